From an optimization exercise on the open Yosys and OpenROAD flow, aimed at small area, a short achievable clock period and few clock cycles per item; shortcuts taken in it are not production practice.
Where RTL was checked, it was by simulation tests only, not by an equivalence proof against the original.
The runs stand in the order in which they began. Some may have run side by side, so a run need not build on the results above it, and the first need not be the original design.
Some runs may be left out. An edit can pass the tests and still lose a function that they never use.
For runs 2, 5 to 7 and 9, only the layout was checked, not whether the RTL still works.

==> design.v <==
module chunk_inner_loop(
	input logic [511:0] chunk, output logic [255:0] hash,
	input logic valid, reset, clk,
	output logic ready
);
localparam [1:0] IDLE = 2'd0, PREP = 2'd1, ROUND = 2'd2;
logic [1:0]  state;
logic [5:0]  n;               
logic [31:0] w [0:15];        
logic [31:0] a, b, c, d, e, f, g, h;
logic [31:0] hv [0:7];        
logic [31:0] da, de;          
function automatic [31:0] rotr(input [31:0] x, input integer s);
	rotr = (x >> s) | (x << (32 - s));
endfunction
function automatic [31:0] kconst(input [5:0] i);
	case (i)
		6'd0: kconst = 32'h428a2f98;  6'd1: kconst = 32'h71374491;  6'd2: kconst = 32'hb5c0fbcf;  6'd3: kconst = 32'he9b5dba5;
		6'd4: kconst = 32'h3956c25b;  6'd5: kconst = 32'h59f111f1;  6'd6: kconst = 32'h923f82a4;  6'd7: kconst = 32'hab1c5ed5;
		6'd8: kconst = 32'hd807aa98;  6'd9: kconst = 32'h12835b01;  6'd10: kconst = 32'h243185be; 6'd11: kconst = 32'h550c7dc3;
		6'd12: kconst = 32'h72be5d74; 6'd13: kconst = 32'h80deb1fe; 6'd14: kconst = 32'h9bdc06a7; 6'd15: kconst = 32'hc19bf174;
		6'd16: kconst = 32'he49b69c1; 6'd17: kconst = 32'hefbe4786; 6'd18: kconst = 32'h0fc19dc6; 6'd19: kconst = 32'h240ca1cc;
		6'd20: kconst = 32'h2de92c6f; 6'd21: kconst = 32'h4a7484aa; 6'd22: kconst = 32'h5cb0a9dc; 6'd23: kconst = 32'h76f988da;
		6'd24: kconst = 32'h983e5152; 6'd25: kconst = 32'ha831c66d; 6'd26: kconst = 32'hb00327c8; 6'd27: kconst = 32'hbf597fc7;
		6'd28: kconst = 32'hc6e00bf3; 6'd29: kconst = 32'hd5a79147; 6'd30: kconst = 32'h06ca6351; 6'd31: kconst = 32'h14292967;
		6'd32: kconst = 32'h27b70a85; 6'd33: kconst = 32'h2e1b2138; 6'd34: kconst = 32'h4d2c6dfc; 6'd35: kconst = 32'h53380d13;
		6'd36: kconst = 32'h650a7354; 6'd37: kconst = 32'h766a0abb; 6'd38: kconst = 32'h81c2c92e; 6'd39: kconst = 32'h92722c85;
		6'd40: kconst = 32'ha2bfe8a1; 6'd41: kconst = 32'ha81a664b; 6'd42: kconst = 32'hc24b8b70; 6'd43: kconst = 32'hc76c51a3;
		6'd44: kconst = 32'hd192e819; 6'd45: kconst = 32'hd6990624; 6'd46: kconst = 32'hf40e3585; 6'd47: kconst = 32'h106aa070;
		6'd48: kconst = 32'h19a4c116; 6'd49: kconst = 32'h1e376c08; 6'd50: kconst = 32'h2748774c; 6'd51: kconst = 32'h34b0bcb5;
		6'd52: kconst = 32'h391c0cb3; 6'd53: kconst = 32'h4ed8aa4a; 6'd54: kconst = 32'h5b9cca4f; 6'd55: kconst = 32'h682e6ff3;
		6'd56: kconst = 32'h748f82ee; 6'd57: kconst = 32'h78a5636f; 6'd58: kconst = 32'h84c87814; 6'd59: kconst = 32'h8cc70208;
		6'd60: kconst = 32'h90befffa; 6'd61: kconst = 32'ha4506ceb; 6'd62: kconst = 32'hbef9a3f7; default: kconst = 32'hc67178f2;
	endcase
endfunction
wire last = (state == ROUND) && (n == 6'd0);    
wire pre_last = (state == ROUND) && (n == 6'd63);  
wire [31:0] sig1 = rotr(e, 6) ^ rotr(e, 11) ^ rotr(e, 25);
wire [31:0] ch   = (e & f) ^ (~e & g);
wire [31:0] sig0 = rotr(a, 2) ^ rotr(a, 13) ^ rotr(a, 22);
wire [31:0] maj  = (a & b) ^ (a & c) ^ (b & c);
wire [31:0] a_new = da + sig1 + ch + sig0 + maj;
wire [31:0] e_new = de + sig1 + ch;
wire [31:0] kn   = kconst(n);
wire [31:0] hn   = (state == ROUND) ? g : h;
wire [31:0] dn   = (state == ROUND) ? c : d;
wire [31:0] wn   = (state == ROUND) ? w[1] : w[0];
wire [31:0] da_n = hn + kn + wn + (pre_last ? hv[0] : 32'd0);
wire [31:0] de_n = dn + hn + kn + wn + (pre_last ? hv[4] : 32'd0);
wire [31:0] s0w = rotr(w[1], 7) ^ rotr(w[1], 18) ^ (w[1] >> 3);
wire [31:0] s1w = rotr(w[14], 17) ^ rotr(w[14], 19) ^ (w[14] >> 10);
wire [31:0] w_new = w[0] + s0w + w[9] + s1w;
assign ready = (state == IDLE);
assign hash = {hv[0], hv[1], hv[2], hv[3], hv[4], hv[5], hv[6], hv[7]};
integer j;
always_ff @(posedge clk) begin
	if (state == IDLE) begin
		for (j = 0; j < 16; j++) w[j] <= chunk[511 - 32*j -: 32];
	end else if (state == ROUND) begin
		for (j = 0; j < 15; j++) w[j] <= w[j+1];
		w[15] <= w_new;
	end
	if (state == ROUND) begin
		a <= a_new; b <= a; c <= b; d <= c;
		e <= e_new; f <= e; g <= f; h <= g;
	end else if (state == IDLE) begin
		a <= hv[0]; b <= hv[1]; c <= hv[2]; d <= hv[3];
		e <= hv[4]; f <= hv[5]; g <= hv[6]; h <= hv[7];
	end
	da <= da_n;
	de <= de_n;
end
always_ff @(posedge clk) begin
	if (reset) begin
		state <= IDLE;
		n <= 6'd0;
		hv[0] <= 32'h6a09e667; hv[1] <= 32'hbb67ae85; hv[2] <= 32'h3c6ef372; hv[3] <= 32'ha54ff53a;
		hv[4] <= 32'h510e527f; hv[5] <= 32'h9b05688c; hv[6] <= 32'h1f83d9ab; hv[7] <= 32'h5be0cd19;
	end else begin
		case (state)
			IDLE: begin
				n <= 6'd0;
				if (valid) state <= PREP;
			end
			PREP: begin
				n <= 6'd1;
				state <= ROUND;
			end
			default: begin
				n <= n + 6'd1;
				if (last) begin
					state <= IDLE;
					hv[0] <= a_new;      hv[1] <= hv[1] + a; hv[2] <= hv[2] + b; hv[3] <= hv[3] + c;
					hv[4] <= e_new;      hv[5] <= hv[5] + e; hv[6] <= hv[6] + f; hv[7] <= hv[7] + g;
				end
			end
		endcase
	end
end
endmodule
==> run.sh <==
#!/bin/bash
# synth_recipe.tcl (not shown) runs the flow's synth.tcl, then flattens the netlist and writes it again
# the make line also repeats each setting of config.mk as NAME=value (left out here)
make -C /OpenROAD-flow-scripts/flow DESIGN_CONFIG=/design/flow/config.mk WORK_HOME=/design/flow/orfs CLKGATE_MAP_FILE= SYNTH_SCRIPT=/design/flow/synth_recipe.tcl finish
==> config.mk <==
export PLATFORM = sky130hd
export DESIGN_NAME = chunk_inner_loop
export DESIGN_NICKNAME = chunk_inner_loop
export VERILOG_FILES = /design/flow/design.v
export SDC_FILE = /design/flow/constraint.sdc
export NUM_CORES = 4
export LEC_CHECK = 0
export CAP_MARGIN = 20
export CORE_MARGIN = 2
export CORE_UTILIZATION = 40
export SLEW_MARGIN = 20
==> constraint.sdc <==
create_clock -name core_clock -period 12.0 [get_ports {clk}]
set_input_delay 2.4000 -clock core_clock [delete_from_list [all_inputs] [get_ports {clk}]]
set_output_delay 2.4000 -clock core_clock [all_outputs]
set_load 0.01 [all_outputs]
==> results of run 1 <==
==> cells in the final DEF, fill, tap and decap left out, types with 57 or more instances in the layout <==
cell type        synthesis  layout
nand3_1                 85      84
inv_1                  664     661
edfxtp_1               736     736
o211ai_1               113     113
xnor2_1                371     371
nor3_1                  72      72
buf_4                    0      66
nand2_1               2514    2509
o21a_1                  57      57
dfxtp_1                392     391
xor2_1                 153     153
ha_1                   360     354
nor2_1                 328     324
clkdlybuf4s50_1          0     770
fa_1                   346     343
a21oi_1                518     508
clkbuf_16                0     142
a21o_1                 131     130
mux2i_1                 70      67
o21ai_0                371     360
and2_1                  72      72
==> routing by layer <==
metal  part of all wire  vias up  track usage  routed length, um
met5             0.0011        -            0                350
met4              0.051       54       0.1461              15480
met3              0.061      539      0.05736              18510
met2               0.50     2183       0.5498             152100
met1               0.39    30775       0.3707             118500
li1                   -    29556            -                  -
==> critical path: stages (launching register included) <==
cell      delay [ps]
dfxtp_1          630
nor2b_4          620
buf_4            800
nand3_1          250
nor2_4           130
buf_4            570
and2_1           260
fa_1             400
ha_1             380
nand3_1          170
o221ai_1         400
a21oi_1          160
o31ai_2          540
a41oi_1          310
o21ai_1          270
a21o_1           160
a21oi_1           70
xnor2_1          130
==> cells by family after synthesis <==
kind of cell / share of synthesized area
AND/OR/NAND/NOR: 0.1829
AO/OA/AOI/OAI: 0.1327
flip-flops: 0.4014
buffers and inverters: 0.05447
adder cells (fa/ha/maj): 0.1571
XOR/XNOR: 0.06151
multiplexers: 0.009844
==> state kept, by name, summed over array words and instances, names as in the netlist <==
name and cells:
h 32, hv 256, g 32, d 32, de 32, kn 32
n 6, c 32, da 32, w 512, b 32, state 2
f 32, a 32, e 32
==> stage by stage <==
stage	utilization	std cells	setup WS, ps
2_1_floorplan	-	8465	-2881
3_3_place_gp	0.4571	11374	5265
3_5_place_dp	0.4572	11375	5417
4_1_cts	0.4823	11633	5517
5_1_grt	0.4825	11645	5072
6_report	0.4826	11652	5469
==> worst min path at each step <==
stage | slack, ps | endpoint
after floorplan | 480 | w[0][31]
after global placement | 480 | hv[5][30]
after detailed placement | 500 | w[2][29]
after CTS | 490 | w[14][24]
after global routing | 530 | w[10][3]
final | 490 | w[14][24]
==> final cells by class <==
cell class              instances  area, um2
flip-flops and latches       1128      29950
clock inverters                74      869.6
diodes                         19      47.55
well taps                    2480       3103
multi-input cells            6255      40850
fillers                     17990      95940
inverters                     668       2520
clock buffers                 184       3791
repair buffers                844       8354
==> results.py, run 1 <==
metrics = {
    "run_status": {
        "outcome": "complete, no violations",
    },
    "timing": {
        "worstMarginPinSlew_ps": 1355,
        "setup_viol": 0,
        "max_freq_ghz": 0.1531,
        "finalSetupTns_ps": 0,
        "rsz0062_at_grt": "no",
        "slew_violations": 0,
        "slew_headroom": 0.09675,
        "clock_skew_ps": 27.04,
        "min_period_over_period": 0.5443,
        "hold_viol_final": 0,
        "period_minus_slack_ps": 6531,
        "whs_ps": 490.7,
    },
    "routing": {
        "vias_per_cell": 5.416,
        "dr.pass1.iters": 6,
        "antenna_left": 0,
        "initialDrtViolationCount": 5488,
        "avgRoutedWirePerCell_um": 26.17,
        "num_vias": 63107,
        "drt-total-wl_um": 305000,
        "drc_errors": 0,
    },
    "die": {
        "die_w_um": 435.9,
        "core-area_mm2": 0.1854,
        "dieArea_mm2": 0.1900,
        "die_y_um": 435.9,
        "rows": 158,
        "ios": 772,
        "start_util": 0.4024,
    },
    "logic_synthesis": {
        "synth.distinct_cells": 91,
        "syn_avg_cell_area_um2": 8.814,
        "ys_warn_count": 3,
        "synth_seq_area_share": 0.4014,
        "syn-cell-area_mm2": 0.07461,
        "synth_top_area_share": 0.2962,
        "syn_nets": 9686,
        "async_flop_share": 0,
        "ys.flop_type": "edfxtp_1",
        "synthTopCellsByCount": "nand2_1 (2,514), edfxtp_1 (736), inv_1 (664)",
        "synth_edf_count": 736,
        "synth_area_leaders": "edfxtp_1 (30%), nand2_1 (13%), dfxtp_1 (11%)",
        "ys_ff_latch": 1128,
        "synth_top_area_cell": "edfxtp_1",
        "synth_cells": 8465,
        "yosysMostFrequentCell": "nand2_1",
    },
    "final_layout": {
        "design_area_mm2": 0.08949,
        "num-nets-final": 10259,
        "area_growth_pct": 19.95,
        "drive_gt1_frac": 0.04097,
    },
    "worst_hold_path": {
        "min_path_cells": 2,
        "min_path_type": "flip-flop to flip-flop",
        "worstHoldStart": "w[15][24]",
    },
    "global_routing": {
        "grt_max_degree": 217,
        "grt_pass1_wl_um": 435600,
        "grt-ovfl-total": 0,
        "grt_pass1_vias": 62168,
        "gr-usage-all-layers": 0.3136,
        "antenna_found_initial": 58,
    },
    "setup_path": {
        "cp-endpoint": "da[30]",
        "r2r_slack_ps": 5470,
        "cp.arrival_ps": 7240,
        "reg2regPathDepth": 17,
        "setup.worst_path.class": "flip-flop to flip-flop",
        "cp-end-kind": "flip-flop",
        "r2r-start": "state[1]",
        "cp-start-kind": "flip-flop",
        "r2r_end": "da[30]",
        "cp-startpoint": "state[1]",
        "required_ps": 12710,
        "crit_fanout": 80,
    },
    "placed_design": {
        "placed_cell_area_mm2": 0.08478,
        "dp_hpwl_um": 238500,
        "gp_congestion": 0.9822,
        "io_buffers": 771,
    },
    "cts": {
        "cts.htree.levels": 4,
        "cts_setup_buffers": 0,
        "clock_latency_ps": 820,
        "cts_root_buffer": "clkbuf_16",
        "cts_tree": "yes",
        "cts.clk_slew.worst_paths_ps": 60,
        "clock_path_buffers": 3,
        "post_cts_resized": 0,
        "cts.sinks": 1128,
        "numCtsBuffers": 141,
        "hold_buffers": 0,
    },
    "run": {
        "maxCapViolations": 0,
    },
}
Testbench counts, summed over its fixed seeds: cycles 12,680, items 192.
Power of run 1 is not shown: the default activity estimate is doubtful for this run.
==> inputs of run 2 (changes only) <==
--- a/design.v
+++ b/design.v
@@ -35,4 +35,6 @@
 endfunction
-wire last = (state == ROUND) && (n == 6'd0);    
-wire pre_last = (state == ROUND) && (n == 6'd63);  
+wire rnd = (state == ROUND);
+wire last = rnd && (n == 6'd0);       
+wire pre_last = rnd && (n == 6'd63);  
+wire fin = rnd && (n == 6'd62 || n == 6'd63 || n == 6'd0);  
 wire [31:0] sig1 = rotr(e, 6) ^ rotr(e, 11) ^ rotr(e, 25);
@@ -44,7 +46,6 @@
 wire [31:0] kn   = kconst(n);
-wire [31:0] hn   = (state == ROUND) ? g : h;
-wire [31:0] dn   = (state == ROUND) ? c : d;
-wire [31:0] wn   = (state == ROUND) ? w[1] : w[0];
-wire [31:0] da_n = hn + kn + wn + (pre_last ? hv[0] : 32'd0);
-wire [31:0] de_n = dn + hn + kn + wn + (pre_last ? hv[4] : 32'd0);
+wire [31:0] hn   = rnd ? g : h;
+wire [31:0] dn   = rnd ? c : d;
+wire [31:0] da_n = hn + kn + w[0] + (pre_last ? hv[0] : 32'd0);
+wire [31:0] de_n = dn + hn + kn + w[0] + (pre_last ? hv[4] : 32'd0);
 wire [31:0] s0w = rotr(w[1], 7) ^ rotr(w[1], 18) ^ (w[1] >> 3);
@@ -52,2 +53,4 @@
 wire [31:0] w_new = w[0] + s0w + w[9] + s1w;
+wire [31:0] fa_sum = hv[3] + a;
+wire [31:0] fe_sum = hv[7] + e;
 assign ready = (state == IDLE);
@@ -58,3 +61,3 @@
 		for (j = 0; j < 16; j++) w[j] <= chunk[511 - 32*j -: 32];
-	end else if (state == ROUND) begin
+	end else begin
 		for (j = 0; j < 15; j++) w[j] <= w[j+1];
@@ -62,6 +65,6 @@
 	end
-	if (state == ROUND) begin
+	if (rnd) begin
 		a <= a_new; b <= a; c <= b; d <= c;
 		e <= e_new; f <= e; g <= f; h <= g;
-	end else if (state == IDLE) begin
+	end else begin
 		a <= hv[0]; b <= hv[1]; c <= hv[2]; d <= hv[3];
@@ -92,4 +95,8 @@
 					state <= IDLE;
-					hv[0] <= a_new;      hv[1] <= hv[1] + a; hv[2] <= hv[2] + b; hv[3] <= hv[3] + c;
-					hv[4] <= e_new;      hv[5] <= hv[5] + e; hv[6] <= hv[6] + f; hv[7] <= hv[7] + g;
+					hv[0] <= a_new;
+					hv[4] <= e_new;
+				end
+				if (fin) begin
+					hv[1] <= fa_sum; hv[2] <= hv[1]; hv[3] <= hv[2];
+					hv[5] <= fe_sum; hv[6] <= hv[5]; hv[7] <= hv[6];
 				end
==> results.py, run 2 <==
metrics = {
    "routing": {
        "initialDrtViolationCount": 4945,
        "avgRoutedWirePerCell_um": 25.89,
        "num_vias": 54943,
        "dr.pass1.iters": 10,
        "drt-total-wl_um": 269900,
        "drc_errors": 0,
        "antenna_left": 0,
        "vias_per_cell": 5.270,
    },
    "logic_synthesis": {
        "synth_top_area_share": 0.3684,
        "synth_top_area_cell": "dfxtp_1",
        "synth.distinct_cells": 90,
        "ys_warn_count": 3,
        "synth_cells": 7745,
        "synthTopCellsByCount": "nand2_1 (2,717), dfxtp_1 (1,128), inv_1 (620)",
        "async_flop_share": 0,
        "syn_avg_cell_area_um2": 7.915,
        "ys.flop_type": "dfxtp_1",
        "synth_seq_area_share": 0.3684,
        "synth_area_leaders": "dfxtp_1 (37%), nand2_1 (17%), fa_1 (11%)",
        "ys_ff_latch": 1128,
        "synth_edf_count": 0,
        "syn-cell-area_mm2": 0.06130,
        "yosysMostFrequentCell": "nand2_1",
        "syn_nets": 8839,
    },
    "cts": {
        "cts_setup_buffers": 0,
        "cts.sinks": 1128,
        "cts.clk_slew.worst_paths_ps": 60,
        "clock_path_buffers": 3,
        "hold_buffers": 0,
        "clock_latency_ps": 780,
        "post_cts_resized": 0,
        "cts_tree": "yes",
        "cts_root_buffer": "clkbuf_16",
        "cts.htree.levels": 4,
        "numCtsBuffers": 134,
    },
    "setup_path": {
        "reg2regPathDepth": 20,
        "cp-end-kind": "flip-flop",
        "crit_path_max_incr_delay_ps": 810,
        "crit_chain": "nand2b_4 -> buf_4 -> nand2_1 -> nand2_1 -> fa_1 -> fa_1 -> inv_1 -> fa_1 -> inv_1 -> ha_1 -> o21ai_0 -> a21oi_1 -> o211ai_1 -> a221oi_1 -> nand3_1 -> a31oi_1 -> o211a_1 -> o21a_1 -> o21a_1 -> o311ai_1",
        "setup.worst_path.class": "flip-flop to flip-flop",
        "cpMostUsedCell": "fa_1",
        "crit_family": "compound AO/OA/AOI/OAI gates",
        "r2r_end": "de[30]",
        "cp-start-kind": "flip-flop",
        "required_ps": 12640,
        "r2r-start": "state[0]",
        "r2r_slack_ps": 5570,
        "cp.arrival_ps": 7070,
        "crit_fanout": 92,
        "slowest_stage": "buf_4",
        "path_buf_inv": 3,
    },
    "final_layout": {
        "biggestRegsByFlops": "w (512), hv (256)",
        "top_register": "w",
        "final_common_cell": "nand2_1",
        "seq_area_mm2": 0.02258,
        "largest_reg_flops": 512,
        "layout_common_cells": "nand2_1 (2,717), dfxtp_1 (1,128), clkdlybuf4s50_1 (770)",
        "drive_gt1_frac": 0.03671,
        "area_growth_pct": 22.70,
        "post-route-util": 0.4946,
        "stdcell_count": 10425,
        "num-nets-final": 9378,
        "multi_input_area_mm2": 0.03493,
        "n_fill_cell": 14988,
    },
    "global_routing": {
        "grt_max_degree": 186,
        "gr-usage-all-layers": 0.3378,
        "grt_pass1_vias": 54349,
        "antenna_found_initial": 22,
        "grt_pass1_wl_um": 383900,
        "grt-ovfl-total": 0,
    },
    "timing": {
        "finalSetupTns_ps": 0,
        "slew_violations": 0,
        "setup_viol": 0,
        "rsz0062_at_grt": "no",
        "max_freq_ghz": 0.1556,
        "hold_viol_final": 0,
        "whs_ps": 411.8,
        "period_minus_slack_ps": 6427,
        "slew_headroom": 0.1536,
        "min_period_over_period": 0.5356,
        "clock_skew_ps": 37.65,
        "worstMarginPinSlew_ps": 1258,
    },
    "die": {
        "die_y_um": 395.5,
        "rows": 143,
        "die_w_um": 395.5,
        "dieArea_mm2": 0.1564,
        "start_util": 0.4031,
        "core-area_mm2": 0.1521,
        "ios": 772,
    },
    "worst_hold_path": {
        "worstHoldStart": "w[6][30]",
        "min_path_type": "flip-flop to flip-flop",
        "min_path_cells": 2,
        "holdPathEnd": "w[5][30]",
    },
    "run_status": {
        "outcome": "complete, no violations",
    },
    "placed_design": {
        "dp_hpwl_um": 214800,
        "dp_cells": 10178,
        "io_buffers": 771,
        "gp_congestion": 1.057,
    },
    "run": {
        "maxCapViolations": 0,
    },
}
[run 2: per-layer routing]
metal | up-vias | wire [um] | track usage
met5 | - | 169 | 0
met4 | 26 | 17490 | 0.1874
met3 | 630 | 21550 | 0.07831
met2 | 2444 | 127200 | 0.5643
met1 | 26164 | 103500 | 0.3992
li1 | 25679 | - | -
[run 2: metrics by stage]
stage	area, um2	setup slack (ps)
floorplan	61300	6647
global placement	70490	5756
detailed placement	70490	5786
CTS	75200	5763
global route	75210	5298
finish	75210	5573
[run 2: how the worst max path moves through the flow]
stage / start / end / slack, ps / depth (start not counted)
finish: state[0] / de[30] / 5570 / 20
global route: state[0] / de[30] / 5300 / 20
CTS: state[0] / de[30] / 5760 / 20
detailed placement: state[0] / de[30] / 5790 / 20
global placement: state[0] / de[30] / 5760 / 20
floorplan: state[0] / de[25] / 6650 / 23
[run 2: tightest hold or removal path, delay by kind of cell, from the launching register on]
| family | cells | cell delay, ps |
|---|---|---|
| flip-flops | 1 | 300 |
| AND/OR/NAND/NOR | 2 | 90 |
[run 2: area by class of cell]
type / instances / area share
antenna: 4 / 0.0001331
clock buffer: 191 / 0.05227
clock inverter: 52 / 0.01025
inverter: 623 / 0.03122
multi-input combinational: 5584 / 0.4644
sequential: 1128 / 0.3002
tap: 2030 / 0.03377
timing repair buffer: 813 / 0.1077
[run 2: kinds of logic after synthesis]
kind of cell | Yosys count | synth area share
flops | 1128 | 0.3684
mux | 40 | 0.006532
fa+ha+maj | 608 | 0.1648
buf+inv | 1033 | 0.06328
simple gates | 3382 | 0.2217
compound gates | 1103 | 0.1109
xor+xnor | 451 | 0.06444
Power of run 2 is not shown: the default activity estimate is doubtful for this run.
==> inputs of run 3 (changes only) <==
--- a/design.v
+++ b/design.v
@@ -5,5 +5,6 @@
 );
-localparam [1:0] IDLE = 2'd0, PREP = 2'd1, ROUND = 2'd2;
-logic [1:0]  state;
+logic        busy;            
 logic [5:0]  n;               
+logic        pl;              
+logic        fin;             
 logic [31:0] w [0:15];        
@@ -11,3 +12,4 @@
 logic [31:0] hv [0:7];        
-logic [31:0] da, de;          
+logic [31:0] das, dac;        
+logic [31:0] des, dec;        
 function automatic [31:0] rotr(input [31:0] x, input integer s);
@@ -35,6 +37,6 @@
 endfunction
-wire rnd = (state == ROUND);
-wire last = rnd && (n == 6'd0);       
-wire pre_last = rnd && (n == 6'd63);  
-wire fin = rnd && (n == 6'd62 || n == 6'd63 || n == 6'd0);  
+function automatic [31:0] maj3(input [31:0] x, input [31:0] y, input [31:0] z);
+	maj3 = (x & y) | (x & z) | (y & z);
+endfunction
+wire last = busy && (n == 6'd0);      
 wire [31:0] sig1 = rotr(e, 6) ^ rotr(e, 11) ^ rotr(e, 25);
@@ -43,9 +45,18 @@
 wire [31:0] maj  = (a & b) ^ (a & c) ^ (b & c);
-wire [31:0] a_new = da + sig1 + ch + sig0 + maj;
-wire [31:0] e_new = de + sig1 + ch;
-wire [31:0] kn   = kconst(n);
-wire [31:0] hn   = rnd ? g : h;
-wire [31:0] dn   = rnd ? c : d;
-wire [31:0] da_n = hn + kn + w[0] + (pre_last ? hv[0] : 32'd0);
-wire [31:0] de_n = dn + hn + kn + w[0] + (pre_last ? hv[4] : 32'd0);
+wire [31:0] a_new = das + dac + sig1 + ch + sig0 + maj;
+wire [31:0] e_new = des + dec + sig1 + ch;
+wire [31:0] kn  = kconst(n);
+wire [31:0] hn  = busy ? g : hv[7];
+wire [31:0] dn  = busy ? c : hv[3];
+wire [31:0] wn  = busy ? w[1] : chunk[511:480];
+wire [31:0] g0  = pl ? hv[0] : 32'd0;
+wire [31:0] g4  = pl ? hv[4] : 32'd0;
+wire [31:0] p_s = hn ^ kn ^ wn;
+wire [31:0] p_c = {maj3(hn, kn, wn), 1'b0};
+wire [31:0] das_n = p_s ^ p_c ^ g0;
+wire [31:0] dac_n = {maj3(p_s, p_c, g0), 1'b0};
+wire [31:0] q_s = p_s ^ p_c ^ dn;
+wire [31:0] q_c = {maj3(p_s, p_c, dn), 1'b0};
+wire [31:0] des_n = q_s ^ q_c ^ g4;
+wire [31:0] dec_n = {maj3(q_s, q_c, g4), 1'b0};
 wire [31:0] s0w = rotr(w[1], 7) ^ rotr(w[1], 18) ^ (w[1] >> 3);
@@ -55,3 +66,3 @@
 wire [31:0] fe_sum = hv[7] + e;
-assign ready = (state == IDLE);
+assign ready = !busy;
 assign hash = {hv[0], hv[1], hv[2], hv[3], hv[4], hv[5], hv[6], hv[7]};
@@ -59,3 +70,3 @@
 always_ff @(posedge clk) begin
-	if (state == IDLE) begin
+	if (!busy) begin
 		for (j = 0; j < 16; j++) w[j] <= chunk[511 - 32*j -: 32];
@@ -65,3 +76,3 @@
 	end
-	if (rnd) begin
+	if (busy) begin
 		a <= a_new; b <= a; c <= b; d <= c;
@@ -72,4 +83,4 @@
 	end
-	da <= da_n;
-	de <= de_n;
+	das <= das_n; dac <= dac_n;
+	des <= des_n; dec <= dec_n;
 end
@@ -77,4 +88,6 @@
 	if (reset) begin
-		state <= IDLE;
+		busy <= 1'b0;
 		n <= 6'd0;
+		pl <= 1'b0;
+		fin <= 1'b0;
 		hv[0] <= 32'h6a09e667; hv[1] <= 32'hbb67ae85; hv[2] <= 32'h3c6ef372; hv[3] <= 32'ha54ff53a;
@@ -82,24 +95,20 @@
 	end else begin
-		case (state)
-			IDLE: begin
-				n <= 6'd0;
-				if (valid) state <= PREP;
+		pl <= busy && (n == 6'd62);
+		fin <= busy && (n == 6'd61 || n == 6'd62 || n == 6'd63);
+		if (!busy) begin
+			n <= valid ? 6'd1 : 6'd0;
+			busy <= valid;
+		end else begin
+			n <= n + 6'd1;
+			if (last) begin
+				busy <= 1'b0;
+				n <= 6'd0;        
+				hv[0] <= a_new;
+				hv[4] <= e_new;
 			end
-			PREP: begin
-				n <= 6'd1;
-				state <= ROUND;
+			if (fin) begin
+				hv[1] <= fa_sum; hv[2] <= hv[1]; hv[3] <= hv[2];
+				hv[5] <= fe_sum; hv[6] <= hv[5]; hv[7] <= hv[6];
 			end
-			default: begin
-				n <= n + 6'd1;
-				if (last) begin
-					state <= IDLE;
-					hv[0] <= a_new;
-					hv[4] <= e_new;
-				end
-				if (fin) begin
-					hv[1] <= fa_sum; hv[2] <= hv[1]; hv[3] <= hv[2];
-					hv[5] <= fe_sum; hv[6] <= hv[5]; hv[7] <= hv[6];
-				end
-			end
-		endcase
+		end
 	end
==> flow/run.sh (new file) <==
#!/bin/bash
# Layout: the standard flow (standard.sh, unchanged synthesis), with
#  - sky130_fd_sc_hd__buf_1 as the port buffer (every port still gets one),
#  - timing repair aimed at a setup slack of SETUP_SLACK_MARGIN ns, so the
#    design is repaired below the 12 ns constraint it is signed off at.
# make's full output goes to standard.log in the work folder; ORFS's per-step
# logs stay under orfs/logs/.
set -uo pipefail
cd "$(dirname "$0")/.."
bash standard.sh \
  "BUFFER_PORTS_ARGS=-buffer_cell sky130_fd_sc_hd__buf_1" \
  "SETUP_SLACK_MARGIN=8" \
  finish > standard.log 2>&1
status=$?
tail -n 40 standard.log
exit $status
==> standard.sh (new file) <==
#!/bin/bash
# synth_recipe.tcl (not shown) runs the flow's synth.tcl, then flattens the netlist and writes it again
# the make line also repeats each setting of config.mk as NAME=value (left out here)
make -C /OpenROAD-flow-scripts/flow DESIGN_CONFIG=/design/flow/config.mk WORK_HOME=/design/flow/orfs CLKGATE_MAP_FILE= SYNTH_SCRIPT=/design/flow/synth_recipe.tcl "${@:-finish}"
--- a/config.mk
+++ b/config.mk
@@ -9,3 +9,4 @@
 export CORE_MARGIN = 2
-export CORE_UTILIZATION = 40
+export CORE_UTILIZATION = 60
+export PLACE_DENSITY = 0.72
 export SLEW_MARGIN = 20
removed: run.sh
==> results.py, run 3 <==
metrics = {
    "timing": {
        "whs_ps": 438.9,
        "setup_viol": 0,
        "worstMarginPinSlew_ps": 1075,
        "hold_viol_final": 0,
        "slew_violations": 0,
        "min_period_over_period": 0.4169,
        "period_minus_slack_ps": 5002,
        "clock_skew_ps": 26.26,
        "rsz0062_at_grt": "yes",
        "max_freq_ghz": 0.1999,
        "slew_headroom": 0.2834,
        "finalSetupTns_ps": 0,
    },
    "setup_path": {
        "setup.worst_path.class": "flip-flop to flip-flop",
        "path_buf_inv": 4,
        "crit_chain": "xnor2_4 -> xor2_2 -> fa_1 -> inv_2 -> fa_1 -> inv_2 -> fa_1 -> inv_2 -> ha_4 -> fa_2 -> a21oi_2 -> a2bb2oi_2 -> o211ai_1 -> a31oi_4 -> buf_12 -> o21ai_4 -> a21boi_2 -> a21oi_2 -> a31oi_1 -> xnor2_1 -> mux2_4",
        "cp.arrival_ps": 5600,
        "crit_family": "adder cells",
        "crit_path_max_incr_delay_ps": 530,
        "cp-end-kind": "flip-flop",
        "cp-start-kind": "flip-flop",
        "crit_fanout": 4,
        "required_ps": 12600,
        "slowest_stage": "fa_1",
    },
    "cts": {
        "clock_path_buffers": 3,
        "cts.sinks": 1095,
        "hold_buffers": 0,
        "cts_tree": "yes",
        "cts.htree.levels": 3,
        "cts_root_buffer": "clkbuf_16",
        "cts.clk_slew.worst_paths_ps": 60,
        "numCtsBuffers": 112,
        "clock_latency_ps": 730,
    },
    "logic_synthesis": {
        "ys.flop_type": "dfxtp_1",
        "ys_ff_latch": 1095,
        "synth_top_area_share": 0.3837,
        "synth_edf_count": 0,
        "syn_avg_cell_area_um2": 10.21,
        "synth_seq_area_share": 0.3837,
        "synth_top_area_cell": "dfxtp_1",
        "async_flop_share": 0,
        "yosysMostFrequentCell": "dfxtp_1",
        "synthTopCellsByCount": "dfxtp_1 (1,095), mux2_2 (739), nand2_1 (557)",
        "syn_nets": 6656,
        "synth.distinct_cells": 79,
        "ys_warn_count": 3,
        "syn-cell-area_mm2": 0.05713,
        "synth_cells": 5595,
        "synth_area_leaders": "dfxtp_1 (38%), mux2_2 (15%), fa_1 (13%)",
    },
    "die": {
        "die_w_um": 312.6,
        "ios": 772,
        "rows": 113,
        "dieArea_mm2": 0.09770,
        "core-area_mm2": 0.09473,
        "start_util": 0.6031,
        "die_y_um": 312.6,
    },
    "global_routing": {
        "grt_max_degree": 196,
        "grt_pass1_vias": 43716,
        "gr-usage-all-layers": 0.4144,
        "grt-ovfl-total": 0,
        "antenna_found_initial": 29,
        "grt_pass1_wl_um": 295200,
    },
    "routing": {
        "drc_errors": 0,
        "vias_per_cell": 5.884,
        "initialDrtViolationCount": 5200,
        "avgRoutedWirePerCell_um": 27.20,
        "num_vias": 45481,
        "dr.pass1.iters": 8,
        "drt-total-wl_um": 210200,
        "antenna_left": 0,
    },
    "worst_hold_path": {
        "min_path_type": "flip-flop to flip-flop",
    },
    "final_layout": {
        "drive_gt1_frac": 0.2481,
        "final_common_cell": "dfxtp_1",
        "top_register": "w",
        "area_growth_pct": 20.73,
        "biggestRegsByFlops": "w (512), hv (256)",
        "num-nets-final": 7415,
        "largest_reg_flops": 512,
        "layout_common_cells": "dfxtp_1 (979), buf_1 (767), mux2_2 (691)",
    },
    "run_status": {
        "outcome": "complete, no violations",
    },
    "placed_design": {
        "io_buffers": 771,
        "gp_congestion": 0.9905,
        "dp_hpwl_um": 160200,
    },
    "run": {
        "maxCapViolations": 0,
    },
}
==> run 3: cell count changes after synthesis, moves of 24 or more <==
cell | previous run | this run
dfxtp_1 | 1128 | 1095
fa_1 | 342 | 369
mux2_2 | 0 | 739
nand2_1 | 2717 | 557
o211ai_1 | 62 | 38
ha_1 | 237 | 177
nor2_1 | 236 | 161
inv_1 | 620 | 541
a21o_1 | 87 | 62
clkbuf_1 | 387 | 269
xnor2_1 | 333 | 294
o21ai_0 | 285 | 132
a21oi_1 | 362 | 305
xor2_1 | 118 | 92
==> run 3: repair_timing <==
item,CTS,global route
endpoints found under the setup margin,288,241
pin swaps,110,100
setup buffers,74,61
resized for setup,414,204
cloned,1,1
==> run 3: logic make-up (layout without fill, tap and decap cells) <==
group,Yosys count,count (layout),share of synthesized area
mux,790,790,0.1555
buf+inv,845,1699,0.05552
other cells,0,15,0
flops,1095,1095,0.3837
simple gates,1096,1096,0.08511
compound gates,807,807,0.08767
fa+ha+maj,576,576,0.1733
xor+xnor,386,386,0.05918
==> run 3: metrics by stage <==
stage / cell area (um2) / cells / util / setup slack (ps)
after floorplan: 57790 / 5595 / - / 7466
after global placement: 61330 / 7368 / 0.6474 / 6768
after detailed placement: 61330 / 7368 / 0.6474 / 6646
after CTS: 67460 / 7652 / 0.7121 / 7170
after global routing: 68960 / 7724 / 0.7279 / 6914
final: 68970 / 7729 / 0.7281 / 6998
==> run 3: routing by layer <==
metal / GRT usage / vias up / part of all wire
met1: 0.5830 / 22422 / 0.41
met3: 0.1211 / 414 / 0.12
met4: 0.1419 / 16 / 0.038
met5: 0 / - / 0.00049
met2: 0.6105 / 2456 / 0.43
li1: - / 20173 / -
==> run 3: path summary, 6_finish.rpt <==
| kind | start | slack (ps) | depth (start not counted) | endpoint |
|---|---|---|---|---|
| hold reg to reg | w[6][11] | 440 | 1 | w[5][11] |
| hold / removal | w[6][11] | 440 | 1 | w[5][11] |
| setup / recovery | e[8] | 7000 | 21 | a[30] |
| setup reg to reg | e[8] | 7000 | 21 | a[30] |
==> run 3: area by class of cell <==
class                           count  area (um2)
Multi-Input combinational cell   3655       34720
Fill cell                        6869       25760
Sequential cell                  1095       22210
Timing Repair Buffer              944        4526
Clock buffer                      163        3234
Inverter                          546        2062
Tap cell                         1265        1583
Clock inverter                     46       601.8
Antenna cell                       15       37.54
==> run 3: worst register-to-register path, cell delays in order (launching register included) <==
cell	delay, ps
dfxtp_4	390
xnor2_4	160
xor2_2	180
fa_1	530
inv_2	40
fa_1	510
inv_2	40
fa_1	510
inv_2	50
ha_4	160
fa_2	400
a21oi_2	200
a2bb2oi_2	190
o211ai_1	190
a31oi_4	210
buf_12	150
o21ai_4	70
a21boi_2	190
a21oi_2	80
a31oi_1	210
xnor2_1	120
mux2_4	270
Testbench counts for the RTL of run 3, summed over its fixed seeds: cycles 12,488, items 192.
Power of run 3 is left out: the tool's default activity adds up to more than one toggle a clock period on the data nets, which glitch-free logic cannot reach.
==> inputs of run 4 (changes only) <==
--- a/config.mk
+++ b/config.mk
@@ -9,4 +9,3 @@
 export CORE_MARGIN = 2
-export CORE_UTILIZATION = 60
-export PLACE_DENSITY = 0.72
+export CORE_UTILIZATION = 40
 export SLEW_MARGIN = 20
==> results.py, run 4 <==
metrics = {
    "run_status": {
        "outcome": "complete, no violations",
    },
    "logic_synthesis": {
        "synth_top_area_share": 0.3837,
        "synth_area_leaders": "dfxtp_1 (38%), mux2_2 (15%), fa_1 (13%)",
        "synth_edf_count": 0,
        "ys.flop_type": "dfxtp_1",
        "synth_seq_area_share": 0.3837,
        "ys_warn_count": 3,
        "synth_top_area_cell": "dfxtp_1",
        "syn_nets": 6656,
        "synth_cells": 5595,
        "synth.distinct_cells": 79,
        "syn-cell-area_mm2": 0.05713,
        "syn_avg_cell_area_um2": 10.21,
        "async_flop_share": 0,
        "yosysMostFrequentCell": "dfxtp_1",
        "ys_ff_latch": 1095,
        "synthTopCellsByCount": "dfxtp_1 (1,095), mux2_2 (739), nand2_1 (557)",
    },
    "global_routing": {
        "grt-ovfl-total": 0,
        "grt_pass1_vias": 43500,
        "gr-usage-all-layers": 0.3021,
        "grt_max_degree": 97,
        "grt_pass1_wl_um": 316400,
        "antenna_found_initial": 37,
    },
    "setup_path": {
        "cp-end-kind": "flip-flop",
        "slowest_stage": "fa_1",
        "cp-start-kind": "flip-flop",
        "r2r_slack_ps": 6920,
        "crit_fanout": 3,
        "required_ps": 12650,
        "crit_chain": "xnor2_2 -> xor2_1 -> buf_4 -> fa_1 -> inv_2 -> fa_1 -> inv_1 -> fa_1 -> inv_2 -> ha_4 -> fa_2 -> a21oi_4 -> a2bb2oi_4 -> o211ai_1 -> a31oi_4 -> o21ai_4 -> a21boi_2 -> a21oi_2 -> a31oi_1 -> xnor2_1 -> mux2_4",
        "cp.arrival_ps": 5730,
        "reg2regPathDepth": 21,
        "cp-endpoint": "a[30]",
        "cp-startpoint": "e[13]",
        "crit_path_max_incr_delay_ps": 490,
        "r2r_end": "a[30]",
        "r2r-start": "e[13]",
        "cpMostUsedCell": "fa_1",
        "setup.worst_path.class": "flip-flop to flip-flop",
    },
    "routing": {
        "initialDrtViolationCount": 3980,
        "num_vias": 44588,
        "vias_per_cell": 5.328,
        "drc_errors": 0,
        "drt-total-wl_um": 228400,
        "avgRoutedWirePerCell_um": 27.30,
        "dr.pass1.iters": 6,
        "antenna_left": 0,
    },
    "cts": {
        "cts.htree.levels": 3,
        "cts_tree": "yes",
        "numCtsBuffers": 119,
        "cts.sinks": 1095,
        "cts.clk_slew.worst_paths_ps": 60,
        "clock_path_buffers": 3,
        "clock_latency_ps": 790,
        "cts_root_buffer": "clkbuf_16",
    },
    "timing": {
        "setup_viol": 0,
        "max_freq_ghz": 0.1970,
        "slew_headroom": 0.2008,
        "finalSetupTns_ps": 0,
        "hold_viol_final": 0,
        "fin_ws_ps": 6923,
        "period_minus_slack_ps": 5077,
        "min_period_over_period": 0.4231,
        "slew_violations": 0,
        "clock_skew_ps": 65.48,
        "worstMarginPinSlew_ps": 1190,
        "rsz0062_at_grt": "yes",
    },
    "die": {
        "rows": 138,
        "die_w_um": 381.9,
        "dieArea_mm2": 0.1459,
        "die_y_um": 381.9,
        "ios": 772,
        "core-area_mm2": 0.1416,
        "start_util": 0.4035,
    },
    "final_layout": {
        "biggestRegsByFlops": "w (512), hv (256)",
        "layout_common_cells": "dfxtp_1 (967), buf_1 (759), mux2_2 (689)",
        "drive_gt1_frac": 0.2560,
        "top_register": "w",
        "area_growth_pct": 22.84,
        "num-nets-final": 7423,
        "largest_reg_flops": 512,
        "final_common_cell": "dfxtp_1",
        "n_fill_cell": 13138,
    },
    "worst_hold_path": {
        "min_path_type": "flip-flop to flip-flop",
    },
    "placed_design": {
        "gp_congestion": 0.9952,
        "pre_cts_ws_ps": 6640,
        "dp_hpwl_um": 177800,
        "io_buffers": 771,
    },
    "run": {
        "maxCapViolations": 0,
    },
}
==> run 4: cell counts after synthesis <==
No cell type changed its count.
==> run 4: worst min-delay path by stage <==
stage / start / to / slack (ps) / depth (start not counted)
after CTS: w[15][22] / w[14][22] / 420 / 1
after global placement: w[3][11] / w[2][11] / 440 / 1
final: w[15][22] / w[14][22] / 420 / 1
after floorplan: w[15][11] / w[14][11] / 430 / 1
after detailed placement: w[11][22] / w[10][22] / 440 / 1
after global routing: w[15][21] / w[14][21] / 430 / 1
==> run 4: critical path: cells and delay by family, from the launching register on <==
| kind | cells | cell delay, ps |
|---|---|---|
| buffers and inverters | 4 | 300 |
| xor gates and xnor gates | 3 | 410 |
| AOI/OAI and AO/OA | 8 | 1590 |
| muxes | 1 | 260 |
| DFF | 1 | 370 |
| adders and majority gates | 5 | 2050 |
==> run 4: metal layers <==
| layer | track usage | up-vias | share of wire |
|---|---|---|---|
| met5 | 0 | - | 0.00062 |
| met4 | 0.1032 | 24 | 0.041 |
| met3 | 0.07403 | 385 | 0.086 |
| met2 | 0.4702 | 1860 | 0.45 |
| met1 | 0.4086 | 22177 | 0.42 |
| li1 | - | 20142 | - |
==> run 4: final cells by class <==
type / count / area (um2) / area share
repair buffers: 945 / 4561 / 0.06499
clock inverters: 56 / 765.7 / 0.01091
diodes: 16 / 40.04 / 0.0005705
multi-input cells: 3655 / 34640 / 0.4936
flip-flops and latches: 1095 / 22230 / 0.3167
inverters: 546 / 2067 / 0.02945
clock buffers: 165 / 3513 / 0.05007
well taps: 1890 / 2365 / 0.03370
==> run 4: stage by stage <==
step,cells,area [um2],util,hold WS (ps)
after floorplan,5595,57790,-,432.8
after global placement,7987,62070,0.4384,435.7
after detailed placement,7987,62070,0.4384,438.4
after CTS,8296,68780,0.4858,421.3
after global routing,8363,70160,0.4956,432.1
final,8368,70180,0.4956,424.7
==> run 4: what timing repair did <==
item | 4_1_cts | 5_1_grt
pin swaps | 110 | 113
hold buffers | 0 | 0
setup endpoints to repair | 478 | 237
setup buffers | 85 | 53
resized for setup | 437 | 193
cloned | 3 | 2
==> run 4: logic make-up after synthesis <==
| logic type | after synthesis | share of synthesized area |
|---|---|---|
| fa+ha+maj | 576 | 0.1733 |
| buf+inv | 845 | 0.05552 |
| xor+xnor | 386 | 0.05918 |
| compound gates | 807 | 0.08767 |
| simple gates | 1096 | 0.08511 |
| flops | 1095 | 0.3837 |
| mux | 790 | 0.1555 |
Power of run 4 is left out for the same reason.
==> inputs of run 5 (changes only) <==
--- a/design.v
+++ b/design.v
@@ -40,2 +40,18 @@
 endfunction
+function automatic [31:0] add_bk(input [31:0] p, input [31:0] q);
+	logic [31:0] t, gg, pp;
+	integer i, k;
+	t = p ^ q; gg = p & q; pp = t;
+	for (k = 1; k < 32; k = k * 2)
+		for (i = 2*k - 1; i < 32; i = i + 2*k) begin
+			gg[i] = gg[i] | (pp[i] & gg[i-k]);
+			pp[i] = pp[i] & pp[i-k];
+		end
+	for (k = 8; k >= 1; k = k / 2)
+		for (i = 3*k - 1; i < 32; i = i + 2*k) begin
+			gg[i] = gg[i] | (pp[i] & gg[i-k]);
+			pp[i] = pp[i] & pp[i-k];
+		end
+	add_bk = t ^ {gg[30:0], 1'b0};
+endfunction
 wire last = busy && (n == 6'd0);      
@@ -64,4 +80,4 @@
 wire [31:0] w_new = w[0] + s0w + w[9] + s1w;
-wire [31:0] fa_sum = hv[3] + a;
-wire [31:0] fe_sum = hv[7] + e;
+wire [31:0] fa_sum = add_bk(hv[3], a);
+wire [31:0] fe_sum = add_bk(hv[7], e);
 assign ready = !busy;
--- a/flow/run.sh
+++ b/flow/run.sh
@@ -4,3 +4,4 @@
 #  - timing repair aimed at a setup slack of SETUP_SLACK_MARGIN ns, so the
-#    design is repaired below the 12 ns constraint it is signed off at.
+#    design is repaired below the 12 ns constraint it is signed off at,
+#  - a clock tree of clkbuf_8 buffers without dummy loads.
 # make's full output goes to standard.log in the work folder; ORFS's per-step
@@ -12,2 +13,3 @@
   "SETUP_SLACK_MARGIN=8" \
+  "CTS_ARGS=-sink_clustering_enable -repair_clock_nets -dont_use_dummy_load -buf_list sky130_fd_sc_hd__clkbuf_8" \
   finish > standard.log 2>&1
--- a/config.mk
+++ b/config.mk
@@ -9,3 +9,4 @@
 export CORE_MARGIN = 2
-export CORE_UTILIZATION = 40
+export CORE_UTILIZATION = 60
+export PLACE_DENSITY = 0.72
 export SLEW_MARGIN = 20
==> results.py, run 5 <==
metrics = {
    "run_status": {
        "outcome": "complete, no violations",
    },
    "routing": {
        "num_vias": 44962,
        "avgRoutedWirePerCell_um": 28.11,
        "dr.pass1.iters": 6,
        "vias_per_cell": 5.912,
        "drt-total-wl_um": 213800,
        "drc_errors": 0,
        "antenna_left": 0,
        "initialDrtViolationCount": 4840,
    },
    "global_routing": {
        "grt-ovfl-total": 0,
        "grt_pass1_wl_um": 296800,
        "grt_max_degree": 186,
        "antenna_found_initial": 29,
        "grt_pass1_vias": 44025,
        "gr-usage-all-layers": 0.4224,
    },
    "cts": {
        "cts.htree.levels": 4,
        "clock_path_buffers": 3,
        "cts_tree": "yes",
        "cts.clk_slew.worst_paths_ps": 60,
        "numCtsBuffers": 177,
        "cts.sinks": 1095,
        "clock_latency_ps": 880,
        "cts_root_buffer": "clkbuf_8",
    },
    "placed_design": {
        "io_buffers": 771,
        "dp_hpwl_um": 162000,
        "gp_congestion": 1.045,
    },
    "setup_path": {
        "crit_chain": "xnor2_2 -> xor2_1 -> buf_4 -> fa_1 -> inv_2 -> fa_1 -> inv_1 -> fa_1 -> inv_2 -> ha_4 -> a21o_1 -> buf_6 -> o41ai_4 -> buf_4 -> a211oi_4 -> o311ai_2 -> a21oi_2 -> buf_4 -> o21ai_4 -> mux2i_2 -> o211ai_1",
        "setup.worst_path.class": "flip-flop to flip-flop",
        "crit_path_max_incr_delay_ps": 510,
        "cp-start-kind": "flip-flop",
        "crit_fanout": 3,
        "required_ps": 12680,
        "cp.arrival_ps": 5610,
        "slowest_stage": "fa_1",
        "cp-end-kind": "flip-flop",
    },
    "die": {
        "dieArea_mm2": 0.09745,
        "ios": 772,
        "die_w_um": 312.2,
        "die_y_um": 312.2,
        "rows": 113,
        "core-area_mm2": 0.09459,
        "start_util": 0.6024,
    },
    "logic_synthesis": {
        "synth_area_leaders": "dfxtp_1 (38%), mux2_2 (15%), fa_1 (14%)",
        "ys_warn_count": 3,
        "synth_edf_count": 0,
        "ys_ff_latch": 1095,
        "synth_cells": 5479,
        "synth_seq_area_share": 0.3847,
        "syn_avg_cell_area_um2": 10.40,
        "synth_top_area_share": 0.3847,
        "synth_top_area_cell": "dfxtp_1",
        "syn_nets": 6566,
        "synth.distinct_cells": 85,
        "syn-cell-area_mm2": 0.05698,
        "async_flop_share": 0,
        "synthTopCellsByCount": "dfxtp_1 (1,095), mux2_2 (738), nand2_1 (555)",
        "ys.flop_type": "dfxtp_1",
        "yosysMostFrequentCell": "dfxtp_1",
    },
    "run": {
        "maxCapViolations": 0,
    },
    "timing": {
        "hold_viol_final": 0,
        "finalSetupTns_ps": 0,
        "setup_viol": 0,
        "min_period_over_period": 0.4111,
        "clock_skew_ps": 59.83,
        "slew_headroom": 0.1711,
        "max_freq_ghz": 0.2027,
        "slew_violations": 0,
        "worstMarginPinSlew_ps": 1209,
        "period_minus_slack_ps": 4934,
        "rsz0062_at_grt": "yes",
    },
    "final_layout": {
        "num-nets-final": 7416,
        "biggestRegsByFlops": "w (512), hv (256)",
        "n_fill_cell": 7007,
        "final_common_cell": "dfxtp_1",
        "area_growth_pct": 20.18,
        "drive_gt1_frac": 0.2790,
        "layout_common_cells": "dfxtp_1 (945), buf_1 (751), mux2_2 (683)",
        "top_register": "w",
        "seq_area_mm2": 0.02231,
        "largest_reg_flops": 512,
        "multi_input_area_mm2": 0.03505,
    },
    "worst_hold_path": {
        "min_path_type": "flip-flop to flip-flop",
    },
}
-- run 5: worst max-delay path: cells and delay by family, from the launching register on --
| kind | cells | cell delay, ps |
|---|---|---|
| AOI/OAI and AO/OA | 7 | 1300 |
| DFF | 1 | 390 |
| adders and majority gates | 4 | 1710 |
| buffers and inverters | 7 | 800 |
| muxes | 1 | 280 |
| xor gates and xnor gates | 2 | 290 |
-- run 5: worst paths after layout --
path                            cells past startpoint       from  slack [ps]         to
worst max register to register                     21       e[4]        7070  hv[0][30]
worst min register to register                      1  w[12][24]         420  w[11][24]
worst max-delay path                               21       e[4]        7070  hv[0][30]
worst min-delay path                                1  w[12][24]         420  w[11][24]
-- run 5: per-layer routing --
| layer | track usage | vias to the layer above | wire length, um |
|---|---|---|---|
| met4 | 0.2379 | 26 | 14360 |
| met5 | 0 | - | 272 |
| li1 | - | 19727 | - |
| met2 | 0.6732 | 2507 | 98760 |
| met3 | 0.1251 | 650 | 22990 |
| met1 | 0.5129 | 22052 | 77380 |
-- run 5: area by class of cell --
class | instances | area share
clock buffers | 177 | 0.03557
diodes | 13 | 0.0004750
well taps | 1265 | 0.02311
inverters | 554 | 0.03075
flip-flops and latches | 1095 | 0.3258
multi-input cells | 3525 | 0.5118
repair buffers | 976 | 0.07252
-- run 5: cells by family (layout without fill, tap and decap cells) --
kind of cell | Yosys count | in the layout | share of synthesized area
compound gates | 724 | 724 | 0.08171
xor+xnor | 371 | 371 | 0.05703
fa+ha+maj | 601 | 601 | 0.1833
buf+inv | 859 | 1707 | 0.05667
flops | 1095 | 1095 | 0.3847
mux | 791 | 791 | 0.1574
other cells | 0 | 13 | 0
simple gates | 1038 | 1038 | 0.07927
-- run 5: metrics by stage --
| stage | setup slack (ps) | cell area (um2) | utilization | hold WS [ps] | std cells |
|---|---|---|---|---|---|
| after floorplan | 7456 | 57470 | - | 432.9 | 5479 |
| after global placement | 6508 | 60890 | 0.6438 | 434.6 | 7238 |
| after detailed placement | 6521 | 60890 | 0.6438 | 438.3 | 7238 |
| after CTS | 7146 | 66790 | 0.7061 | 422.7 | 7527 |
| after global routing | 6942 | 68460 | 0.7238 | 429.0 | 7597 |
| final | 7066 | 68480 | 0.7240 | 423.0 | 7605 |
-- run 5: what timing repair did --
item / in CTS / in global routing
setup endpoints to repair: 405 / 196
resized for setup: 622 / 219
pin swaps: 142 / 139
hold buffers: 0 / 0
gates cloned: 0 / 4
setup buffers: 112 / 61
Power of run 5 is left out for the same reason.
==> inputs of run 6 (changes only) <==
--- a/flow/run.sh
+++ b/flow/run.sh
@@ -5,3 +5,6 @@
 #    design is repaired below the 12 ns constraint it is signed off at,
-#  - a clock tree of clkbuf_8 buffers without dummy loads.
+#  - a clock tree of clkbuf_8 buffers without dummy loads,
+#  - no full/half adder cells (ADDER_MAP_FILE empty): adders stay plain gates
+#    for abc, which maps them faster than the fa/ha cells. Registers are
+#    unchanged.
 # make's full output goes to standard.log in the work folder; ORFS's per-step
@@ -13,2 +16,3 @@
   "SETUP_SLACK_MARGIN=8" \
+  "ADDER_MAP_FILE=" \
   "CTS_ARGS=-sink_clustering_enable -repair_clock_nets -dont_use_dummy_load -buf_list sky130_fd_sc_hd__clkbuf_8" \
==> results.py, run 6 <==
metrics = {
    "run_status": {
        "outcome": "complete, no violations",
    },
    "timing": {
        "slew_violations": 0,
        "finalSetupTns_ps": 0,
        "setup_viol": 0,
        "period_minus_slack_ps": 4911,
        "clock_skew_ps": 73.58,
        "worstMarginPinSlew_ps": 1164,
        "max_freq_ghz": 0.2036,
        "rsz0062_at_grt": "yes",
        "hold_viol_final": 0,
        "slew_headroom": 0.2239,
        "min_period_over_period": 0.4093,
    },
    "final_layout": {
        "top_register": "w",
        "post-route-util": 0.7234,
        "largest_reg_flops": 512,
        "stdcell_count": 8753,
        "area_growth_pct": 19.62,
        "drive_gt1_frac": 0.2542,
        "num-nets-final": 7959,
        "layout_common_cells": "dfxtp_1 (963), nand2_1 (823), buf_1 (746)",
        "n_fill_cell": 7593,
        "biggestRegsByFlops": "w (512), hv (256)",
        "final_common_cell": "dfxtp_1",
    },
    "routing": {
        "num_vias": 52827,
        "drt-total-wl_um": 231300,
        "dr.pass1.iters": 7,
        "initialDrtViolationCount": 4811,
        "drc_errors": 0,
        "vias_per_cell": 6.035,
        "avgRoutedWirePerCell_um": 26.43,
        "antenna_left": 0,
    },
    "logic_synthesis": {
        "yosysMostFrequentCell": "dfxtp_1",
        "synth_top_area_cell": "dfxtp_1",
        "synth.distinct_cells": 99,
        "syn-cell-area_mm2": 0.06056,
        "synth_area_leaders": "dfxtp_1 (36%), mux2_2 (13%), xnor2_1 (9.9%)",
        "synth_cells": 6463,
        "synthTopCellsByCount": "dfxtp_1 (1,095), nand2_1 (837), mux2_2 (712)",
        "synth_top_area_share": 0.3620,
        "ys_warn_count": 3,
        "synth_seq_area_share": 0.3620,
        "syn_avg_cell_area_um2": 9.371,
        "async_flop_share": 0,
        "syn_nets": 6978,
        "ys.flop_type": "dfxtp_1",
        "ys_ff_latch": 1095,
        "synth_edf_count": 0,
    },
    "cts": {
        "cts_root_buffer": "clkbuf_8",
        "cts.htree.levels": 4,
        "cts_tree": "yes",
        "cts.clk_slew.worst_paths_ps": 60,
        "clock_path_buffers": 3,
        "hold_buffers": 0,
        "clock_latency_ps": 870,
        "numCtsBuffers": 180,
        "cts.sinks": 1095,
    },
    "die": {
        "start_util": 0.6047,
        "ios": 772,
        "die_w_um": 321.7,
        "core-area_mm2": 0.1001,
        "die_y_um": 321.7,
        "rows": 116,
        "dieArea_mm2": 0.1035,
    },
    "setup_path": {
        "required_ps": 12730,
        "r2r-start": "e[14]",
        "cp.arrival_ps": 5640,
        "cp-end-kind": "flip-flop",
        "crit_path_max_incr_delay_ps": 490,
        "cp-start-kind": "flip-flop",
        "slowest_stage": "xnor3_2",
        "crit_fanout": 4,
        "crit_chain": "xnor3_2 -> buf_12 -> o21a_4 -> maj3_2 -> a221o_1 -> a21oi_2 -> xor2_2 -> buf_4 -> inv_1 -> a21oi_2 -> o211ai_1 -> buf_4 -> a21oi_4 -> o21bai_4 -> a21o_1 -> a31o_4 -> a211oi_4 -> nor3_2 -> o31ai_2 -> xnor2_1 -> a211oi_1",
        "cp-startpoint": "e[14]",
        "setup.worst_path.class": "flip-flop to flip-flop",
    },
    "worst_hold_path": {
        "worstHoldStart": "w[7][4]",
        "min_path_type": "flip-flop to flip-flop",
    },
    "global_routing": {
        "gr-usage-all-layers": 0.4252,
        "grt_pass1_vias": 50082,
        "grt_max_degree": 180,
        "grt_pass1_wl_um": 324500,
        "grt-ovfl-total": 0,
        "antenna_found_initial": 17,
    },
    "placed_design": {
        "io_buffers": 771,
        "gp_congestion": 0.9963,
        "dp_cells": 8285,
        "dp_hpwl_um": 173100,
    },
    "run": {
        "maxCapViolations": 0,
    },
}
## run 6: cells by family (layout without fill, tap and decap cells)
group / count (synthesis) / count (layout) / share of synthesized area
adder cells (fa/ha/maj): 300 / 300 / 0.04989
XOR/XNOR: 1107 / 1107 / 0.1891
buffers and inverters: 427 / 1405 / 0.02795
flip-flops: 1095 / 1095 / 0.3620
other: 0 / 13 / 0
AND/OR/NAND/NOR: 1662 / 1662 / 0.1163
multiplexers: 785 / 785 / 0.1445
AO/OA/AOI/OAI: 1087 / 1088 / 0.1104
## run 6: through the flow
step,area [um2],hold slack [ps],setup slack [ps]
after floorplan,61040,432.8,7470
after global placement,64790,434.7,6603
after detailed placement,64790,438.4,6418
after CTS,70500,421.3,7147
after global routing,72420,430.3,6916
final,72450,423.8,7089
## run 6: per-layer routing
layer / vias to the layer above / part of all wire / GRT usage
met5: - / 0.00027 / 0
met2: 2754 / 0.44 / 0.6682
met3: 697 / 0.092 / 0.08872
met4: 10 / 0.086 / 0.2987
li1: 24094 / - / -
met1: 25272 / 0.38 / 0.5213
## run 6: layout make-up
type,count,area (um2),area share
Timing Repair Buffer,1109,5883,0.08121
Sequential cell,1095,22240,0.3070
Antenna cell,13,32.53,0.0004490
Tap cell,1298,1624,0.02242
Inverter,115,454.2,0.006269
Timing Repair inverter,1,7.507,0.0001036
Multi-Input combinational cell,4942,39730,0.5484
Clock buffer,180,2477,0.03420
## run 6: what timing repair did
item / CTS / global route
resized for setup: 476 / 254
gates cloned: 2 / 2
buffers inserted: 170 / 101
endpoints found under the setup margin: 456 / 316
pin swaps: 158 / 158
## run 6: worst paths after layout
path                    end  cells past startpoint  slack [ps]
setup / recovery  hv[0][31]                     21        7090
hold / removal      w[6][4]                      1         420
setup reg to reg  hv[0][31]                     21        7090
hold reg to reg     w[6][4]                      1         420
## run 6: critical path, delay by kind of cell (launching register included)
family                   cells  cell delay, ps
AO/OA/AOI/OAI               12            2640
XOR/XNOR                     3             830
adder cells (fa/ha/maj)      1             310
buffers and inverters        4             560
flip-flops                   1             390
AND/OR/NAND/NOR              1              80
Power of run 6 is left out for the same reason.
==> inputs of run 7 (changes only) <==
--- a/flow/run.sh
+++ b/flow/run.sh
@@ -5,6 +5,3 @@
 #    design is repaired below the 12 ns constraint it is signed off at,
-#  - a clock tree of clkbuf_8 buffers without dummy loads,
-#  - no full/half adder cells (ADDER_MAP_FILE empty): adders stay plain gates
-#    for abc, which maps them faster than the fa/ha cells. Registers are
-#    unchanged.
+#  - a clock tree of clkbuf_8 buffers without dummy loads.
 # make's full output goes to standard.log in the work folder; ORFS's per-step
@@ -15,4 +12,3 @@
   "BUFFER_PORTS_ARGS=-buffer_cell sky130_fd_sc_hd__buf_1" \
-  "SETUP_SLACK_MARGIN=8" \
-  "ADDER_MAP_FILE=" \
+  "SETUP_SLACK_MARGIN=7.2" \
   "CTS_ARGS=-sink_clustering_enable -repair_clock_nets -dont_use_dummy_load -buf_list sky130_fd_sc_hd__clkbuf_8" \
==> results.py, run 7 <==
metrics = {
    "final_layout": {
        "top_register": "w",
        "biggestRegsByFlops": "w (512), hv (256)",
        "seq_area_mm2": 0.02215,
        "drive_gt1_frac": 0.2057,
        "num-nets-final": 7308,
        "multi_input_area_mm2": 0.03278,
        "layout_common_cells": "dfxtp_1 (1,016), buf_1 (770), mux2_2 (725)",
        "largest_reg_flops": 512,
        "area_growth_pct": 13.55,
        "n_fill_cell": 7437,
        "final_common_cell": "dfxtp_1",
    },
    "die": {
        "core-area_mm2": 0.09459,
        "die_y_um": 312.2,
        "die_w_um": 312.2,
        "start_util": 0.6024,
        "rows": 113,
        "dieArea_mm2": 0.09745,
        "ios": 772,
    },
    "logic_synthesis": {
        "synth_edf_count": 0,
        "synth_cells": 5479,
        "syn_nets": 6566,
        "synth_top_area_cell": "dfxtp_1",
        "syn-cell-area_mm2": 0.05698,
        "yosysMostFrequentCell": "dfxtp_1",
        "syn_avg_cell_area_um2": 10.40,
        "synth_top_area_share": 0.3847,
        "ys.flop_type": "dfxtp_1",
        "synthTopCellsByCount": "dfxtp_1 (1,095), mux2_2 (738), nand2_1 (555)",
        "synth_seq_area_share": 0.3847,
        "synth.distinct_cells": 85,
        "async_flop_share": 0,
        "ys_warn_count": 3,
        "synth_area_leaders": "dfxtp_1 (38%), mux2_2 (15%), fa_1 (14%)",
        "ys_ff_latch": 1095,
    },
    "global_routing": {
        "grt-ovfl-total": 0,
        "gr-usage-all-layers": 0.4180,
        "antenna_found_initial": 14,
        "grt_max_degree": 96,
        "grt_pass1_wl_um": 294200,
        "grt_pass1_vias": 43674,
    },
    "setup_path": {
        "crit_chain": "xor2_1 -> xnor2_2 -> fa_1 -> fa_1 -> fa_1 -> inv_1 -> ha_2 -> inv_2 -> fa_2 -> nor2b_2 -> o31a_1 -> o221ai_4 -> a211oi_4 -> o311ai_2 -> a21oi_2 -> o211ai_1 -> and3b_2 -> o41ai_2",
        "setup.worst_path.class": "flip-flop to flip-flop",
        "crit_path_max_incr_delay_ps": 500,
        "reg2regPathDepth": 18,
        "r2r_slack_ps": 7070,
        "required_ps": 12750,
        "slowest_stage": "fa_1",
        "cpMostUsedCell": "fa_1",
        "cp-end-kind": "flip-flop",
        "cp.arrival_ps": 5670,
        "cp-start-kind": "flip-flop",
        "crit_fanout": 6,
    },
    "cts": {
        "cts_root_buffer": "clkbuf_8",
        "cts.clk_slew.worst_paths_ps": 60,
        "cts.htree.levels": 4,
        "numCtsBuffers": 176,
        "clock_latency_ps": 880,
        "cts_tree": "yes",
        "cts.sinks": 1095,
        "hold_buffers": 0,
        "clock_path_buffers": 3,
    },
    "run_status": {
        "outcome": "complete, no violations",
    },
    "timing": {
        "worstMarginPinSlew_ps": 1128,
        "min_period_over_period": 0.4106,
        "period_minus_slack_ps": 4927,
        "hold_viol_final": 0,
        "clock_skew_ps": 64.71,
        "max_freq_ghz": 0.2029,
        "slew_headroom": 0.2404,
        "setup_viol": 0,
        "finalSetupTns_ps": 0,
        "rsz0062_at_grt": "yes",
        "slew_violations": 0,
    },
    "worst_hold_path": {
        "min_path_type": "flip-flop to flip-flop",
        "min_path_cells": 1,
    },
    "routing": {
        "num_vias": 43419,
        "drc_errors": 0,
        "drt-total-wl_um": 207300,
        "initialDrtViolationCount": 3814,
        "vias_per_cell": 5.795,
        "avgRoutedWirePerCell_um": 27.67,
        "antenna_left": 0,
        "dr.pass1.iters": 6,
    },
    "placed_design": {
        "gp_congestion": 1.060,
        "dp_hpwl_um": 162400,
        "io_buffers": 771,
    },
    "run": {
        "maxCapViolations": 0,
    },
}
run 7: cell types whose count changed after synthesis, sizes merged, moves of 51 or more:
cell | previous run | this run
fa | 0 | 399
nand2 | 837 | 555
xor3 | 55 | 0
nor2 | 485 | 155
nand3 | 86 | 137
xnor3 | 63 | 0
ha | 0 | 173
maj3 | 300 | 29
xnor2 | 691 | 298
xor2 | 298 | 73
a21oi | 372 | 265
o21ai | 290 | 126
buf | 82 | 27
inv | 112 | 551
run 7: final cells by class:
cell class,instances,share of cell area
diodes,9,0.0003481
clock buffers,176,0.03744
inverters,554,0.03224
multi-input cells,3525,0.5067
flip-flops and latches,1095,0.3423
well taps,1265,0.02446
repair buffers,869,0.05653
run 7: kinds of logic (layout without fill, tap and decap cells):
| kind of cell | Yosys count | count (layout) | synth area share |
|---|---|---|---|
| flip-flops | 1095 | 1095 | 0.3847 |
| AND/OR/NAND/NOR | 1038 | 1038 | 0.07927 |
| buffers and inverters | 859 | 1599 | 0.05667 |
| multiplexers | 791 | 791 | 0.1574 |
| AO/OA/AOI/OAI | 724 | 724 | 0.08171 |
| adder cells (fa/ha/maj) | 601 | 601 | 0.1833 |
| XOR/XNOR | 371 | 371 | 0.05703 |
| other | 0 | 9 | 0 |
run 7: critical path: cells and delay by family (launching register included):
kind,cells,cell delay [ps]
fa+ha+maj,5,1910
compound gates,7,1490
xor+xnor,2,500
flops,1,390
simple gates,2,390
buf+inv,2,110
run 7: repair_timing:
| item | in CTS | in global routing |
|---|---|---|
| setup buffers | 32 | 28 |
| endpoints found under the setup margin | 126 | 84 |
| pin swaps | 39 | 40 |
| gates resized for setup | 206 | 95 |
run 7: final timing paths:
| check | start | endpoint |
|---|---|---|
| max reg2reg | e[7] | hv[0][28] |
| min reg2reg | w[13][10] | w[12][10] |
| max | e[7] | hv[0][28] |
| min | w[13][10] | w[12][10] |
run 7: metal layers:
metal  vias to the layer above  track usage  share of wire
met5                         -            0        0.00030
met4                        10       0.3179          0.090
li1                      19490            -              -
met1                     21147       0.4761           0.36
met2                      2118       0.6856           0.47
met3                       654      0.09602          0.082
run 7: per-stage QoR:
| step | worst slack, ps | util | instance area, um2 | instances | hold WS (ps) |
|---|---|---|---|---|---|
| finish | 7073 | 0.6840 | 64700 | 7493 | 425.1 |
| global route | 6952 | 0.6839 | 64690 | 7488 | 431.2 |
| CTS | 7075 | 0.6770 | 64030 | 7456 | 419.2 |
| detailed placement | 6462 | 0.6410 | 60630 | 7248 | 438.8 |
| global placement | 6516 | 0.6410 | 60630 | 7248 | 434.8 |
| floorplan | 7202 | - | 56980 | 5479 | 432.9 |
Power of run 7 is left out for the same reason.
==> inputs of run 8 (changes only) <==
--- a/design.v
+++ b/design.v
@@ -7,4 +7,4 @@
 logic [5:0]  n;               
-logic        pl;              
 logic        fin;             
+logic        tail;            
 logic [31:0] w [0:15];        
@@ -56,3 +56,4 @@
 endfunction
-wire last = busy && (n == 6'd0);      
+wire rnd = busy && !tail;
+wire last = rnd && (n == 6'd0);       
 wire [31:0] sig1 = rotr(e, 6) ^ rotr(e, 11) ^ rotr(e, 25);
@@ -61,21 +62,33 @@
 wire [31:0] maj  = (a & b) ^ (a & c) ^ (b & c);
-wire [31:0] a_new = das + dac + sig1 + ch + sig0 + maj;
-wire [31:0] e_new = des + dec + sig1 + ch;
+wire [31:0] a1s = das ^ dac ^ ch;
+wire [31:0] a1c = {maj3(das, dac, ch), 1'b0};
+wire [31:0] a2s = sig1 ^ sig0 ^ maj;
+wire [31:0] a2c = {maj3(sig1, sig0, maj), 1'b0};
+wire [31:0] a3s = a1s ^ a1c ^ a2s;
+wire [31:0] a3c = {maj3(a1s, a1c, a2s), 1'b0};
+wire [31:0] a4s = a3s ^ a3c ^ a2c;
+wire [31:0] a4c = {maj3(a3s, a3c, a2c), 1'b0};
+wire [31:0] a_new = a4s + a4c;
+wire [31:0] e1s = des ^ dec ^ ch;
+wire [31:0] e1c = {maj3(des, dec, ch), 1'b0};
+wire [31:0] e2s = e1s ^ e1c ^ sig1;
+wire [31:0] e2c = {maj3(e1s, e1c, sig1), 1'b0};
+wire [31:0] e_new = e2s + e2c;
 wire [31:0] kn  = kconst(n);
-wire [31:0] hn  = busy ? g : hv[7];
-wire [31:0] dn  = busy ? c : hv[3];
-wire [31:0] wn  = busy ? w[1] : chunk[511:480];
-wire [31:0] g0  = pl ? hv[0] : 32'd0;
-wire [31:0] g4  = pl ? hv[4] : 32'd0;
+wire [31:0] hn  = rnd ? g : hv[7];
+wire [31:0] dn  = rnd ? c : hv[3];
+wire [31:0] wn  = rnd ? w[1] : chunk[511:480];
 wire [31:0] p_s = hn ^ kn ^ wn;
 wire [31:0] p_c = {maj3(hn, kn, wn), 1'b0};
-wire [31:0] das_n = p_s ^ p_c ^ g0;
-wire [31:0] dac_n = {maj3(p_s, p_c, g0), 1'b0};
-wire [31:0] q_s = p_s ^ p_c ^ dn;
-wire [31:0] q_c = {maj3(p_s, p_c, dn), 1'b0};
-wire [31:0] des_n = q_s ^ q_c ^ g4;
-wire [31:0] dec_n = {maj3(q_s, q_c, g4), 1'b0};
+wire [31:0] das_n = p_s;
+wire [31:0] dac_n = p_c;
+wire [31:0] des_n = p_s ^ p_c ^ dn;
+wire [31:0] dec_n = {maj3(p_s, p_c, dn), 1'b0};
 wire [31:0] s0w = rotr(w[1], 7) ^ rotr(w[1], 18) ^ (w[1] >> 3);
 wire [31:0] s1w = rotr(w[14], 17) ^ rotr(w[14], 19) ^ (w[14] >> 10);
-wire [31:0] w_new = w[0] + s0w + w[9] + s1w;
+wire [31:0] w1s = w[0] ^ w[9] ^ s0w;
+wire [31:0] w1c = {maj3(w[0], w[9], s0w), 1'b0};
+wire [31:0] w2s = w1s ^ w1c ^ s1w;
+wire [31:0] w2c = {maj3(w1s, w1c, s1w), 1'b0};
+wire [31:0] w_new = w2s + w2c;
 wire [31:0] fa_sum = add_bk(hv[3], a);
@@ -92,3 +105,3 @@
 	end
-	if (busy) begin
+	if (rnd) begin
 		a <= a_new; b <= a; c <= b; d <= c;
@@ -106,4 +119,4 @@
 		n <= 6'd0;
-		pl <= 1'b0;
 		fin <= 1'b0;
+		tail <= 1'b0;
 		hv[0] <= 32'h6a09e667; hv[1] <= 32'hbb67ae85; hv[2] <= 32'h3c6ef372; hv[3] <= 32'ha54ff53a;
@@ -111,4 +124,4 @@
 	end else begin
-		pl <= busy && (n == 6'd62);
-		fin <= busy && (n == 6'd61 || n == 6'd62 || n == 6'd63);
+		fin <= rnd && (n == 6'd61 || n == 6'd62 || n == 6'd63 || n == 6'd0);
+		tail <= last;
 		if (!busy) begin
@@ -117,12 +130,7 @@
 		end else begin
-			n <= n + 6'd1;
-			if (last) begin
-				busy <= 1'b0;
-				n <= 6'd0;        
-				hv[0] <= a_new;
-				hv[4] <= e_new;
-			end
+			if (rnd && !last) n <= n + 6'd1;    
+			if (tail) busy <= 1'b0;
 			if (fin) begin
-				hv[1] <= fa_sum; hv[2] <= hv[1]; hv[3] <= hv[2];
-				hv[5] <= fe_sum; hv[6] <= hv[5]; hv[7] <= hv[6];
+				hv[0] <= fa_sum; hv[1] <= hv[0]; hv[2] <= hv[1]; hv[3] <= hv[2];
+				hv[4] <= fe_sum; hv[5] <= hv[4]; hv[6] <= hv[5]; hv[7] <= hv[6];
 			end
--- a/flow/run.sh
+++ b/flow/run.sh
@@ -12,3 +12,3 @@
   "BUFFER_PORTS_ARGS=-buffer_cell sky130_fd_sc_hd__buf_1" \
-  "SETUP_SLACK_MARGIN=7.2" \
+  "SETUP_SLACK_MARGIN=8" \
   "CTS_ARGS=-sink_clustering_enable -repair_clock_nets -dont_use_dummy_load -buf_list sky130_fd_sc_hd__clkbuf_8" \
==> results.py, run 8 <==
metrics = {
    "routing": {
        "met1_length_um": 71470,
        "avgRoutedWirePerCell_um": 26.82,
        "antenna_left": 0,
        "initialDrtViolationCount": 4007,
        "top_layer": "met5",
        "dr_wl_met2_um": 101500,
        "drt-total-wl_um": 208900,
        "met3WireLength_um": 14930,
        "vias_per_cell": 5.871,
        "dr.pass1.iters": 9,
        "num_vias": 45726,
        "drc_errors": 0,
    },
    "timing": {
        "period_minus_slack_ps": 4631,
        "finalSetupTns_ps": 0,
        "clock_skew_ps": 69.43,
        "hold_viol_final": 0,
        "slew_headroom": 0.09763,
        "max_freq_ghz": 0.2159,
        "slew_violations": 0,
        "setup_viol": 0,
        "rsz0062_at_grt": "yes",
        "min_period_over_period": 0.3859,
        "worstMarginPinSlew_ps": 1354,
    },
    "logic_synthesis": {
        "async_flop_share": 0,
        "synth_seq_area_share": 0.4044,
        "synth_top_area_share": 0.4044,
        "synth_top_area_cell": "dfxtp_1",
        "synth_cells": 5726,
        "syn_nets": 6752,
        "synth.distinct_cells": 77,
        "synth_area_leaders": "dfxtp_1 (40%), fa_1 (12%), mux2_2 (11%)",
        "yosysMostFrequentCell": "nand2_1",
        "ys_warn_count": 3,
        "syn-cell-area_mm2": 0.05579,
        "ys_ff_latch": 1127,
        "syn_avg_cell_area_um2": 9.743,
        "ys.flop_type": "dfxtp_1",
        "synthTopCellsByCount": "nand2_1 (1,305), dfxtp_1 (1,127), mux2_2 (530)",
        "synth_edf_count": 0,
    },
    "global_routing": {
        "grt-ovfl-total": 0,
        "grt_pass1_wl_um": 289500,
        "grt_pass1_vias": 45351,
        "gr-usage-all-layers": 0.4203,
        "grt_max_degree": 192,
        "antenna_found_initial": 36,
    },
    "final_layout": {
        "num-nets-final": 7543,
        "largest_reg_flops": 512,
        "layout_common_cells": "nand2_1 (1,285), dfxtp_1 (1,019), buf_1 (766)",
        "top_register": "w",
        "biggestRegsByFlops": "w (512), hv (256)",
        "drive_gt1_frac": 0.2064,
        "post-route-util": 0.7158,
        "final_common_cell": "nand2_1",
        "area_growth_pct": 17.97,
    },
    "die": {
        "dieArea_mm2": 0.09543,
        "ios": 772,
        "start_util": 0.6068,
        "rows": 111,
        "die_w_um": 308.9,
        "die_y_um": 308.9,
        "core-area_mm2": 0.09194,
    },
    "run_status": {
        "outcome": "complete, no violations",
    },
    "cts": {
        "cts.clk_slew.worst_paths_ps": 60,
        "clock_latency_ps": 890,
        "cts.htree.levels": 4,
        "cts_tree": "yes",
        "cts_root_buffer": "clkbuf_8",
        "numCtsBuffers": 181,
        "cts.sinks": 1127,
        "clock_path_buffers": 3,
    },
    "setup_path": {
        "reg2regPathDepth": 14,
        "setup.worst_path.class": "flip-flop to flip-flop",
        "cp.arrival_ps": 5400,
        "r2r_slack_ps": 7370,
        "slowest_stage": "fa_1",
        "cp-end-kind": "flip-flop",
        "cp-start-kind": "flip-flop",
        "r2r-start": "e[24]",
        "crit_family": "adder cells",
        "required_ps": 12770,
        "crit_chain": "xor2_1 -> xnor2_2 -> fa_1 -> inv_1 -> fa_1 -> fa_1 -> ha_1 -> nand4_1 -> o21a_1 -> o31a_1 -> a31oi_4 -> nand3_2 -> a211o_1 -> nand3_1",
        "crit_path_max_incr_delay_ps": 540,
        "crit_fanout": 7,
        "r2r_end": "a[30]",
        "path_buf_inv": 1,
        "cpMostUsedCell": "fa_1",
    },
    "worst_hold_path": {
        "worstHoldStart": "b[29]",
        "min_path_type": "flip-flop to flip-flop",
        "min_path_cells": 2,
        "holdPathEnd": "c[29]",
    },
    "run": {
        "maxCapViolations": 0,
    },
    "placed_design": {
        "gp_congestion": 0.9918,
        "dp_hpwl_um": 156700,
        "io_buffers": 771,
    },
}
==> run 8: layer usage <==
layer | track usage | vias to the layer above
li1 | - | 20465
met1 | 0.4471 | 22354
met2 | 0.7127 | 2131
met3 | 0.09229 | 760
met4 | 0.3553 | 16
met5 | 0 | -
==> run 8: tightest hold or removal path: cells and delay by family (launching register included) <==
| family | cells | cell delay, ps |
|---|---|---|
| simple gates | 2 | 90 |
| flops | 1 | 320 |
==> run 8: per-stage QoR <==
stage	hold slack, ps	worst slack, ps	cell area (um2)	instances
3_3_place_gp	418.0	5920	59510	7426
2_1_floorplan	409.9	7826	56390	5726
6_report	419.7	7369	65810	7788
3_5_place_dp	428.1	5892	59510	7426
4_1_cts	414.8	7495	64020	7682
5_1_grt	436.5	7213	65790	7779
==> run 8: area by class of cell <==
type | count | area [um2]
diodes | 30 | 75.07
inverters | 250 | 968.4
repair buffers | 953 | 4513
well taps | 1243 | 1555
flip-flops and latches | 1127 | 22860
fillers | 6975 | 26130
clock buffers | 181 | 2491
multi-input cells | 4004 | 33350
==> run 8: how the worst max path moves through the flow <==
stage	from	endpoint	slack, ps	cells past startpoint
floorplan	e[12]	a[30]	7830	21
detailed placement	reset	kn[8]	5890	11
global placement	reset	kn[8]	5920	11
CTS	a[5]	a[29]	7500	19
global route	e[28]	a[29]	7210	15
finish	e[24]	a[30]	7370	14
==> run 8: repair_timing <==
action	CTS	global route
cloned	1	2
setup endpoints to repair	288	186
buffers inserted	74	74
gates resized for setup	369	232
hold buffers	0	0
pin swaps	99	129
==> run 8: kinds of logic after synthesis <==
kind of cell               share of synthesized area
muxes                                         0.1093
buffers and inverters                        0.04086
adders and majority gates                     0.1603
AOI/OAI and AO/OA                            0.09344
xor gates and xnor gates                     0.05809
DFF                                           0.4044
and+or+nand+nor                               0.1336
Testbench counts for the RTL of run 8, summed over its fixed seeds: cycles 12,680, items 192.
Power of run 8 is left out for the same reason.
==> inputs of run 9 (changes only) <==
--- a/design.v
+++ b/design.v
@@ -7,4 +7,4 @@
 logic [5:0]  n;               
+logic        pl;              
 logic        fin;             
-logic        tail;            
 logic [31:0] w [0:15];        
@@ -56,4 +56,3 @@
 endfunction
-wire rnd = busy && !tail;
-wire last = rnd && (n == 6'd0);       
+wire last = busy && (n == 6'd0);      
 wire [31:0] sig1 = rotr(e, 6) ^ rotr(e, 11) ^ rotr(e, 25);
@@ -77,11 +76,15 @@
 wire [31:0] kn  = kconst(n);
-wire [31:0] hn  = rnd ? g : hv[7];
-wire [31:0] dn  = rnd ? c : hv[3];
-wire [31:0] wn  = rnd ? w[1] : chunk[511:480];
+wire [31:0] hn  = busy ? g : hv[7];
+wire [31:0] dn  = busy ? c : hv[3];
+wire [31:0] wn  = busy ? w[1] : chunk[511:480];
+wire [31:0] g0  = pl ? hv[0] : 32'd0;
+wire [31:0] g4  = pl ? hv[4] : 32'd0;
 wire [31:0] p_s = hn ^ kn ^ wn;
 wire [31:0] p_c = {maj3(hn, kn, wn), 1'b0};
-wire [31:0] das_n = p_s;
-wire [31:0] dac_n = p_c;
-wire [31:0] des_n = p_s ^ p_c ^ dn;
-wire [31:0] dec_n = {maj3(p_s, p_c, dn), 1'b0};
+wire [31:0] das_n = p_s ^ p_c ^ g0;
+wire [31:0] dac_n = {maj3(p_s, p_c, g0), 1'b0};
+wire [31:0] q_s = p_s ^ p_c ^ dn;
+wire [31:0] q_c = {maj3(p_s, p_c, dn), 1'b0};
+wire [31:0] des_n = q_s ^ q_c ^ g4;
+wire [31:0] dec_n = {maj3(q_s, q_c, g4), 1'b0};
 wire [31:0] s0w = rotr(w[1], 7) ^ rotr(w[1], 18) ^ (w[1] >> 3);
@@ -105,3 +108,3 @@
 	end
-	if (rnd) begin
+	if (busy) begin
 		a <= a_new; b <= a; c <= b; d <= c;
@@ -119,4 +122,4 @@
 		n <= 6'd0;
+		pl <= 1'b0;
 		fin <= 1'b0;
-		tail <= 1'b0;
 		hv[0] <= 32'h6a09e667; hv[1] <= 32'hbb67ae85; hv[2] <= 32'h3c6ef372; hv[3] <= 32'ha54ff53a;
@@ -124,4 +127,4 @@
 	end else begin
-		fin <= rnd && (n == 6'd61 || n == 6'd62 || n == 6'd63 || n == 6'd0);
-		tail <= last;
+		pl <= busy && (n == 6'd62);
+		fin <= busy && (n == 6'd61 || n == 6'd62 || n == 6'd63);
 		if (!busy) begin
@@ -130,7 +133,12 @@
 		end else begin
-			if (rnd && !last) n <= n + 6'd1;    
-			if (tail) busy <= 1'b0;
+			n <= n + 6'd1;
+			if (last) begin
+				busy <= 1'b0;
+				n <= 6'd0;        
+				hv[0] <= a_new;
+				hv[4] <= e_new;
+			end
 			if (fin) begin
-				hv[0] <= fa_sum; hv[1] <= hv[0]; hv[2] <= hv[1]; hv[3] <= hv[2];
-				hv[4] <= fe_sum; hv[5] <= hv[4]; hv[6] <= hv[5]; hv[7] <= hv[6];
+				hv[1] <= fa_sum; hv[2] <= hv[1]; hv[3] <= hv[2];
+				hv[5] <= fe_sum; hv[6] <= hv[5]; hv[7] <= hv[6];
 			end
--- a/flow/run.sh
+++ b/flow/run.sh
@@ -12,3 +12,3 @@
   "BUFFER_PORTS_ARGS=-buffer_cell sky130_fd_sc_hd__buf_1" \
-  "SETUP_SLACK_MARGIN=8" \
+  "SETUP_SLACK_MARGIN=7.5" \
   "CTS_ARGS=-sink_clustering_enable -repair_clock_nets -dont_use_dummy_load -buf_list sky130_fd_sc_hd__clkbuf_8" \
==> results.py, run 9 <==
metrics = {
    "global_routing": {
        "grt_pass1_vias": 43515,
        "gr-usage-all-layers": 0.4315,
        "grt_pass1_wl_um": 296600,
        "grt-ovfl-total": 0,
        "antenna_found_initial": 15,
        "grt_max_degree": 187,
    },
    "timing": {
        "whs_ps": 426.9,
        "min_period_over_period": 0.4101,
        "worstMarginPinSlew_ps": 1173,
        "finalSetupTns_ps": 0,
        "slew_violations": 0,
        "setup_viol": 0,
        "period_minus_slack_ps": 4921,
        "clock_skew_ps": 87.33,
        "slew_headroom": 0.2151,
        "max_freq_ghz": 0.2032,
        "rsz0062_at_grt": "yes",
        "hold_viol_final": 0,
    },
    "logic_synthesis": {
        "yosysMostFrequentCell": "dfxtp_1",
        "synth_top_family_by_area": "adder cells",
        "yosys.area_share.simple": 0.08290,
        "synth.distinct_cells": 79,
        "synth_mux_area_frac": 0.1575,
        "synth_edf_count": 0,
        "syn_avg_cell_area_um2": 10.54,
        "synth_top_area_share": 0.3892,
        "synth_cells": 5346,
        "synth_adder_area_share": 0.1801,
        "ys_warn_count": 3,
        "syn_nets": 6432,
        "synth_top_area_cell": "dfxtp_1",
        "ys.flop_type": "dfxtp_1",
        "ys_ff_latch": 1095,
        "synth_area_leaders": "dfxtp_1 (39%), mux2_2 (15%), fa_1 (14%)",
        "async_flop_share": 0,
        "syn-cell-area_mm2": 0.05632,
        "synth-compound-area-share": 0.08619,
        "synth_seq_area_share": 0.3892,
        "synth_xor_xnor_area_share": 0.05878,
        "synthTopCellsByCount": "dfxtp_1 (1,095), mux2_2 (746), nand2_1 (594)",
    },
    "final_layout": {
        "area_growth_pct": 15.16,
        "largest_reg_flops": 512,
        "num-nets-final": 7211,
        "top_register": "w",
        "final_common_cell": "dfxtp_1",
        "layout_common_cells": "dfxtp_1 (1,010), buf_1 (770), mux2_2 (737)",
        "n_fill_cell": 7165,
        "biggestRegsByFlops": "w (512), hv (256)",
        "drive_gt1_frac": 0.2203,
        "design_area_mm2": 0.06486,
    },
    "routing": {
        "antenna_left": 0,
        "dr.pass1.iters": 6,
        "avgRoutedWirePerCell_um": 28.70,
        "num_vias": 43628,
        "initialDrtViolationCount": 3693,
        "vias_per_cell": 5.903,
        "drc_errors": 0,
        "drt-total-wl_um": 212100,
    },
    "worst_hold_path": {
        "min_path_type": "flip-flop to flip-flop",
        "min_path_cells": 1,
    },
    "die": {
        "die_w_um": 310.4,
        "rows": 112,
        "ios": 772,
        "die_y_um": 310.4,
        "start_util": 0.6044,
        "core-area_mm2": 0.09319,
        "dieArea_mm2": 0.09634,
    },
    "cts": {
        "cts.clk_slew.worst_paths_ps": 60,
        "cts.sinks": 1095,
        "cts.htree.levels": 4,
        "clock_path_buffers": 3,
        "clock_latency_ps": 880,
        "hold_buffers": 0,
        "numCtsBuffers": 174,
        "cts_tree": "yes",
        "cts_root_buffer": "clkbuf_8",
    },
    "setup_path": {
        "crit_fanout": 6,
        "cp-end-kind": "flip-flop",
        "reg2regPathDepth": 14,
        "required_ps": 12710,
        "cp.arrival_ps": 5640,
        "setup.worst_path.class": "flip-flop to flip-flop",
        "cp-start-kind": "flip-flop",
    },
    "placed_design": {
        "io_buffers": 771,
        "placed_cell_area_mm2": 0.06016,
        "dp_hpwl_um": 164900,
        "gp_congestion": 1.052,
    },
    "run_status": {
        "outcome": "complete, no violations",
    },
    "run": {
        "maxCapViolations": 0,
    },
}
==> run 9: what timing repair did <==
action,CTS,global route
pin swaps,47,55
endpoints found under the setup margin,153,98
resized for setup,248,150
buffers inserted,45,34
gates cloned,2,0
==> run 9: final cells by class <==
class	instances	area, um2	area share
Antenna cell	14	35.03	0.0005401
Multi-Input combinational cell	3571	33260	0.5127
Tap cell	1254	1569	0.02419
Clock buffer	174	2395	0.03692
Timing Repair Buffer	890	3953	0.06094
Inverter	393	1486	0.02292
Sequential cell	1095	22170	0.3418
==> run 9: layer usage <==
layer,vias to the layer above,track usage,share of wire
li1,19361,-,-
met1,21393,0.5004,0.36
met2,2189,0.6992,0.47
met3,677,0.1003,0.088
met4,8,0.3201,0.083
met5,-,0,0.00025
==> run 9: metrics by stage <==
step	std cells	worst slack [ps]	util
after floorplan	5346	7457	-
after global placement	7122	6572	0.6456
after detailed placement	7122	6591	0.6456
after CTS	7343	7159	0.6853
after global routing	7385	6996	0.6959
final	7391	7079	0.6960
==> run 9: worst paths after layout <==
kind	startpoint	end	slack, ps
worst max-delay path	e[11]	hv[0][26]	7080
worst min-delay path	w[4][13]	w[3][13]	430
worst max register to register	e[11]	hv[0][26]	7080
worst min register to register	w[4][13]	w[3][13]	430
==> run 9: kinds of logic (layout without fill, tap and decap cells) <==
| group | count (synthesis) | count (layout) |
|---|---|---|
| AOI/OAI and AO/OA | 760 | 760 |
| xor gates and xnor gates | 378 | 378 |
| adders and majority gates | 572 | 572 |
| buffers and inverters | 680 | 1457 |
| DFF | 1095 | 1095 |
| muxes | 792 | 792 |
| other | 0 | 14 |
| and+or+nand+nor | 1069 | 1069 |
==> run 9: worst max-delay path, cell delays in order (launching register included) <==
cell	delay (ps)
dfxtp_4	430
mux2_4	340
fa_2	590
fa_1	430
fa_1	590
ha_4	220
a21o_1	190
a221o_1	420
buf_6	150
a21oi_4	210
a211o_1	220
and3_4	220
o21ai_4	80
or4b_1	510
a31oi_1	190
Power of run 9 is left out for the same reason.
==> inputs of run 10 (changes only) <==
--- a/design.v
+++ b/design.v
@@ -7,4 +7,4 @@
 logic [5:0]  n;               
-logic        pl;              
 logic        fin;             
+logic        tail;            
 logic [31:0] w [0:15];        
@@ -56,3 +56,4 @@
 endfunction
-wire last = busy && (n == 6'd0);      
+wire rnd = busy && !tail;
+wire last = rnd && (n == 6'd0);       
 wire [31:0] sig1 = rotr(e, 6) ^ rotr(e, 11) ^ rotr(e, 25);
@@ -76,15 +77,11 @@
 wire [31:0] kn  = kconst(n);
-wire [31:0] hn  = busy ? g : hv[7];
-wire [31:0] dn  = busy ? c : hv[3];
-wire [31:0] wn  = busy ? w[1] : chunk[511:480];
-wire [31:0] g0  = pl ? hv[0] : 32'd0;
-wire [31:0] g4  = pl ? hv[4] : 32'd0;
+wire [31:0] hn  = rnd ? g : hv[7];
+wire [31:0] dn  = rnd ? c : hv[3];
+wire [31:0] wn  = rnd ? w[1] : chunk[511:480];
 wire [31:0] p_s = hn ^ kn ^ wn;
 wire [31:0] p_c = {maj3(hn, kn, wn), 1'b0};
-wire [31:0] das_n = p_s ^ p_c ^ g0;
-wire [31:0] dac_n = {maj3(p_s, p_c, g0), 1'b0};
-wire [31:0] q_s = p_s ^ p_c ^ dn;
-wire [31:0] q_c = {maj3(p_s, p_c, dn), 1'b0};
-wire [31:0] des_n = q_s ^ q_c ^ g4;
-wire [31:0] dec_n = {maj3(q_s, q_c, g4), 1'b0};
+wire [31:0] das_n = p_s;
+wire [31:0] dac_n = p_c;
+wire [31:0] des_n = p_s ^ p_c ^ dn;
+wire [31:0] dec_n = {maj3(p_s, p_c, dn), 1'b0};
 wire [31:0] s0w = rotr(w[1], 7) ^ rotr(w[1], 18) ^ (w[1] >> 3);
@@ -108,3 +105,3 @@
 	end
-	if (busy) begin
+	if (rnd) begin
 		a <= a_new; b <= a; c <= b; d <= c;
@@ -122,4 +119,4 @@
 		n <= 6'd0;
-		pl <= 1'b0;
 		fin <= 1'b0;
+		tail <= 1'b0;
 		hv[0] <= 32'h6a09e667; hv[1] <= 32'hbb67ae85; hv[2] <= 32'h3c6ef372; hv[3] <= 32'ha54ff53a;
@@ -127,4 +124,4 @@
 	end else begin
-		pl <= busy && (n == 6'd62);
-		fin <= busy && (n == 6'd61 || n == 6'd62 || n == 6'd63);
+		fin <= rnd && (n == 6'd61 || n == 6'd62 || n == 6'd63 || n == 6'd0);
+		tail <= last;
 		if (!busy) begin
@@ -133,12 +130,7 @@
 		end else begin
-			n <= n + 6'd1;
-			if (last) begin
-				busy <= 1'b0;
-				n <= 6'd0;        
-				hv[0] <= a_new;
-				hv[4] <= e_new;
-			end
+			if (rnd && !last) n <= n + 6'd1;    
+			if (tail) busy <= 1'b0;
 			if (fin) begin
-				hv[1] <= fa_sum; hv[2] <= hv[1]; hv[3] <= hv[2];
-				hv[5] <= fe_sum; hv[6] <= hv[5]; hv[7] <= hv[6];
+				hv[0] <= fa_sum; hv[1] <= hv[0]; hv[2] <= hv[1]; hv[3] <= hv[2];
+				hv[4] <= fe_sum; hv[5] <= hv[4]; hv[6] <= hv[5]; hv[7] <= hv[6];
 			end
--- a/flow/run.sh
+++ b/flow/run.sh
@@ -12,3 +12,3 @@
   "BUFFER_PORTS_ARGS=-buffer_cell sky130_fd_sc_hd__buf_1" \
-  "SETUP_SLACK_MARGIN=7.5" \
+  "SETUP_SLACK_MARGIN=7.35" \
   "CTS_ARGS=-sink_clustering_enable -repair_clock_nets -dont_use_dummy_load -buf_list sky130_fd_sc_hd__clkbuf_8" \
--- a/config.mk
+++ b/config.mk
@@ -9,4 +9,4 @@
 export CORE_MARGIN = 2
-export CORE_UTILIZATION = 60
-export PLACE_DENSITY = 0.72
+export CORE_UTILIZATION = 70
+export PLACE_DENSITY = 0.8
 export SLEW_MARGIN = 20
==> results.py, run 10 <==
metrics = {
    "timing": {
        "max_freq_ghz": 0.1725,
        "slew_violations": 2,
        "setup_viol": 0,
        "rsz0062_at_grt": "yes",
        "finalSetupTns_ps": 0,
        "period_minus_slack_ps": 5797,
        "min_period_over_period": 0.4831,
        "clock_skew_ps": 85.55,
        "hold_viol_final": 0,
        "slew_headroom": -0.4015,
        "worstMarginPinSlew_ps": 2080,
    },
    "cts": {
        "cts.sinks": 1127,
        "numCtsBuffers": 172,
        "cts.clk_slew.worst_paths_ps": 60,
        "cts.htree.levels": 4,
        "cts_tree": "yes",
        "clock_path_buffers": 3,
        "clock_latency_ps": 890,
        "cts_root_buffer": "clkbuf_8",
    },
    "routing": {
        "initialDrtViolationCount": 4808,
        "antenna_left": 0,
        "num_vias": 47388,
        "drt-total-wl_um": 213200,
        "avgRoutedWirePerCell_um": 28.47,
        "vias_per_cell": 6.329,
        "dr.pass1.iters": 7,
        "drc_errors": 0,
    },
    "die": {
        "start_util": 0.7062,
        "dieArea_mm2": 0.08197,
        "rows": 103,
        "ios": 772,
        "die_y_um": 286.3,
        "die_w_um": 286.3,
        "core-area_mm2": 0.07900,
    },
    "final_layout": {
        "seq_area_mm2": 0.02276,
        "final_common_cell": "nand2_1",
        "num-nets-final": 7420,
        "area_growth_pct": 12.58,
        "top_register": "w",
        "n_fill_cell": 4815,
        "layout_common_cells": "nand2_1 (1,303), dfxtp_1 (1,048), buf_1 (770)",
        "multi_input_area_mm2": 0.03184,
        "drive_gt1_frac": 0.1547,
        "biggestRegsByFlops": "w (512), hv (256)",
        "largest_reg_flops": 512,
    },
    "logic_synthesis": {
        "ys.flop_type": "dfxtp_1",
        "syn_avg_cell_area_um2": 9.743,
        "synth_top_area_cell": "dfxtp_1",
        "ys_warn_count": 3,
        "synth_top_area_share": 0.4044,
        "synth_area_leaders": "dfxtp_1 (40%), fa_1 (12%), mux2_2 (11%)",
        "synth_cells": 5726,
        "synth.distinct_cells": 77,
        "async_flop_share": 0,
        "syn_nets": 6752,
        "synth_edf_count": 0,
        "ys_ff_latch": 1127,
        "synthTopCellsByCount": "nand2_1 (1,305), dfxtp_1 (1,127), mux2_2 (530)",
        "yosysMostFrequentCell": "nand2_1",
        "syn-cell-area_mm2": 0.05579,
        "synth_seq_area_share": 0.4044,
    },
    "setup_path": {
        "cpMostUsedCell": "fa_1",
        "cp-startpoint": "b[8]",
        "r2r_slack_ps": 6200,
        "slowest_stage": "o21ai_0",
        "crit_fanout": 4,
        "cp-endpoint": "a[29]",
        "r2r_end": "a[29]",
        "cp-end-kind": "flip-flop",
        "setup.worst_path.class": "flip-flop to flip-flop",
        "cp-start-kind": "flip-flop",
        "crit_chain": "o21ai_0 -> fa_1 -> inv_1 -> fa_1 -> fa_1 -> ha_4 -> nand2_1 -> or3_1 -> nor4_4 -> nor3_2 -> buf_4 -> o211ai_1 -> a31oi_1 -> xor2_1 -> o21ai_0",
        "required_ps": 12690,
        "r2r-start": "b[8]",
        "crit_path_max_incr_delay_ps": 1570,
        "reg2regPathDepth": 15,
        "cp.arrival_ps": 6480,
    },
    "run_status": {
        "failed_checks": "capacitance limit, slew limit",
        "outcome": "complete, but fails checks",
    },
    "global_routing": {
        "grt_max_degree": 166,
        "grt_pass1_wl_um": 294800,
        "antenna_found_initial": 56,
        "grt-ovfl-total": 0,
        "gr-usage-all-layers": 0.4929,
        "grt_pass1_vias": 47778,
    },
    "placed_design": {
        "gp_congestion": 1.008,
        "io_buffers": 771,
        "dp_hpwl_um": 157000,
    },
    "worst_hold_path": {
        "min_path_type": "flip-flop to flip-flop",
    },
    "run": {
        "maxCapViolations": 1,
    },
}
-- run 10: cell types whose count changed after synthesis, moves of 26 or more --
cell and change:
a21oi_1 -26, and2_1 -48, buf_2 +28, clkbuf_1 +40, dfxtp_1 +32, fa_1 -60, inv_1 -144, mux2_2 -216
mux2i_1 -32, nand2_1 +711, nand3_1 -128, nand3b_1 +124, o21ai_0 +76
-- run 10: worst min-delay path by stage --
stage / start / to / slack, ps / cells after the start
CTS: f[14] / g[14] / 410 / 2
global placement: f[7] / g[7] / 420 / 2
global route: f[0] / g[0] / 440 / 2
floorplan: f[0] / g[0] / 410 / 2
finish: f[14] / g[14] / 420 / 2
detailed placement: f[0] / g[0] / 420 / 2
-- run 10: logic make-up after synthesis --
family	share of synthesized area
mux	0.1093
fa+ha+maj	0.1603
xor+xnor	0.05809
simple gates	0.1336
buf+inv	0.04086
compound gates	0.09344
flops	0.4044
-- run 10: layer usage --
layer | up-vias | track usage | wire length, um
met4 | 22 | 0.5076 | 26410
li1 | 20217 | - | -
met2 | 3149 | 0.7979 | 98350
met3 | 1268 | 0.1320 | 20850
met5 | - | 0 | 166
met1 | 22732 | 0.5055 | 67420
-- run 10: final cells by class --
type | instances | area share
Antenna cell | 45 | 0.001793
Clock buffer | 172 | 0.03769
Inverter | 250 | 0.01506
Multi-Input combinational cell | 4002 | 0.5069
Sequential cell | 1127 | 0.3624
Tap cell | 1050 | 0.02092
Timing Repair Buffer | 841 | 0.05528
-- run 10: per-stage QoR --
stage               setup WS (ps)    util  area, um2  hold slack [ps]  instances
floorplan                    7353       -      55790            409.9       5726
global placement             6214  0.7466      58980            418.9       7234
detailed placement           6167  0.7466      58980            423.1       7234
CTS                          7285  0.7807      61670            414.9       7410
global route                 6237  0.7947      62780            443.7       7476
finish                       6203  0.7950      62810            420.1       7487
-- run 10: critical path: cells and delay by family, from the launching register on --
| family | cells | cell delay (ps) |
|---|---|---|
| and+or+nand+nor | 4 | 890 |
| AOI/OAI and AO/OA | 4 | 2100 |
| buffers and inverters | 2 | 260 |
| DFF | 1 | 320 |
| xor gates and xnor gates | 1 | 160 |
| adders and majority gates | 4 | 1870 |
-- run 10: what timing repair did --
action                                  4_1_cts  5_1_grt
endpoints found under the setup margin       56       50
pin swaps                                     8       41
hold buffers                                  0        0
setup buffers                                 4       32
gates resized for setup                      81      188
Testbench counts for the RTL of run 10, summed over its fixed seeds: cycles 12,680, items 192.
Power of run 10 is not shown: the default activity estimate is doubtful for this run.
==> inputs of run 11 (changes only) <==
--- a/flow/run.sh
+++ b/flow/run.sh
@@ -12,3 +12,3 @@
   "BUFFER_PORTS_ARGS=-buffer_cell sky130_fd_sc_hd__buf_1" \
-  "SETUP_SLACK_MARGIN=7.35" \
+  "SETUP_SLACK_MARGIN=7.4" \
   "CTS_ARGS=-sink_clustering_enable -repair_clock_nets -dont_use_dummy_load -buf_list sky130_fd_sc_hd__clkbuf_8" \
--- a/config.mk
+++ b/config.mk
@@ -9,4 +9,4 @@
 export CORE_MARGIN = 2
-export CORE_UTILIZATION = 70
-export PLACE_DENSITY = 0.8
+export CORE_UTILIZATION = 60
+export PLACE_DENSITY = 0.72
 export SLEW_MARGIN = 20
==> results.py, run 11 <==
metrics = {
    "logic_synthesis": {
        "synth-compound-area-share": 0.09344,
        "synth_seq_area_share": 0.4044,
        "synth_adder_area_share": 0.1603,
        "synthTopCellsByCount": "nand2_1 (1,305), dfxtp_1 (1,127), mux2_2 (530)",
        "synth_top_area_share": 0.4044,
        "yosysMostFrequentCell": "nand2_1",
        "synth_mux_area_frac": 0.1093,
        "synth_top_area_cell": "dfxtp_1",
        "ys_ff_latch": 1127,
        "yosys.area_share.simple": 0.1336,
        "async_flop_share": 0,
        "syn-cell-area_mm2": 0.05579,
        "synth_edf_count": 0,
        "synth_top_family_by_area": "adder cells",
        "synth_area_leaders": "dfxtp_1 (40%), fa_1 (12%), mux2_2 (11%)",
        "synth_xor_xnor_area_share": 0.05809,
        "synth.distinct_cells": 77,
        "synth_cells": 5726,
        "syn_nets": 6752,
        "ys.flop_type": "dfxtp_1",
        "syn_avg_cell_area_um2": 9.743,
        "ys_warn_count": 3,
    },
    "die": {
        "die_w_um": 308.9,
        "core-area_mm2": 0.09194,
        "rows": 111,
        "ios": 772,
        "die_y_um": 308.9,
        "start_util": 0.6068,
        "dieArea_mm2": 0.09543,
    },
    "cts": {
        "cts_tree": "yes",
        "hold_buffers": 0,
        "numCtsBuffers": 180,
        "cts.htree.levels": 4,
        "cts_root_buffer": "clkbuf_8",
        "clock_path_buffers": 3,
        "cts.clk_slew.worst_paths_ps": 60,
        "clock_latency_ps": 900,
        "cts.sinks": 1127,
    },
    "timing": {
        "slew_headroom": 0.2570,
        "rsz0062_at_grt": "yes",
        "finalSetupTns_ps": 0,
        "hold_viol_final": 0,
        "clock_skew_ps": 85.75,
        "slew_violations": 0,
        "worstMarginPinSlew_ps": 1115,
        "max_freq_ghz": 0.2145,
        "min_period_over_period": 0.3885,
        "setup_viol": 0,
        "period_minus_slack_ps": 4662,
    },
    "routing": {
        "met3WireLength_um": 13770,
        "avgRoutedWirePerCell_um": 26.41,
        "dr_wl_met2_um": 101300,
        "drc_errors": 0,
        "top_layer": "met5",
        "dr.pass1.iters": 5,
        "num_vias": 44499,
        "vias_per_cell": 5.792,
        "met1_length_um": 70770,
        "antenna_left": 0,
        "drt-total-wl_um": 202900,
        "initialDrtViolationCount": 3948,
    },
    "worst_hold_path": {
        "min_path_cells": 1,
        "min_path_type": "flip-flop to flip-flop",
        "worstHoldStart": "w[4][31]",
        "holdPathEnd": "w[3][31]",
    },
    "setup_path": {
        "required_ps": 12670,
        "reg2regPathDepth": 18,
        "r2r_end": "a[22]",
        "cp.arrival_ps": 5330,
        "r2r-start": "e[13]",
        "r2r_slack_ps": 7340,
        "cp-end-kind": "flip-flop",
        "setup.worst_path.class": "flip-flop to flip-flop",
        "crit_fanout": 6,
        "cp-start-kind": "flip-flop",
    },
    "run_status": {
        "outcome": "complete, no violations",
    },
    "placed_design": {
        "io_buffers": 771,
        "dp_cells": 7428,
        "gp_congestion": 0.9904,
        "placed_cell_area_mm2": 0.05923,
        "dp_hpwl_um": 156800,
    },
    "global_routing": {
        "gr-usage-all-layers": 0.4123,
        "grt_max_degree": 166,
        "antenna_found_initial": 37,
        "grt_pass1_wl_um": 283400,
        "grt_pass1_vias": 44139,
        "grt-ovfl-total": 0,
    },
    "final_layout": {
        "stdcell_count": 7683,
        "final_common_cell": "nand2_1",
        "area_growth_pct": 13.63,
        "biggestRegsByFlops": "w (512), hv (256)",
        "largest_reg_flops": 512,
        "layout_common_cells": "nand2_1 (1,301), dfxtp_1 (1,048), buf_1 (770)",
        "num-nets-final": 7446,
        "drive_gt1_frac": 0.1603,
        "top_register": "w",
        "design_area_mm2": 0.06339,
    },
    "run": {
        "maxCapViolations": 0,
    },
}
[run 11: cell counts after synthesis]
No cell type changed its count.
[run 11: through the flow]
| step | utilization | hold slack [ps] | setup WS (ps) |
|---|---|---|---|
| 2_1_floorplan | - | 409.9 | 7408 |
| 3_3_place_gp | 0.6442 | 420.8 | 6171 |
| 3_5_place_dp | 0.6442 | 429.8 | 6149 |
| 4_1_cts | 0.6757 | 404.7 | 7344 |
| 5_1_grt | 0.6893 | 437.8 | 7243 |
| 6_report | 0.6895 | 403.9 | 7338 |
[run 11: kinds of logic after synthesis]
group,after synthesis
and+or+nand+nor,1750
adders and majority gates,512
xor gates and xnor gates,370
muxes,543
DFF,1127
buffers and inverters,597
AOI/OAI and AO/OA,827
[run 11: cell type report]
type / count / area, um2
diodes: 22 / 55.05
clock buffers: 180 / 2477
fillers: 7303 / 28550
well taps: 1243 / 1555
repair buffers: 858 / 3643
inverters: 250 / 948.4
multi-input cells: 4003 / 31950
flip-flops and latches: 1127 / 22770
[run 11: critical path, stage by stage, from the launching register on]
cell      delay, ps
dfxtp_4         390
xor2_4          210
xnor2_4         280
fa_1            470
inv_1           100
fa_1            450
fa_1            520
ha_4            190
fa_2            370
a211oi_2        260
nor2_2           80
o21ai_2         180
o21a_1          220
buf_4           130
o21ai_2          60
a21o_1          190
a21oi_2         130
xor2_1          170
o21ai_1          70
[run 11: metal layers]
metal	GRT usage	up-vias
li1	-	20253
met1	0.4425	21728
met2	0.7181	1868
met3	0.08749	618
met4	0.3024	32
met5	0	-
[run 11: what timing repair did]
action / 4_1_cts / 5_1_grt
endpoints found under the setup margin: 58 / 47
gates resized for setup: 103 / 192
buffers inserted: 7 / 45
gates cloned: 1 / 0
pin swaps: 10 / 75
hold endpoints to repair: 0 / 0
[run 11: worst max-delay path by stage]
| stage | slack, ps | end | start |
|---|---|---|---|
| after floorplan | 7410 | a[22] | e[7] |
| after global routing | 7240 | a[29] | e[14] |
| after detailed placement | 6150 | kn[9] | reset |
| final | 7340 | a[22] | e[13] |
| after global placement | 6170 | kn[9] | reset |
| after CTS | 7340 | a[22] | e[7] |
Power of run 11 is not shown: the default activity estimate is doubtful for this run.
==> inputs of run 12 (changes only) <==
--- a/flow/run.sh
+++ b/flow/run.sh
@@ -5,3 +5,3 @@
 #    design is repaired below the 12 ns constraint it is signed off at,
-#  - a clock tree of clkbuf_8 buffers without dummy loads.
+#  - a clock tree of clkbuf_4/clkbuf_8 buffers without dummy loads.
 # make's full output goes to standard.log in the work folder; ORFS's per-step
@@ -13,3 +13,3 @@
   "SETUP_SLACK_MARGIN=7.4" \
-  "CTS_ARGS=-sink_clustering_enable -repair_clock_nets -dont_use_dummy_load -buf_list sky130_fd_sc_hd__clkbuf_8" \
+  "CTS_ARGS=-sink_clustering_enable -repair_clock_nets -dont_use_dummy_load -buf_list sky130_fd_sc_hd__clkbuf_4 sky130_fd_sc_hd__clkbuf_8" \
   finish > standard.log 2>&1
==> results.py, run 12 <==
metrics = {
    "logic_synthesis": {
        "yosysMostFrequentCell": "nand2_1",
        "synth_top_area_cell": "dfxtp_1",
        "synthTopCellsByCount": "nand2_1 (1,305), dfxtp_1 (1,127), mux2_2 (530)",
        "synth_top_area_share": 0.4044,
        "ys.flop_type": "dfxtp_1",
        "synth_edf_count": 0,
        "synth.distinct_cells": 77,
        "synth_area_leaders": "dfxtp_1 (40%), fa_1 (12%), mux2_2 (11%)",
        "async_flop_share": 0,
        "syn-cell-area_mm2": 0.05579,
        "syn_avg_cell_area_um2": 9.743,
        "ys_ff_latch": 1127,
        "synth_cells": 5726,
        "syn_nets": 6752,
        "synth_seq_area_share": 0.4044,
        "ys_warn_count": 3,
    },
    "placed_design": {
        "dp_hpwl_um": 156800,
        "gp_congestion": 0.9904,
        "placed_cell_area_mm2": 0.05923,
        "pre_cts_ws_ps": 6149,
        "io_buffers": 771,
    },
    "die": {
        "ios": 772,
        "rows": 111,
        "start_util": 0.6068,
        "die_y_um": 308.9,
        "die_w_um": 308.9,
    },
    "run_status": {
        "error_line": "[ERROR STA-0564] clock_tree_synthesis positional arguments not supported.",
        "outcome": "stopped before the end",
        "stop_stage": "4_1_cts",
    },
}
run 12: worst max path at each step:
| stage | start | to | slack, ps |
|---|---|---|---|
| after floorplan | e[7] | a[22] | 7410 |
| after global placement | reset | kn[9] | 6170 |
| after detailed placement | reset | kn[9] | 6150 |
run 12: kinds of logic after synthesis:
kind of cell,after synthesis,synth area share
AO/OA/AOI/OAI,827,0.09344
XOR/XNOR,370,0.05809
adder cells (fa/ha/maj),512,0.1603
buffers and inverters,597,0.04086
flip-flops,1127,0.4044
multiplexers,543,0.1093
AND/OR/NAND/NOR,1750,0.1336
run 12: metrics by stage:
step / utilization / cells
3_5_place_dp: 0.6442 / 7428
2_1_floorplan: - / 5726
3_3_place_gp: 0.6442 / 7428
==> inputs of run 13 (changes only) <==
--- a/flow/run.sh
+++ b/flow/run.sh
@@ -5,3 +5,3 @@
 #    design is repaired below the 12 ns constraint it is signed off at,
-#  - a clock tree of clkbuf_4/clkbuf_8 buffers without dummy loads.
+#  - a clock tree of clkbuf_8 buffers without dummy loads.
 # make's full output goes to standard.log in the work folder; ORFS's per-step
@@ -12,4 +12,4 @@
   "BUFFER_PORTS_ARGS=-buffer_cell sky130_fd_sc_hd__buf_1" \
-  "SETUP_SLACK_MARGIN=7.4" \
-  "CTS_ARGS=-sink_clustering_enable -repair_clock_nets -dont_use_dummy_load -buf_list sky130_fd_sc_hd__clkbuf_4 sky130_fd_sc_hd__clkbuf_8" \
+  "SETUP_SLACK_MARGIN=7.3" \
+  "CTS_ARGS=-sink_clustering_enable -repair_clock_nets -dont_use_dummy_load -buf_list sky130_fd_sc_hd__clkbuf_8" \
   finish > standard.log 2>&1
--- a/config.mk
+++ b/config.mk
@@ -9,4 +9,4 @@
 export CORE_MARGIN = 2
-export CORE_UTILIZATION = 60
-export PLACE_DENSITY = 0.72
+export CORE_UTILIZATION = 55
+export PLACE_DENSITY = 0.68
 export SLEW_MARGIN = 20
==> results.py, run 13 <==
metrics = {
    "run_status": {
        "outcome": "complete, no violations",
    },
    "placed_design": {
        "dp_hpwl_um": 163800,
        "gp_congestion": 0.9922,
        "io_buffers": 771,
        "dp_cells": 7545,
    },
    "cts": {
        "cts_tree": "yes",
        "cts.sinks": 1127,
        "cts.clk_slew.worst_paths_ps": 60,
        "cts_root_buffer": "clkbuf_8",
        "numCtsBuffers": 186,
        "clock_path_buffers": 3,
        "cts.htree.levels": 4,
        "clock_latency_ps": 870,
    },
    "logic_synthesis": {
        "synth_adder_area_share": 0.1603,
        "ys_ff_latch": 1127,
        "ys.flop_type": "dfxtp_1",
        "syn_nets": 6752,
        "synthTopCellsByCount": "nand2_1 (1,305), dfxtp_1 (1,127), mux2_2 (530)",
        "yosys.area_share.simple": 0.1336,
        "synth.distinct_cells": 77,
        "synth_mux_area_frac": 0.1093,
        "synth_area_leaders": "dfxtp_1 (40%), fa_1 (12%), mux2_2 (11%)",
        "synth_cells": 5726,
        "synth-compound-area-share": 0.09344,
        "synth_top_area_cell": "dfxtp_1",
        "async_flop_share": 0,
        "synth_edf_count": 0,
        "synth_top_family_by_area": "adder cells",
        "ys_warn_count": 3,
        "synth_seq_area_share": 0.4044,
        "synth_xor_xnor_area_share": 0.05809,
        "syn_avg_cell_area_um2": 9.743,
        "yosysMostFrequentCell": "nand2_1",
        "syn-cell-area_mm2": 0.05579,
        "synth_top_area_share": 0.4044,
    },
    "global_routing": {
        "grt_max_degree": 199,
        "grt-ovfl-total": 0,
        "gr-usage-all-layers": 0.3922,
        "grt_pass1_vias": 43883,
        "antenna_found_initial": 28,
        "grt_pass1_wl_um": 292700,
    },
    "timing": {
        "finalSetupTns_ps": 0,
        "setup_viol": 0,
        "max_freq_ghz": 0.2152,
        "clock_skew_ps": 54.04,
        "min_period_over_period": 0.3872,
        "slew_headroom": 0.2596,
        "slew_violations": 0,
        "worstMarginPinSlew_ps": 1111,
        "hold_viol_final": 0,
        "period_minus_slack_ps": 4646,
        "rsz0062_at_grt": "yes",
    },
    "routing": {
        "drc_errors": 0,
        "drt-total-wl_um": 207700,
        "initialDrtViolationCount": 3439,
        "dr.pass1.iters": 8,
        "avgRoutedWirePerCell_um": 26.74,
        "antenna_left": 0,
        "vias_per_cell": 5.649,
        "num_vias": 43876,
    },
    "setup_path": {
        "cp-startpoint": "reset",
        "cp-start-kind": "input pin",
        "cp-end-kind": "flip-flop",
        "r2r-start": "e[7]",
        "required_ps": 12670,
        "crit_fanout": 26,
        "setup.worst_path.class": "input pin to flip-flop",
        "cp.arrival_ps": 5320,
    },
    "die": {
        "start_util": 0.5563,
        "die_w_um": 322.5,
        "die_y_um": 322.5,
        "core-area_mm2": 0.1003,
        "rows": 116,
        "ios": 772,
        "dieArea_mm2": 0.1040,
    },
    "final_layout": {
        "top_register": "w",
        "final_common_cell": "nand2_1",
        "n_fill_cell": 8702,
        "post-route-util": 0.6267,
        "biggestRegsByFlops": "w (512), hv (256)",
        "num-nets-final": 7418,
        "area_growth_pct": 12.67,
        "layout_common_cells": "nand2_1 (1,304), dfxtp_1 (1,058), buf_1 (770)",
        "drive_gt1_frac": 0.1465,
        "stdcell_count": 7767,
        "largest_reg_flops": 512,
    },
    "worst_hold_path": {
        "min_path_type": "flip-flop to flip-flop",
        "worstHoldStart": "w[5][10]",
    },
    "run": {
        "maxCapViolations": 0,
    },
}
run 13: cell counts after synthesis:
No cell type changed its count.
run 13: cells by family (layout without fill, tap and decap cells):
logic type      after synthesis  after routing
other cells                   0             20
fa+ha+maj                   512            512
simple gates               1750           1751
flops                      1127           1127
compound gates              827            827
buf+inv                     597           1260
mux                         543            543
xor+xnor                    370            370
run 13: area by class of cell:
| type | count | area [um2] | share of cell area |
|---|---|---|---|
| antenna | 20 | 50.05 | 0.0007963 |
| tap | 1357 | 1698 | 0.02701 |
| clock buffer | 186 | 2560 | 0.04073 |
| sequential | 1127 | 22730 | 0.3616 |
| inverter | 250 | 940.9 | 0.01497 |
| timing repair buffer | 824 | 3379 | 0.05377 |
| multi-input combinational | 4003 | 31500 | 0.5012 |
run 13: critical path, cell delays in order:
cell and delay (ps):
clkbuf_4 280, a211o_1 300, buf_4 220, inv_1 80
buf_4 230, ha_1 630, nand2b_1 440, o21a_1 280
o21ai_0 130, a22oi_1 190, o21ai_0 90
run 13: repair_timing:
item                       in CTS  in global routing
pin swaps                       5                 13
cloned                          1                  0
resized for setup              65                131
setup endpoints to repair      47                 63
hold buffers                    0                  0
buffers inserted                4                 11
run 13: path summary, 6_finish.rpt:
path | slack (ps) | cells past startpoint | endpoint
worst max-delay path | 7350 | 11 | kn[24]
worst min-delay path | 410 | 1 | w[4][10]
worst max register to register | 7400 | 18 | a[28]
worst min register to register | 410 | 1 | w[4][10]
run 13: routing by layer:
layer  vias to the layer above  routed length, um  GRT usage
li1                      20212                  -          -
met1                     21353              74600     0.4347
met3                       512              13640    0.07842
met2                      1789             103900     0.6807
met5                         -                 68          0
met4                        10              15500     0.2636
run 13: through the flow:
step                instance area [um2]  hold WS (ps)  setup WS, ps
floorplan                         55790         409.9          7353
global placement                  59400         422.2          6382
detailed placement                59410         427.2          6409
CTS                               62250         410.5          7239
global route                      62840         432.0          7225
finish                            62850         413.2          7354
Power of run 13 is not shown: the default activity estimate is doubtful for this run.
==> inputs of run 14 (changes only) <==
--- a/flow/run.sh
+++ b/flow/run.sh
@@ -5,3 +5,3 @@
 #    design is repaired below the 12 ns constraint it is signed off at,
-#  - a clock tree of clkbuf_8 buffers without dummy loads.
+#  - a clock tree of clkbuf_4/clkbuf_8 buffers without dummy loads.
 # make's full output goes to standard.log in the work folder; ORFS's per-step
@@ -12,4 +12,4 @@
   "BUFFER_PORTS_ARGS=-buffer_cell sky130_fd_sc_hd__buf_1" \
-  "SETUP_SLACK_MARGIN=7.3" \
-  "CTS_ARGS=-sink_clustering_enable -repair_clock_nets -dont_use_dummy_load -buf_list sky130_fd_sc_hd__clkbuf_8" \
+  "SETUP_SLACK_MARGIN=7.4" \
+  "CTS_ARGS=-sink_clustering_enable -repair_clock_nets -dont_use_dummy_load -buf_list {sky130_fd_sc_hd__clkbuf_4 sky130_fd_sc_hd__clkbuf_8}" \
   finish > standard.log 2>&1
--- a/config.mk
+++ b/config.mk
@@ -9,4 +9,4 @@
 export CORE_MARGIN = 2
-export CORE_UTILIZATION = 55
-export PLACE_DENSITY = 0.68
+export CORE_UTILIZATION = 60
+export PLACE_DENSITY = 0.72
 export SLEW_MARGIN = 20
==> results.py, run 14 <==
metrics = {
    "cts": {
        "cts.sinks": 1127,
        "cts_tree": "yes",
        "cts.clk_slew.worst_paths_ps": 60,
        "clock_latency_ps": 900,
        "cts.htree.levels": 4,
        "hold_buffers": 0,
        "clock_path_buffers": 3,
        "numCtsBuffers": 180,
        "cts_root_buffer": "clkbuf_8",
    },
    "setup_path": {
        "r2r-start": "e[13]",
        "reg2regPathDepth": 18,
        "setup.worst_path.class": "flip-flop to flip-flop",
        "cp.arrival_ps": 5330,
        "cp-end-kind": "flip-flop",
        "cp-start-kind": "flip-flop",
        "r2r_slack_ps": 7340,
        "required_ps": 12670,
        "crit_fanout": 6,
        "r2r_end": "a[22]",
    },
    "final_layout": {
        "largest_reg_flops": 512,
        "n_fill_cell": 7303,
        "area_growth_pct": 13.63,
        "stdcell_count": 7683,
        "layout_common_cells": "nand2_1 (1,301), dfxtp_1 (1,048), buf_1 (770)",
        "biggestRegsByFlops": "w (512), hv (256)",
        "final_common_cell": "nand2_1",
        "drive_gt1_frac": 0.1603,
        "top_register": "w",
        "num-nets-final": 7446,
    },
    "logic_synthesis": {
        "syn-cell-area_mm2": 0.05579,
        "ys.flop_type": "dfxtp_1",
        "synth.distinct_cells": 77,
        "synth_seq_area_share": 0.4044,
        "ys_ff_latch": 1127,
        "syn_nets": 6752,
        "yosysMostFrequentCell": "nand2_1",
        "synth_area_leaders": "dfxtp_1 (40%), fa_1 (12%), mux2_2 (11%)",
        "syn_avg_cell_area_um2": 9.743,
        "synthTopCellsByCount": "nand2_1 (1,305), dfxtp_1 (1,127), mux2_2 (530)",
        "synth_edf_count": 0,
        "synth_top_area_cell": "dfxtp_1",
        "synth_cells": 5726,
        "async_flop_share": 0,
        "ys_warn_count": 3,
        "synth_top_area_share": 0.4044,
    },
    "timing": {
        "slew_violations": 0,
        "whs_ps": 403.9,
        "worstMarginPinSlew_ps": 1115,
        "rsz0062_at_grt": "yes",
        "min_period_over_period": 0.3885,
        "clock_skew_ps": 85.75,
        "hold_viol_final": 0,
        "max_freq_ghz": 0.2145,
        "period_minus_slack_ps": 4662,
        "slew_headroom": 0.2570,
        "setup_viol": 0,
        "finalSetupTns_ps": 0,
    },
    "routing": {
        "num_vias": 44499,
        "drt-total-wl_um": 202900,
        "avgRoutedWirePerCell_um": 26.41,
        "initialDrtViolationCount": 3948,
        "antenna_left": 0,
        "drc_errors": 0,
        "dr.pass1.iters": 5,
        "vias_per_cell": 5.792,
    },
    "global_routing": {
        "grt_pass1_wl_um": 283400,
        "grt-ovfl-total": 0,
        "grt_pass1_vias": 44139,
        "gr-usage-all-layers": 0.4123,
        "antenna_found_initial": 37,
        "grt_max_degree": 166,
    },
    "die": {
        "die_w_um": 308.9,
        "rows": 111,
        "die_y_um": 308.9,
        "ios": 772,
        "start_util": 0.6068,
        "dieArea_mm2": 0.09543,
        "core-area_mm2": 0.09194,
    },
    "run_status": {
        "outcome": "complete, no violations",
    },
    "placed_design": {
        "dp_hpwl_um": 156800,
        "io_buffers": 771,
        "gp_congestion": 0.9904,
        "dp_cells": 7428,
    },
    "worst_hold_path": {
        "worstHoldStart": "w[4][31]",
        "min_path_cells": 1,
        "holdPathEnd": "w[3][31]",
        "min_path_type": "flip-flop to flip-flop",
    },
    "run": {
        "maxCapViolations": 0,
    },
}
-- run 14: cell counts after synthesis --
No cell type changed its count.
-- run 14: per-layer routing --
layer / share of wire / up-vias / GRT usage / wire length (um)
met2: 0.50 / 1868 / 0.7181 / 101300
li1: - / 20253 / - / -
met4: 0.083 / 32 / 0.3024 / 16900
met3: 0.068 / 618 / 0.08749 / 13770
met1: 0.35 / 21728 / 0.4425 / 70770
met5: 0.0011 / - / 0 / 218
-- run 14: how the worst max path moves through the flow --
stage           from  endpoint
3_3_place_gp   reset     kn[9]
5_1_grt        e[14]     a[29]
6_report       e[13]     a[22]
3_5_place_dp   reset     kn[9]
4_1_cts         e[7]     a[22]
2_1_floorplan   e[7]     a[22]
-- run 14: cell type report --
type,count,area (um2),area share
timing repair buffer,858,3643,0.05748
multi-input combinational,4003,31950,0.5040
tap,1243,1555,0.02453
sequential,1127,22770,0.3591
clock buffer,180,2477,0.03908
antenna,22,55.05,0.0008685
inverter,250,948.4,0.01496
-- run 14: repair_timing --
item	4_1_cts	5_1_grt
pin swaps	10	75
gates cloned	1	0
setup buffers	7	45
gates resized for setup	103	192
setup endpoints to repair	58	47
-- run 14: through the flow --
step,instance area (um2),worst slack [ps],util
after floorplan,55790,7408,-
after global placement,59230,6171,0.6442
after detailed placement,59230,6149,0.6442
after CTS,62130,7344,0.6757
after global routing,63370,7243,0.6893
final,63390,7338,0.6895
-- run 14: critical path, stage by stage (launching register included) --
cell	delay (ps)
dfxtp_4	390
xor2_4	210
xnor2_4	280
fa_1	470
inv_1	100
fa_1	450
fa_1	520
ha_4	190
fa_2	370
a211oi_2	260
nor2_2	80
o21ai_2	180
o21a_1	220
buf_4	130
o21ai_2	60
a21o_1	190
a21oi_2	130
xor2_1	170
o21ai_1	70
-- run 14: cell families (layout without fill, tap and decap cells) --
group           Yosys count  in the layout  synth area share
compound gates          827            827           0.09344
flops                  1127           1127            0.4044
mux                     543            543            0.1093
buf+inv                 597           1288           0.04086
other cells               0             22                 0
xor+xnor                370            370           0.05809
fa+ha+maj               512            512            0.1603
simple gates           1750           1751            0.1336
Power of run 14 is not shown: the default activity estimate is doubtful for this run.

[port drivers added, routing unchanged]
How much do the figures lean on ideal ports? The routed layouts below were timed once more, with nothing changed but the port constraints.
Step 1 assumes that a clkbuf_16 drives the clock port and a buf_2 every other input.
Step 2, shift: input delay + t, output delay - t, t = (earliest + latest rising clock arrival at the registers) / 2. This alone moves slack from input paths to output paths.
Three values: ideal, step 1, step 2; two values: the first two.
run	shift t [ns]	setup WS [ns]	latest minus earliest clock arrival (ns)	slew at the worst register clock pin (ns)	worst slew at a driven data input, ns
run 1	0.899	5.469 / 5.469 / 5.310	0.032 / 0.032	0.07 / 0.07	0.21
run 2	0.851	5.573 / 5.573 / 5.573	0.038 / 0.038	0.07 / 0.07	0.15
run 3	0.780	6.998 / 6.998 / 6.998	0.028 / 0.027	0.07 / 0.07	0.11
run 4	0.839	6.923 / 6.923 / 6.923	0.073 / 0.074	0.07 / 0.07	0.14
run 5	0.922	7.066 / 7.066 / 7.066	0.060 / 0.060	0.07 / 0.07	0.14
run 6	0.907	7.089 / 7.089 / 7.089	0.082 / 0.082	0.07 / 0.07	0.14
run 7	0.925	7.073 / 7.073 / 6.856	0.064 / 0.065	0.07 / 0.07	0.13
run 8	0.920	7.369 / 7.369 / 7.087	0.073 / 0.073	0.07 / 0.07	0.14
run 9	0.911	7.079 / 7.079 / 7.079	0.088 / 0.088	0.07 / 0.07	0.14
run 10	0.910	6.203 / 6.203 / 6.203	0.086 / 0.086	0.07 / 0.07	0.25
run 11	0.929	7.338 / 7.338 / 6.637	0.086 / 0.086	0.06 / 0.06	0.16
run 13	0.912	7.354 / 7.400 / 6.491	0.063 / 0.063	0.06 / 0.06	0.16
run 14	0.929	7.338 / 7.338 / 6.637	0.086 / 0.086	0.06 / 0.06	0.16
The setup slack of run 13, which loses most, moves by +0.046 ns with the drivers and by -0.863 ns with both steps.
